What follows belongs to an exercise in optimizing a design on an open flow for small area and a short achievable clock period; a production flow would make more cautious choices.
The RTL was checked by simulation tests, not by an equivalence proof against the original design.
Order is by start time. A run may have started before the one above it ended, and the first run may already hold edits.
Not every run is shown, and edits may drop behaviour that the tests do not exercise.
Power and IR drop assume default switching activity.

$ cat flow/design.v
`timescale 1ns / 1ps
module mmu_l1tlb_entry (
    input         rstn,
    input         clk,
    output [31:0] o_normal_valid_32,
    output [ 3:0] o_super_valid_4,
    input  [28:0] i_read_contrast_29,
    output [31:0] o_hit_pte_32,
    output [ 1:0] o_hit_2,
    input  [ 4:0] i_write_position_5,
    input  [60:0] i_write_data_61,
    input  [ 1:0] i_write_en_2,
    input  [38:0] i_flush_contrast_39,
    input         i_flush_en_1
);
    wire [19:0] w_write_vpn_20;
    wire [ 8:0] w_write_asid_9;
    wire [31:0] w_write_pte_32;
    assign {w_write_vpn_20, w_write_asid_9, w_write_pte_32} = i_write_data_61;
    wire [19:0] w_flush_vpn_20;
    wire [ 8:0] w_flush_asid_9;
    wire [ 4:0] w_flush_rs1_5;
    wire [ 4:0] w_flush_rs2_5;
    assign {w_flush_rs2_5, w_flush_rs1_5, w_flush_asid_9, w_flush_vpn_20} = i_flush_contrast_39;
    wire w_flush_asid_any_1 = (w_flush_rs2_5 == 5'd0);
    wire w_flush_vpn_any_1  = (w_flush_rs1_5 == 5'd0);
    wire w_wr_normal_1 = i_write_en_2[0];
    wire w_wr_super_1  = ~i_write_en_2[0] & i_write_en_2[1];
    wire w_flush_1     = (i_write_en_2 == 2'b00) & i_flush_en_1;
    reg  [31:0] r_normal_valid_32;
    reg  [ 3:0] r_super_valid_4;
    wire [31:0] w_normal_hit_32;
    wire [ 3:0] w_super_hit_4;
    wire [31:0] w_normal_we_32;
    wire [ 3:0] w_super_we_4;
    wire [31:0] w_normal_fm_32;
    wire [ 3:0] w_super_fm_4;
    wire [36*31-1:0] w_pte_hi;
    genvar i;
    generate
        for (i = 0; i < 32; i = i + 1) begin : g_normal
            reg [28:0] r_tag_29;    
            reg [30:0] r_pte_31;    
            assign w_normal_we_32[i] = w_wr_normal_1 & (i_write_position_5 == i);
            always @(posedge clk) begin
                if (w_normal_we_32[i]) begin
                    r_tag_29 <= {w_write_asid_9, w_write_vpn_20};
                    r_pte_31 <= w_write_pte_32[31:1];
                end
            end
            tlb_flush_match #(.AW(9), .VW(20)) u_fm (
                .i_tag({r_tag_29[28:20], r_tag_29[19:0]}),
                .i_asid(w_flush_asid_9), .i_vpn(w_flush_vpn_20),
                .i_asid_any(w_flush_asid_any_1), .i_vpn_any(w_flush_vpn_any_1),
                .o_match(w_normal_fm_32[i]));
            tlb_hit #(.W(29)) u_hit (
                .i_valid(r_normal_valid_32[i]), .i_tag(r_tag_29), .i_key(i_read_contrast_29),
                .o_hit(w_normal_hit_32[i]));
            assign w_pte_hi[i*31 +: 31] = r_pte_31;
        end
        for (i = 0; i < 4; i = i + 1) begin : g_super
            reg [18:0] r_tag_19;    
            reg [30:0] r_pte_31;
            assign w_super_we_4[i] = w_wr_super_1 & (i_write_position_5 == i);
            always @(posedge clk) begin
                if (w_super_we_4[i]) begin
                    r_tag_19 <= {w_write_asid_9, w_write_vpn_20[19:10]};
                    r_pte_31 <= w_write_pte_32[31:1];
                end
            end
            tlb_flush_match #(.AW(9), .VW(10)) u_fm (
                .i_tag(r_tag_19),
                .i_asid(w_flush_asid_9), .i_vpn(w_flush_vpn_20[19:10]),
                .i_asid_any(w_flush_asid_any_1), .i_vpn_any(w_flush_vpn_any_1),
                .o_match(w_super_fm_4[i]));
            tlb_hit #(.W(19)) u_hit (
                .i_valid(r_super_valid_4[i]), .i_tag(r_tag_19), .i_key(i_read_contrast_29[28:10]),
                .o_hit(w_super_hit_4[i]));
            assign w_pte_hi[(32+i)*31 +: 31] = r_pte_31;
        end
    endgenerate
    always @(posedge clk or negedge rstn) begin
        if (!rstn) begin
            r_normal_valid_32 <= 32'b0;
            r_super_valid_4   <= 4'b0;
        end else begin
            r_normal_valid_32 <= (w_normal_we_32 & {32{w_write_pte_32[0]}}) |
                                 (~w_normal_we_32 & r_normal_valid_32 & ~({32{w_flush_1}} & w_normal_fm_32));
            r_super_valid_4   <= (w_super_we_4 & {4{w_write_pte_32[0]}}) |
                                 (~w_super_we_4 & r_super_valid_4 & ~({4{w_flush_1}} & w_super_fm_4));
        end
    end
    assign o_normal_valid_32 = r_normal_valid_32;
    assign o_super_valid_4   = r_super_valid_4;
    tlb_hit_select u_sel (
        .i_hit({w_super_hit_4, w_normal_hit_32}), .i_pte_hi(w_pte_hi),
        .o_hit_2(o_hit_2), .o_hit_pte_32(o_hit_pte_32));
endmodule
module tlb_hit #(parameter W = 29) (
    input          i_valid,
    input  [W-1:0] i_tag,
    input  [W-1:0] i_key,
    output         o_hit
);
    assign o_hit = i_valid & (i_tag == i_key);
endmodule
module tlb_flush_match #(parameter AW = 9, parameter VW = 20) (
    input  [AW+VW-1:0] i_tag,
    input  [AW-1:0]    i_asid,
    input  [VW-1:0]    i_vpn,
    input              i_asid_any,
    input              i_vpn_any,
    output             o_match
);
    assign o_match = (i_asid_any | (i_tag[AW+VW-1:VW] == i_asid)) &
                     (i_vpn_any  | (i_tag[VW-1:0] == i_vpn));
endmodule
module tlb_hit_select (
    input  [35:0]      i_hit,
    input  [36*31-1:0] i_pte_hi,
    output [ 1:0]      o_hit_2,
    output [31:0]      o_hit_pte_32
);
    wire [ 8:0] w_grp_any_9;
    wire [35:0] w_local_sel_36;
    genvar g;
    generate
        for (g = 0; g < 9; g = g + 1) begin : g_grp
            wire [3:0] h = i_hit[4*g +: 4];
            assign w_grp_any_9[g] = |h;
            assign w_local_sel_36[4*g+0] = h[0];
            assign w_local_sel_36[4*g+1] = h[1] & ~h[0];
            assign w_local_sel_36[4*g+2] = h[2] & ~(h[0] | h[1]);
            assign w_local_sel_36[4*g+3] = h[3] & ~(h[0] | h[1] | h[2]);
        end
    endgenerate
    wire [8:0] w_grp_before_9;
    assign w_grp_before_9[0] = 1'b0;
    assign w_grp_before_9[1] = w_grp_any_9[0];
    assign w_grp_before_9[2] = |w_grp_any_9[1:0];
    assign w_grp_before_9[3] = |w_grp_any_9[2:0];
    assign w_grp_before_9[4] = |w_grp_any_9[3:0];
    assign w_grp_before_9[5] = |w_grp_any_9[4:0];
    assign w_grp_before_9[6] = |w_grp_any_9[5:0];
    assign w_grp_before_9[7] = |w_grp_any_9[6:0];
    assign w_grp_before_9[8] = |w_grp_any_9[7:0];
    wire [35:0] w_sel_36;
    genvar k;
    generate
        for (k = 0; k < 36; k = k + 1) begin : g_sel
            assign w_sel_36[k] = w_local_sel_36[k] & ~w_grp_before_9[k/4];
        end
    endgenerate
    wire [30:0] r_pte_hi_31;
    tlb_pte_mux u_mux (.i_sel(w_sel_36), .i_pte_hi(i_pte_hi), .o_pte_hi(r_pte_hi_31));
    wire w_any_normal_1 = w_grp_before_9[8];
    wire w_any_super_1  = w_grp_any_9[8];
    assign o_hit_2      = {~w_any_normal_1 & w_any_super_1, w_any_normal_1};
    assign o_hit_pte_32 = {r_pte_hi_31, w_any_normal_1 | w_any_super_1};
endmodule
module tlb_pte_mux (
    input  [35:0]      i_sel,
    input  [36*31-1:0] i_pte_hi,
    output reg [30:0]  o_pte_hi
);
    integer j;
    always @(*) begin
        o_pte_hi = 31'b0;
        for (j = 0; j < 36; j = j + 1)
            o_pte_hi = o_pte_hi | ({31{i_sel[j]}} & i_pte_hi[j*31 +: 31]);
    end
endmodule
$ cat flow/run.sh
#!/bin/bash
# synth_recipe.tcl (not shown) runs the flow's synth.tcl, then flattens the netlist and writes it again
# the make line also repeats each setting of config.mk as NAME=value (left out here)
make -C /OpenROAD-flow-scripts/flow DESIGN_CONFIG=/design/flow/config.mk WORK_HOME=/design/flow/orfs CLKGATE_MAP_FILE= SYNTH_SCRIPT=/design/flow/synth_recipe.tcl finish
$ cat flow/config.mk
export PLATFORM = sky130hd
export DESIGN_NAME = mmu_l1tlb_entry
export DESIGN_NICKNAME = mmu_l1tlb_entry
export VERILOG_FILES = /design/flow/design.v
export SDC_FILE = /design/flow/constraint.sdc
export NUM_CORES = 4
export LEC_CHECK = 0
export CAP_MARGIN = 20
export CORE_MARGIN = 2
export CORE_UTILIZATION = 65
export SETUP_SLACK_MARGIN = 5
export SLEW_MARGIN = 20
export SYNTH_HIERARCHICAL = 1
$ cat flow/constraint.sdc
create_clock -name core_clock -period 12.0 [get_ports {clk}]
set_input_delay 2.4000 -clock core_clock [delete_from_list [all_inputs] [get_ports {clk}]]
set_output_delay 2.4000 -clock core_clock [all_outputs]
set_load 0.01 [all_outputs]
==> run summary, run 1 <==
status: finished clean
Final Skew: 0.0532 ns
Worst-Margin Slew: 1.24 ns
via/cell ratio: 7.48
Hold Path Stages: 2
CP Class: in -> out
Synth warnings: 8
required time of the worst setup path: 9.60 ns
area of the multi-input gates: 30,800 um^2
Final TNS setup: 0 ns
Synth Cell Area: 94,600 um^2
CTS Root Cell: clkbuf_16
worst vdd ir: 0.000192 V
Final nets: 7,072
met3 Use GR: 18.3%
CTS Buf Count: 211
Non-Filler Instances: 9,033
part of the cycle the worst path needs: 73.3%
DRT iter0 DRCs: 13,100
Avg Cell Area, Syn: 15.6 um^2
worst r2r src: g_normal[1].r_tag_29[26]$_DFFE_PP_
Die ar.: 149,000 um^2
leading area contributor after synthesis: edfxtp_1
largest net degree at the start of global routing: 55
max incr delay on CP: 0.47 ns
crit path launch type: input pin
Slew Viols, Final: 0
CP max FO: 7
relative slew slack: 17.0%
global-route wire length before repair: 512,000 um
overall power: 16,500 uW
met2 Track Usage GR: 74.0%
register area share after synthesis: 68.3%
Chip Width: 385 um
clk buf depth: 3
GR Layer Usage met1: 63.9%
prevailing post-synth register cell: edfxtp_1
flop2flop setup slack: 9.84 ns
fraction of registers with async set/reset: 1.67%
Reg2Reg Depth: 7
Row Count: 139
Yosys top cell area share: 67.3%
Pwr Density: 146 nW/um^2
Worst path slowest cell: nor4_4
IO Port Bufs: 208
initial antenna violation count: 23
DR WL/cell: 42.8 um
# setup viols final: 0
critical path arrival: 6.40 ns
most common cell in the netlist: edfxtp_1
Cells after DPL: 8,267
maximum clock frequency: 114 MHz
cells after synthesis: 6,078
Static Leak: 0.0363 uW
Syn Nets: 6,217
busiest grt layer: met2
final hold viol count: 0
Storage cell area: 64,600 um^2
hold worst-path end: r_normal_valid_32[30]$_DFF_PN0_
RSZ-0062 raised after global routing: yes
TritonCTS clock tree: yes
I/O pins: 209
EDFF count, synth: 2,120
Post-synth top cells: 2,120 x edfxtp_1, 1,388 x xnor2_1, 492 x a22oi_1, 492 x xor2_1, 456 x nand4_1
core box area: 144,000 um^2
Final ANT Viol Nets: 0
chain of cells forming the critical path: buf_16 -> buf_16 -> buf_12 -> xnor2_2 -> nand4_1 -> nor4_2 -> and4_4 -> nor2_4 -> nand3b_1 -> buf_4 -> or3_4 -> buf_4 -> nor3_4 -> buf_6 -> buf_12 -> buf_16 -> a22oi_1 -> nand4_1 -> nor4_4 -> nand4_1 -> buf_2
Worst Hold Class: reg -> reg
Reg clk slew, reported paths: 0.06 ns
# clock sinks: 2,156
synthesis-to-layout area growth: 20.0%
WL final: 387,000 um
GRT overflow: 0
Yosys cell types: 53
Max-Cap Viols: 0
Final HPWL DP: 194,000 um
placer congestion estimate: 0.952
RR Endpoint: r_normal_valid_32[1]$_DFF_PN0_
layout cells sized above 1: 18.8%
CP Capture Type: output port
chip height: 385 um
drc violations: 0
initial core utilization: 65.7%
filler cell count: 8,117
via count: 67,600
H-tree depth reported by CTS: 4
drt pass-1 iters: 8
flops & latches, synth: 2,156
Tot GR Track Use: 51.2%
Area contributors post-synth: edfxtp_1 67%, xnor2_1 13%, xor2_1 4.6%, a22oi_1 3.9%, nand4_1 3.0%
number of global-route vias before repair: 64,100
Hold Path Origin: r_normal_valid_32[30]$_DFF_PN0_
clock latency on the worst-skew pair: 0.89 ns
min Tclk post-route: 8.80 ns
[critical path: cells and delay by family]
family          cells  cell delay, ns
compound gates      1            0.23
xor+xnor            1            0.11
buf+inv             9            1.36
simple gates       10            2.26
[kinds of logic (layout without fill, tap and decap cells)]
family / Yosys count / count (layout) / share of synthesized area (%)
AO/OA/AOI/OAI: 766 / 766 / 6.06
XOR/XNOR: 1912 / 1912 / 18.0
buffers and inverters: 234 / 1263 / 1.01
flip-flops: 2156 / 2156 / 68.3
multiplexers: 32 / 32 / 0.381
other: 0 / 16 / 0
AND/OR/NAND/NOR: 978 / 985 / 6.29
[Yosys stat by module (local to each module, per instance), a selection]
module / cells / times used
mmu_l1tlb_entry: 2312 / 1
tlb_pte_mux: 851 / 1
tlb_hit_select: 83 / 1
[per-layer routing]
| layer | vias up | routed length (um) |
|---|---|---|
| met5 | - | 147 |
| met4 | 18 | 37500 |
| met3 | 2070 | 68000 |
| met2 | 7475 | 163000 |
| met1 | 32700 | 118000 |
| li1 | 25300 | - |
[worst max path at each step]
| stage | start | endpoint | slack, ns | cells after the start |
|---|---|---|---|---|
| 3_3_place_gp | i_read_contrast_29[7] | o_hit_pte_32[10] | 1.44 | 17 |
| 6_report | i_read_contrast_29[6] | o_hit_pte_32[4] | 3.20 | 21 |
| 2_1_floorplan | i_read_contrast_29[27] | o_hit_pte_32[25] | 4.43 | 15 |
| 4_1_cts | i_read_contrast_29[7] | o_hit_pte_32[11] | 3.58 | 19 |
| 5_1_grt | i_read_contrast_29[6] | o_hit_pte_32[13] | 3.18 | 19 |
| 3_5_place_dp | i_read_contrast_29[4] | o_hit_pte_32[23] | 1.45 | 16 |
[timing repair]
item                                    4_1_cts  5_1_grt
cloned                                       28        3
endpoints found under the setup margin       34       34
hold buffers                                  0        0
buffers inserted                            245       79
pin swaps                                   143      129
gates resized for setup                     641      132
[layout by cell type, fill, tap and decap left out, types with 14 or more instances in the layout]
| cell type | instances |
|---|---|
| nor4_4 | 22 |
| nor2_4 | 40 |
| clkdlybuf4s50_1 | 57 |
| clkinv_2 | 44 |
| o21ai_0 | 27 |
| a31oi_1 | 64 |
| nor2_1 | 77 |
| edfxtp_1 | 2120 |
| and4_4 | 33 |
| inv_1 | 103 |
| buf_12 | 93 |
| a22o_1 | 33 |
| dfrtp_1 | 36 |
| bufinv_16 | 15 |
| a22oi_2 | 47 |
| xor2_1 | 492 |
| nor4_1 | 153 |
| mux2_2 | 29 |
| buf_6 | 59 |
| nor4_2 | 45 |
| o22ai_1 | 31 |
| clkbuf_1 | 57 |
| nor3_4 | 14 |
| nand4_1 | 456 |
| buf_8 | 27 |
| xnor2_1 | 1364 |
| xnor2_2 | 21 |
| buf_2 | 96 |
| clkbuf_16 | 216 |
| a21boi_0 | 32 |
| buf_4 | 364 |
| buf_16 | 53 |
| a222oi_1 | 32 |
| diode_2 | 16 |
| nand2_1 | 31 |
| nor3_1 | 38 |
| xor2_2 | 32 |
| a22oi_1 | 445 |
| a221oi_1 | 35 |
| clkinv_1 | 42 |
[state kept, by name (all words and copies together) (netlist names)]
name,flops
g_normal.r_pte_31,992
g_normal.r_tag_29,928
g_super.r_pte_31,124
g_super.r_tag_19,76
r_normal_valid_32,32
r_super_valid_4,4
[area by class of cell]
cell class / count / area share (%)
clock buffer: 281 / 5.02
timing repair buffer: 760 / 7.43
inverter: 109 / 0.368
sequential: 2156 / 56.9
clock inverter: 113 / 0.995
antenna: 16 / 0.0353
multi-input combinational: 3695 / 27.1
tap: 1903 / 2.10
[report_power, final]
| group | internal [uW] | switching, uW | total, uW |
|---|---|---|---|
| combinational | 471 | 865 | 1340 |
| sequential | 8380 | 87.4 | 8470 |
| clock | 3670 | 3030 | 6700 |
| total | 12500 | 3980 | 16500 |
[metrics by stage]
stage          hold slack (ns)  setup WS [ns]  cell area, um^2  utilization (%)
4_1_cts                  0.723           3.58           112000             77.9
6_report                 0.750           3.20           113000             78.8
3_3_place_gp             0.690           1.44           100000             69.5
3_5_place_dp             0.710           1.45           100000             69.5
5_1_grt                  0.780           3.18           113000             78.8
2_1_floorplan            0.692           4.43            94700                -
==> run 2, diff against run 1 <==
--- a/flow/config.mk
+++ b/flow/config.mk
@@ -9,3 +9,3 @@
 export CORE_MARGIN = 2
-export CORE_UTILIZATION = 65
+export CORE_UTILIZATION = 40
 export SETUP_SLACK_MARGIN = 5
==> run summary, run 2 <==
status: finished clean (unchanged)
initial core utilization: 40.2% (was 65.7%)
number of global-route vias before repair: 62,700 (was 64,100)
Post-synth top cells: 2,120 x edfxtp_1, 1,388 x xnor2_1, 492 x a22oi_1, 492 x xor2_1, 456 x nand4_1 (unchanged)
clk buf depth: 3 (unchanged)
max incr delay on CP: 0.49 ns (was 0.47 ns)
Final HPWL DP: 215,000 um (was 194,000 um)
Worst path slowest cell: or4_4 (was nor4_4)
via count: 65,900 (was 67,600)
Slew Viols, Final: 0 (unchanged)
hold worst-path end: r_normal_valid_32[15]$_DFF_PN0_ (was r_normal_valid_32[30]$_DFF_PN0_)
# setup viols final: 0 (unchanged)
# clock sinks: 2,156 (unchanged)
Final ANT Viol Nets: 0 (unchanged)
worst vdd ir: 0.000127 V (was 0.000192 V)
Synth warnings: 8 (unchanged)
worst r2r src: g_normal[1].r_tag_29[26]$_DFFE_PP_ (unchanged)
IO Port Bufs: 208 (unchanged)
synthesis-to-layout area growth: 22.2% (was 20.0%)
Yosys cell types: 53 (unchanged)
drt pass-1 iters: 9 (was 8)
largest net degree at the start of global routing: 53 (was 55)
WP buf/inv: 5 (was 9)
leading cell type in the layout, fill and taps excluded: edfxtp_1 (unchanged)
CTS Root Cell: clkbuf_16 (unchanged)
Area contributors post-synth: edfxtp_1 67%, xnor2_1 13%, xor2_1 4.6%, a22oi_1 3.9%, nand4_1 3.0% (unchanged)
drc violations: 0 (unchanged)
Final nets: 7,110 (was 7,072)
Chip Width: 490 um (was 385 um)
maximum clock frequency: 115 MHz (was 114 MHz)
WL final: 398,000 um (was 387,000 um)
Synth Cell Area: 94,600 um^2 (unchanged)
via/cell ratio: 6.39 (was 7.48)
fraction of registers with async set/reset: 1.67% (unchanged)
Pwr Density: 142 nW/um^2 (was 146 nW/um^2)
Avg Cell Area, Syn: 15.6 um^2 (unchanged)
top cell family by delay on the critical path: simple AND/OR/NAND/NOR gates (unchanged)
leading area contributor after synthesis: edfxtp_1 (unchanged)
Max-Cap Viols: 0 (unchanged)
crit path launch type: input pin (unchanged)
Syn Nets: 6,217 (unchanged)
post-route setup slack: 3.27 ns (was 3.20 ns)
EDFF count, synth: 2,120 (unchanged)
chain of cells forming the critical path: buf_16 -> buf_8 -> xnor2_1 -> nand4_1 -> nor4_4 -> and4_4 -> or4_4 -> or3_4 -> nor3_4 -> and4_4 -> buf_4 -> buf_12 -> a22oi_1 -> nand4_1 -> nor4_2 -> nand4_1 -> buf_2 (was buf_16 -> buf_16 -> buf_12 -> xnor2_2 -> nand4_1 -> nor4_2 -> and4_4 -> nor2_4 -> nand3b_1 -> buf_4 -> or3_4 -> buf_4 -> nor3_4 -> buf_6 -> buf_12 -> buf_16 -> a22oi_1 -> nand4_1 -> nor4_4 -> nand4_1 -> buf_2)
Static Leak: 0.0366 uW (was 0.0363 uW)
flop2flop setup slack: 9.35 ns (was 9.84 ns)
Reg clk slew, reported paths: 0.06 ns (about the same)
Setup WS pre-CTS: 1.34 ns (was 1.45 ns)
clock latency on the worst-skew pair: 0.88 ns (was 0.89 ns)
I/O pins: 209 (unchanged)
most frequent cells in the layout: 2,120 x edfxtp_1, 1,341 x xnor2_1, 491 x xor2_1 (was 2,120 x edfxtp_1, 1,364 x xnor2_1, 492 x xor2_1)
Reg2Reg Depth: 7 (unchanged)
relative slew slack: 16.4% (was 17.0%)
RSZ-0062 raised after global routing: yes (unchanged)
initial antenna violation count: 28 (was 23)
most common cell in the netlist: edfxtp_1 (unchanged)
TritonCTS clock tree: yes (unchanged)
min Tclk post-route: 8.73 ns (was 8.80 ns)
cells after synthesis: 6,078 (unchanged)
CP max FO: 7 (unchanged)
CP Capture Type: output port (unchanged)
final hold viol count: 0 (unchanged)
Regs by FF count: g_normal.r_pte_31: 992 flops, g_normal.r_tag_29: 928 flops, g_super.r_pte_31: 124 flops (unchanged)
GRT overflow: 0 (unchanged)
DRT iter0 DRCs: 12,200 (was 13,100)
Worst-Margin Slew: 1.25 ns (was 1.24 ns)
register area share after synthesis: 68.3% (unchanged)
CP Class: in -> out (unchanged)
CTS Buf Count: 214 (was 211)
Most common cell on crit path: nand4_1
Die ar.: 240,000 um^2 (was 149,000 um^2)
Largest register FFs: 992 (unchanged)
H-tree depth reported by CTS: 4 (unchanged)
Tot GR Track Use: 32.0% (was 51.2%)
critical path arrival: 6.33 ns (was 6.40 ns)
largest reg by FF count: g_normal.r_pte_31 (unchanged)
prevailing post-synth register cell: edfxtp_1 (unchanged)
Worst Hold Class: reg -> reg (unchanged)
Final Skew: 0.0367 ns (was 0.0532 ns)
core box area: 235,000 um^2 (was 144,000 um^2)
required time of the worst setup path: 9.60 ns (about the same)
placer congestion estimate: 0.912 (was 0.952)
Final TNS setup: 0 ns (unchanged)
DR WL/cell: 38.6 um (was 42.8 um)
layout cells sized above 1: 20.1% (was 18.8%)
chip height: 490 um (was 385 um)
global-route wire length before repair: 530,000 um (was 512,000 um)
Hold Path Origin: r_normal_valid_32[15]$_DFF_PN0_ (was r_normal_valid_32[30]$_DFF_PN0_)
flops & latches, synth: 2,156 (unchanged)
Row Count: 178 (was 139)
Yosys top cell area share: 67.3% (unchanged)
part of the cycle the worst path needs: 72.7% (was 73.3%)
RR Endpoint: r_normal_valid_32[1]$_DFF_PN0_ (unchanged)
critical path depth: 17 (was 21)
Hold Path Stages: 2 (unchanged)
==> run 2: cells by family after synthesis <==
kind of cell,synth area share [%]
xor gates and xnor gates,18.0
DFF,68.3
muxes,0.381
AOI/OAI and AO/OA,6.06
and+or+nand+nor,6.29
buffers and inverters,1.01
==> run 2: layer usage <==
metal | share of wire [%] | global-route usage, % | vias to the layer above | wire, um
met5 | 0.031 | 0.0198 | - | 122
met4 | 6.5 | 16.9 | 18 | 25800
met3 | 14 | 9.22 | 1273 | 57600
met2 | 43 | 47.2 | 5667 | 171000
met1 | 36 | 42.7 | 33500 | 144000
li1 | - | - | 25400 | -
==> run 2: worst min-delay path: stages, from the launching register on <==
cell and delay [ns]:
dfrtp_1 0.38, a21boi_0 0.18, mux2_2 0.17
==> run 2: per-module statistics from Yosys (local to each module, per instance), a selection <==
module,times used,area [um^2],cells inside,flops+latches
mmu_l1tlb_entry,1,65700,2312,2156
tlb_hit_select,1,546,83,0
tlb_pte_mux,1,5820,851,0
==> run 2: power breakdown <==
part / internal [uW] / leakage, uW / switching [uW]
combinational: 473 / 0.0137 / 856
sequential: 8380 / 0.0195 / 108
clock: 3600 / 0.00327 / 2970
total: 12500 / 0.0366 / 3930
==> run 2: what timing repair did <==
item                       CTS  global route
cloned                      28             6
buffers inserted           252            90
hold buffers                 0             0
pin swaps                  159           157
resized for setup          646           184
setup endpoints to repair   34            34
==> run 2: cell type report <==
class                   instances  area (um^2)
flip-flops and latches       2156        64600
clock buffers                 282         5780
clock inverters               115          883
multi-input cells            3699        31200
well taps                    3150         3940
repair buffers                791         8730
diodes                         21         52.6
fillers                     19900       120000
inverters                     109          418
==> run 2: stage by stage <==
step	instance area [um^2]	cells	hold WS, ns	total power (uW)	util (%)
floorplan	94700	6078	0.692	9030	-
global placement	102000	9523	0.709	9780	43.3
detailed placement	102000	9525	0.722	9790	43.3
CTS	114000	10200	0.746	16300	48.3
global route	116000	10300	0.772	16700	49.1
finish	116000	10300	0.755	16400	49.1
==> run 2: how the worst max path moves through the flow <==
| stage | startpoint | end | slack, ns |
|---|---|---|---|
| floorplan | i_read_contrast_29[27] | o_hit_pte_32[25] | 4.43 |
| finish | i_read_contrast_29[10] | o_hit_pte_32[21] | 3.27 |
| CTS | i_read_contrast_29[0] | o_hit_pte_32[18] | 3.48 |
| detailed placement | i_read_contrast_29[0] | o_hit_pte_32[13] | 1.34 |
| global route | i_read_contrast_29[0] | o_hit_pte_32[2] | 3.27 |
| global placement | i_read_contrast_29[0] | o_hit_pte_32[13] | 1.37 |
==> run 3, diff against run 2 <==
--- a/flow/design.v
+++ b/flow/design.v
@@ -31,4 +31,4 @@
     reg  [ 3:0] r_super_valid_4;
-    wire [31:0] w_normal_hit_32;
-    wire [ 3:0] w_super_hit_4;
+    wire [31:0] w_normal_hit_n_32;
+    wire [ 3:0] w_super_hit_n_4;
     wire [31:0] w_normal_we_32;
@@ -57,3 +57,3 @@
                 .i_valid(r_normal_valid_32[i]), .i_tag(r_tag_29), .i_key(i_read_contrast_29),
-                .o_hit(w_normal_hit_32[i]));
+                .o_hit_n(w_normal_hit_n_32[i]));
             assign w_pte_hi[i*31 +: 31] = r_pte_31;
@@ -77,3 +77,3 @@
                 .i_valid(r_super_valid_4[i]), .i_tag(r_tag_19), .i_key(i_read_contrast_29[28:10]),
-                .o_hit(w_super_hit_4[i]));
+                .o_hit_n(w_super_hit_n_4[i]));
             assign w_pte_hi[(32+i)*31 +: 31] = r_pte_31;
@@ -95,3 +95,3 @@
     tlb_hit_select u_sel (
-        .i_hit({w_super_hit_4, w_normal_hit_32}), .i_pte_hi(w_pte_hi),
+        .i_hit_n({w_super_hit_n_4, w_normal_hit_n_32}), .i_pte_hi(w_pte_hi),
         .o_hit_2(o_hit_2), .o_hit_pte_32(o_hit_pte_32));
@@ -102,5 +102,5 @@
     input  [W-1:0] i_key,
-    output         o_hit
-);
-    assign o_hit = i_valid & (i_tag == i_key);
+    output         o_hit_n
+);
+    assign o_hit_n = ~(i_valid & (i_tag == i_key));
 endmodule
@@ -118,3 +118,3 @@
 module tlb_hit_select (
-    input  [35:0]      i_hit,
+    input  [35:0]      i_hit_n,
     input  [36*31-1:0] i_pte_hi,
@@ -123,43 +123,59 @@
 );
-    wire [ 8:0] w_grp_any_9;
     wire [35:0] w_local_sel_36;
+    wire [6*31-1:0] w_grp_pte;
     genvar g;
     generate
-        for (g = 0; g < 9; g = g + 1) begin : g_grp
-            wire [3:0] h = i_hit[4*g +: 4];
-            assign w_grp_any_9[g] = |h;
-            assign w_local_sel_36[4*g+0] = h[0];
-            assign w_local_sel_36[4*g+1] = h[1] & ~h[0];
-            assign w_local_sel_36[4*g+2] = h[2] & ~(h[0] | h[1]);
-            assign w_local_sel_36[4*g+3] = h[3] & ~(h[0] | h[1] | h[2]);
-        end
-    endgenerate
-    wire [8:0] w_grp_before_9;
-    assign w_grp_before_9[0] = 1'b0;
-    assign w_grp_before_9[1] = w_grp_any_9[0];
-    assign w_grp_before_9[2] = |w_grp_any_9[1:0];
-    assign w_grp_before_9[3] = |w_grp_any_9[2:0];
-    assign w_grp_before_9[4] = |w_grp_any_9[3:0];
-    assign w_grp_before_9[5] = |w_grp_any_9[4:0];
-    assign w_grp_before_9[6] = |w_grp_any_9[5:0];
-    assign w_grp_before_9[7] = |w_grp_any_9[6:0];
-    assign w_grp_before_9[8] = |w_grp_any_9[7:0];
-    wire [35:0] w_sel_36;
+        for (g = 0; g < 6; g = g + 1) begin : g_grp
+            tlb_grp_sel u_gs (.i_hit_n(i_hit_n[6*g +: 6]), .o_sel(w_local_sel_36[6*g +: 6]));
+            tlb_grp_mux u_gm (.i_sel(w_local_sel_36[6*g +: 6]), .i_pte_hi(i_pte_hi[6*g*31 +: 6*31]),
+                              .o_pte_hi(w_grp_pte[g*31 +: 31]));
+        end
+    endgenerate
+    wire [5:1] w_none_below_5;
+    tlb_none_below u_nb (.i_hit_n(i_hit_n[29:0]), .o_none(w_none_below_5));
+    wire [30:0] w_pte_hi_31;
+    tlb_top_mux u_tm (.i_pass(w_none_below_5), .i_pte_hi(w_grp_pte), .o_pte_hi(w_pte_hi_31));
+    tlb_hit_code u_hc (.i_hit_n(i_hit_n), .o_hit_2(o_hit_2), .o_any(o_hit_pte_32[0]));
+    assign o_hit_pte_32[31:1] = w_pte_hi_31;
+endmodule
+module tlb_grp_sel (
+    input  [5:0] i_hit_n,
+    output [5:0] o_sel
+);
     genvar k;
     generate
-        for (k = 0; k < 36; k = k + 1) begin : g_sel
-            assign w_sel_36[k] = w_local_sel_36[k] & ~w_grp_before_9[k/4];
-        end
-    endgenerate
-    wire [30:0] r_pte_hi_31;
-    tlb_pte_mux u_mux (.i_sel(w_sel_36), .i_pte_hi(i_pte_hi), .o_pte_hi(r_pte_hi_31));
-    wire w_any_normal_1 = w_grp_before_9[8];
-    wire w_any_super_1  = w_grp_any_9[8];
-    assign o_hit_2      = {~w_any_normal_1 & w_any_super_1, w_any_normal_1};
-    assign o_hit_pte_32 = {r_pte_hi_31, w_any_normal_1 | w_any_super_1};
-endmodule
-module tlb_pte_mux (
-    input  [35:0]      i_sel,
-    input  [36*31-1:0] i_pte_hi,
-    output reg [30:0]  o_pte_hi
+        for (k = 0; k < 6; k = k + 1) begin : g_s
+            if (k == 0) begin : g0
+                assign o_sel[k] = ~i_hit_n[0];
+            end else begin : gk
+                assign o_sel[k] = ~i_hit_n[k] & (&i_hit_n[k-1:0]);
+            end
+        end
+    endgenerate
+endmodule
+module tlb_none_below (
+    input  [29:0] i_hit_n,
+    output [ 5:1] o_none
+);
+    genvar k;
+    generate
+        for (k = 1; k < 6; k = k + 1) begin : g_n
+            assign o_none[k] = &i_hit_n[6*k-1:0];
+        end
+    endgenerate
+endmodule
+module tlb_hit_code (
+    input  [35:0] i_hit_n,
+    output [ 1:0] o_hit_2,
+    output        o_any
+);
+    wire w_any_normal_1 = ~(&i_hit_n[31:0]);
+    wire w_any_super_1  = ~(&i_hit_n[35:32]);
+    assign o_hit_2 = {~w_any_normal_1 & w_any_super_1, w_any_normal_1};
+    assign o_any   = w_any_normal_1 | w_any_super_1;
+endmodule
+module tlb_grp_mux (
+    input  [5:0]      i_sel,
+    input  [6*31-1:0] i_pte_hi,
+    output reg [30:0] o_pte_hi
 );
@@ -168,3 +184,3 @@
         o_pte_hi = 31'b0;
-        for (j = 0; j < 36; j = j + 1)
+        for (j = 0; j < 6; j = j + 1)
             o_pte_hi = o_pte_hi | ({31{i_sel[j]}} & i_pte_hi[j*31 +: 31]);
@@ -172 +188,13 @@
 endmodule
+module tlb_top_mux (
+    input  [5:1]      i_pass,
+    input  [6*31-1:0] i_pte_hi,
+    output reg [30:0] o_pte_hi
+);
+    integer j;
+    always @(*) begin
+        o_pte_hi = i_pte_hi[0 +: 31];
+        for (j = 1; j < 6; j = j + 1)
+            o_pte_hi = o_pte_hi | ({31{i_pass[j]}} & i_pte_hi[j*31 +: 31]);
+    end
+endmodule
--- a/flow/config.mk
+++ b/flow/config.mk
@@ -10,3 +10,6 @@
 export CORE_UTILIZATION = 40
-export SETUP_SLACK_MARGIN = 5
+export CTS_BUF_LIST = sky130_fd_sc_hd__clkbuf_16
+export CTS_CLUSTER_DIAMETER = 60
+export CTS_CLUSTER_SIZE = 20
+export SETUP_SLACK_MARGIN = 4
 export SLEW_MARGIN = 20
==> run summary, run 3 <==
Static Leak: 0.0352 uW (was 0.0366 uW)
crit path launch type: input pin (unchanged)
largest net degree at the start of global routing: 62 (was 53)
RR Endpoint: r_normal_valid_32[3]$_DFF_PN0_ (was r_normal_valid_32[1]$_DFF_PN0_)
Hold Buf Count CTS: 0 (unchanged)
Worst Hold Class: reg -> reg (unchanged)
DRT iter0 DRCs: 11,800 (was 12,200)
XOR/XNOR share of the synthesized area: 17.7% (was 18.0%)
leading cell type in the layout, fill and taps excluded: edfxtp_1 (unchanged)
total placed instance area: 102,000 um^2 (about the same)
leading area contributor after synthesis: edfxtp_1 (unchanged)
Post-synth top cells: 2,120 x edfxtp_1, 1,388 x xnor2_1, 606 x a22oi_1, 492 x xor2_1, 384 x nand4_1 (was 2,120 x edfxtp_1, 1,388 x xnor2_1, 492 x a22oi_1, 492 x xor2_1, 456 x nand4_1)
maximum clock frequency: 123 MHz (was 115 MHz)
max incr delay on CP: 0.36 ns (was 0.49 ns)
Final Skew: 0.0374 ns (was 0.0367 ns)
via/cell ratio: 6.44 (was 6.39)
Most common cell on crit path: nand4_1 (unchanged)
initial antenna violation count: 23 (was 28)
CP max FO: 8 (was 7)
Synth Area in Compound Gates: 6.63% (was 6.06%)
Reg clk slew, reported paths: 0.07 ns (was 0.06 ns)
overall power: 15,200 uW (was 16,400 uW)
largest family of logic cells by synthesized area: XOR/XNOR gates (unchanged)
cell area after layout: 112,000 um^2 (was 116,000 um^2)
Hold Path Stages: 2 (unchanged)
relative slew slack: 18.8% (was 16.4%)
chain of cells forming the critical path: buf_16 -> buf_12 -> buf_4 -> xnor2_2 -> nand4_1 -> nor4_2 -> nand4_1 -> buf_6 -> nand4_1 -> buf_4 -> nor3b_4 -> clkbuf_16 -> buf_12 -> a22oi_1 -> nand3_1 -> a22oi_2 -> nand3_2 -> dlygate4sd2_1 (was buf_16 -> buf_8 -> xnor2_1 -> nand4_1 -> nor4_4 -> and4_4 -> or4_4 -> or3_4 -> nor3_4 -> and4_4 -> buf_4 -> buf_12 -> a22oi_1 -> nand4_1 -> nor4_2 -> nand4_1 -> buf_2)
WP buf/inv: 8 (was 5)
critical path depth: 18 (was 17)
CTS Root Cell: clkbuf_16 (unchanged)
CP Class: in -> out (unchanged)
drc violations: 0 (unchanged)
critical path arrival: 5.76 ns (was 6.33 ns)
GRT overflow: 0 (unchanged)
Regs by FF count: g_normal.r_pte_31: 992 flops, g_normal.r_tag_29: 928 flops, g_super.r_pte_31: 124 flops (unchanged)
TritonCTS clock tree: yes (unchanged)
Die ar.: 243,000 um^2 (was 240,000 um^2)
Area contributors post-synth: edfxtp_1 67%, xnor2_1 13%, a22oi_1 4.8%, xor2_1 4.5%, nand4_1 2.5% (was edfxtp_1 67%, xnor2_1 13%, xor2_1 4.6%, a22oi_1 3.9%, nand4_1 3.0%)
number of global-route vias before repair: 60,900 (was 62,700)
core box area: 238,000 um^2 (was 235,000 um^2)
synthesis-to-layout area growth: 16.9% (was 22.2%)
clock latency on the worst-skew pair: 0.85 ns (was 0.88 ns)
# setup viols final: 0 (unchanged)
placer congestion estimate: 0.923 (was 0.912)
most common cell in the netlist: edfxtp_1 (unchanged)
clk buf depth: 3 (unchanged)
final hold viol count: 0 (unchanged)
Synth Cell Area: 95,700 um^2 (was 94,600 um^2)
via count: 65,200 (was 65,900)
Setup WS pre-CTS: 2.06 ns (was 1.34 ns)
top cell family by delay on the critical path: buffers and inverters (was simple AND/OR/NAND/NOR gates)
Reg2Reg Depth: 7 (unchanged)
DR WL/cell: 38.5 um (was 38.6 um)
IO Port Bufs: 208 (unchanged)
register area share after synthesis: 67.5% (was 68.3%)
status: finished clean (unchanged)
H-tree depth reported by CTS: 4 (unchanged)
Avg Cell Area, Syn: 15.4 um^2 (was 15.6 um^2)
crit path to: o_hit_pte_32[26] (was o_hit_pte_32[21])
adder-cell share of the synthesized area: 0% (unchanged)
CTS Buf Count: 150 (was 214)
Final ANT Viol Nets: 0 (unchanged)
Max-Cap Viols: 0 (unchanged)
Yosys top cell area share: 66.5% (was 67.3%)
Synth warnings: 9 (was 8)
Pwr Density: 136 nW/um^2 (was 142 nW/um^2)
post-route setup slack: 3.84 ns (was 3.27 ns)
WL final: 389,000 um (was 398,000 um)
Worst path slowest cell: nor4_2 (was or4_4)
worst r2r src: g_normal[3].r_tag_29[28]$_DFFE_PP_ (was g_normal[1].r_tag_29[26]$_DFFE_PP_)
initial core utilization: 40.2% (about the same)
layout cells sized above 1: 16.0% (was 20.1%)
min Tclk post-route: 8.16 ns (was 8.73 ns)
EDFF count, synth: 2,120 (unchanged)
Slew Viols, Final: 0 (unchanged)
cells after synthesis: 6,216 (was 6,078)
Final nets: 6,962 (was 7,110)
Final HPWL DP: 205,000 um (was 215,000 um)
Worst-Margin Slew: 1.22 ns (was 1.25 ns)
largest reg by FF count: g_normal.r_pte_31 (unchanged)
required time of the worst setup path: 9.60 ns (about the same)
Largest register FFs: 992 (unchanged)
mux contribution to synthesized area: 0.377% (was 0.381%)
chip height: 493 um (was 490 um)
Row Count: 179 (was 178)
prevailing post-synth register cell: edfxtp_1 (unchanged)
Yosys cell types: 51 (was 53)
I/O pins: 209 (unchanged)
flop2flop setup slack: 9.63 ns (was 9.35 ns)
most frequent cells in the layout: 2,120 x edfxtp_1, 1,372 x xnor2_1, 532 x a22oi_1 (was 2,120 x edfxtp_1, 1,341 x xnor2_1, 491 x xor2_1)
part of the cycle the worst path needs: 68.0% (was 72.7%)
CP Capture Type: output port (unchanged)
Tot GR Track Use: 30.7% (was 32.0%)
flops & latches, synth: 2,156 (unchanged)
Hold WS: 0.755 ns (about the same)
worst vdd ir: 0.000140 V (was 0.000127 V)
fraction of registers with async set/reset: 1.67% (unchanged)
simple-gate portion of the synthesized area: 6.14% (was 6.29%)
Final TNS setup: 0 ns (unchanged)
crit path launch: i_read_contrast_29[24] (was i_read_contrast_29[10])
drt pass-1 iters: 29 (was 9)
Chip Width: 493 um (was 490 um)
global-route wire length before repair: 513,000 um (was 530,000 um)
# clock sinks: 2,156 (unchanged)
Syn Nets: 6,355 (was 6,217)
RSZ-0062 raised after global routing: yes (unchanged)
## run 3: changes by cell type after synthesis, moves of 11 or more
cell	before	now
nand3_1	13	220
a221oi_1	37	4
buf_6	1	77
buf_1	12	1
and4_1	36	2
clkbuf_1	55	9
nand2_1	35	13
a22oi_2	0	14
a22o_1	33	0
nor2_1	114	125
nand4_1	456	384
nor4_1	215	172
a21oi_1	0	31
a22oi_1	492	606
## run 3: report_power, final
group / switching, uW / leakage (uW) / total [uW] / internal [uW]
Combinational: 862 / 0.0132 / 1300 / 442
Sequential: 99.4 / 0.0195 / 8470 / 8370
Clock: 2830 / 0.00245 / 5470 / 2640
Total: 3790 / 0.0352 / 15200 / 11400
## run 3: what timing repair did
action	in CTS	in global routing
gates resized for setup	384	164
setup buffers	82	53
setup endpoints to repair	34	31
pin swaps	76	72
cloned	32	5
## run 3: worst min-delay path, delay by kind of cell, from the launching register on
kind	cells	cell delay (ns)
DFF	1	0.39
muxes	1	0.16
AOI/OAI and AO/OA	1	0.18
## run 3: worst min-delay path by stage
| stage | from | to | slack (ns) |
|---|---|---|---|
| floorplan | r_normal_valid_32[5]$_DFF_PN0_ | r_normal_valid_32[5]$_DFF_PN0_ | 0.69 |
| global placement | r_normal_valid_32[15]$_DFF_PN0_ | r_normal_valid_32[15]$_DFF_PN0_ | 0.69 |
| detailed placement | r_normal_valid_32[15]$_DFF_PN0_ | r_normal_valid_32[15]$_DFF_PN0_ | 0.73 |
| CTS | r_normal_valid_32[15]$_DFF_PN0_ | r_normal_valid_32[15]$_DFF_PN0_ | 0.75 |
| global route | r_normal_valid_32[0]$_DFF_PN0_ | r_normal_valid_32[0]$_DFF_PN0_ | 0.83 |
| finish | r_normal_valid_32[22]$_DFF_PN0_ | r_normal_valid_32[22]$_DFF_PN0_ | 0.76 |
## run 3: final cells by class
type                    count  area [um^2]
well taps                3167         3960
diodes                     20         50.0
flip-flops and latches   2156        64600
clock inverters           103         1150
fillers                 20600       126000
multi-input cells        3820        31300
repair buffers            584         6650
inverters                 111          424
clock buffers             151         3780
## run 3: per-stage QoR
stage               util [%]  cells
detailed placement      43.0   9664
global route            47.0  10100
CTS                     46.4  10000
finish                  47.0  10100
global placement        43.0   9663
floorplan                  -   6216
## run 3: layer usage
metal  GRT usage [%]  vias up  part of all wire [%]
met3            8.52     1049                    15
li1                -    25200                     -
met2            44.5     5525                    42
met1            42.4    33400                    37
met4            15.4       10                   6.1
met5               0        -                 0.014
## run 3: logic make-up (layout without fill, tap and decap cells)
| kind of cell | count (synthesis) | after routing |
|---|---|---|
| flops | 2156 | 2156 |
| xor+xnor | 1912 | 1912 |
| simple gates | 1009 | 1017 |
| compound gates | 859 | 859 |
| buf+inv | 248 | 949 |
| mux | 32 | 32 |
| other cells | 0 | 20 |
## run 3: modules after synthesis (local to each module, per instance), a selection
module           cells inside  copies in the design  cell area (um^2)
mmu_l1tlb_entry          2312                     1             65700
tlb_grp_mux               142                     6              1030
tlb_top_mux               139                     1               895
tlb_none_below             18                     1               116
tlb_hit_code               15                     1               115
tlb_grp_sel                 8                     6              45.0
==> run 4, diff against run 3 <==
--- a/flow/design.v
+++ b/flow/design.v
@@ -31,4 +31,4 @@
     reg  [ 3:0] r_super_valid_4;
-    wire [31:0] w_normal_hit_n_32;
-    wire [ 3:0] w_super_hit_n_4;
+    wire [31:0] w_normal_hit_32;
+    wire [ 3:0] w_super_hit_4;
     wire [31:0] w_normal_we_32;
@@ -57,3 +57,3 @@
                 .i_valid(r_normal_valid_32[i]), .i_tag(r_tag_29), .i_key(i_read_contrast_29),
-                .o_hit_n(w_normal_hit_n_32[i]));
+                .o_hit(w_normal_hit_32[i]));
             assign w_pte_hi[i*31 +: 31] = r_pte_31;
@@ -77,3 +77,3 @@
                 .i_valid(r_super_valid_4[i]), .i_tag(r_tag_19), .i_key(i_read_contrast_29[28:10]),
-                .o_hit_n(w_super_hit_n_4[i]));
+                .o_hit(w_super_hit_4[i]));
             assign w_pte_hi[(32+i)*31 +: 31] = r_pte_31;
@@ -95,3 +95,3 @@
     tlb_hit_select u_sel (
-        .i_hit_n({w_super_hit_n_4, w_normal_hit_n_32}), .i_pte_hi(w_pte_hi),
+        .i_hit({w_super_hit_4, w_normal_hit_32}), .i_pte_hi(w_pte_hi),
         .o_hit_2(o_hit_2), .o_hit_pte_32(o_hit_pte_32));
@@ -102,5 +102,5 @@
     input  [W-1:0] i_key,
-    output         o_hit_n
+    output         o_hit
 );
-    assign o_hit_n = ~(i_valid & (i_tag == i_key));
+    assign o_hit = i_valid & (i_tag == i_key);
 endmodule
@@ -118,3 +118,3 @@
 module tlb_hit_select (
-    input  [35:0]      i_hit_n,
+    input  [35:0]      i_hit,
     input  [36*31-1:0] i_pte_hi,
@@ -124,8 +124,8 @@
     wire [35:0] w_local_sel_36;
-    wire [6*31-1:0] w_grp_pte;
+    wire [9*31-1:0] w_grp_pte;
     genvar g;
     generate
-        for (g = 0; g < 6; g = g + 1) begin : g_grp
-            tlb_grp_sel u_gs (.i_hit_n(i_hit_n[6*g +: 6]), .o_sel(w_local_sel_36[6*g +: 6]));
-            tlb_grp_mux u_gm (.i_sel(w_local_sel_36[6*g +: 6]), .i_pte_hi(i_pte_hi[6*g*31 +: 6*31]),
+        for (g = 0; g < 9; g = g + 1) begin : g_grp
+            tlb_grp_sel u_gs (.i_hit(i_hit[4*g +: 4]), .o_sel(w_local_sel_36[4*g +: 4]));
+            tlb_grp_mux u_gm (.i_sel(w_local_sel_36[4*g +: 4]), .i_pte_hi(i_pte_hi[4*g*31 +: 4*31]),
                               .o_pte_hi(w_grp_pte[g*31 +: 31]));
@@ -133,7 +133,7 @@
     endgenerate
-    wire [5:1] w_none_below_5;
-    tlb_none_below u_nb (.i_hit_n(i_hit_n[29:0]), .o_none(w_none_below_5));
+    wire [8:0] w_none_below_9;
+    tlb_none_below u_nb (.i_hit(i_hit[31:0]), .o_none(w_none_below_9));
     wire [30:0] w_pte_hi_31;
-    tlb_top_mux u_tm (.i_pass(w_none_below_5), .i_pte_hi(w_grp_pte), .o_pte_hi(w_pte_hi_31));
-    tlb_hit_code u_hc (.i_hit_n(i_hit_n), .o_hit_2(o_hit_2), .o_any(o_hit_pte_32[0]));
+    tlb_top_mux u_tm (.i_pass(w_none_below_9), .i_pte_hi(w_grp_pte), .o_pte_hi(w_pte_hi_31));
+    tlb_hit_code u_hc (.i_hit(i_hit), .o_hit_2(o_hit_2), .o_any(o_hit_pte_32[0]));
     assign o_hit_pte_32[31:1] = w_pte_hi_31;
@@ -141,4 +141,13 @@
 module tlb_grp_sel (
-    input  [5:0] i_hit_n,
-    output [5:0] o_sel
+    input  [3:0] i_hit,
+    output [3:0] o_sel
+);
+    assign o_sel[0] = i_hit[0];
+    assign o_sel[1] = i_hit[1] & ~i_hit[0];
+    assign o_sel[2] = i_hit[2] & ~(i_hit[0] | i_hit[1]);
+    assign o_sel[3] = i_hit[3] & ~(i_hit[0] | i_hit[1] | i_hit[2]);
+endmodule
+module tlb_none_below (
+    input  [31:0] i_hit,
+    output [ 8:0] o_none
 );
@@ -146,7 +155,7 @@
     generate
-        for (k = 0; k < 6; k = k + 1) begin : g_s
+        for (k = 0; k < 9; k = k + 1) begin : g_n
             if (k == 0) begin : g0
-                assign o_sel[k] = ~i_hit_n[0];
+                assign o_none[k] = 1'b1;
             end else begin : gk
-                assign o_sel[k] = ~i_hit_n[k] & (&i_hit_n[k-1:0]);
+                assign o_none[k] = ~(|i_hit[4*k-1:0]);
             end
@@ -155,15 +164,4 @@
 endmodule
-module tlb_none_below (
-    input  [29:0] i_hit_n,
-    output [ 5:1] o_none
-);
-    genvar k;
-    generate
-        for (k = 1; k < 6; k = k + 1) begin : g_n
-            assign o_none[k] = &i_hit_n[6*k-1:0];
-        end
-    endgenerate
-endmodule
 module tlb_hit_code (
-    input  [35:0] i_hit_n,
+    input  [35:0] i_hit,
     output [ 1:0] o_hit_2,
@@ -171,4 +169,4 @@
 );
-    wire w_any_normal_1 = ~(&i_hit_n[31:0]);
-    wire w_any_super_1  = ~(&i_hit_n[35:32]);
+    wire w_any_normal_1 = |i_hit[31:0];
+    wire w_any_super_1  = |i_hit[35:32];
     assign o_hit_2 = {~w_any_normal_1 & w_any_super_1, w_any_normal_1};
@@ -177,4 +175,14 @@
 module tlb_grp_mux (
-    input  [5:0]      i_sel,
-    input  [6*31-1:0] i_pte_hi,
+    input  [3:0]      i_sel,
+    input  [4*31-1:0] i_pte_hi,
+    output [30:0]     o_pte_hi
+);
+    assign o_pte_hi = ({31{i_sel[0]}} & i_pte_hi[0*31 +: 31]) |
+                      ({31{i_sel[1]}} & i_pte_hi[1*31 +: 31]) |
+                      ({31{i_sel[2]}} & i_pte_hi[2*31 +: 31]) |
+                      ({31{i_sel[3]}} & i_pte_hi[3*31 +: 31]);
+endmodule
+module tlb_top_mux (
+    input  [8:0]      i_pass,
+    input  [9*31-1:0] i_pte_hi,
     output reg [30:0] o_pte_hi
@@ -184,15 +192,3 @@
         o_pte_hi = 31'b0;
-        for (j = 0; j < 6; j = j + 1)
-            o_pte_hi = o_pte_hi | ({31{i_sel[j]}} & i_pte_hi[j*31 +: 31]);
-    end
-endmodule
-module tlb_top_mux (
-    input  [5:1]      i_pass,
-    input  [6*31-1:0] i_pte_hi,
-    output reg [30:0] o_pte_hi
-);
-    integer j;
-    always @(*) begin
-        o_pte_hi = i_pte_hi[0 +: 31];
-        for (j = 1; j < 6; j = j + 1)
+        for (j = 0; j < 9; j = j + 1)
             o_pte_hi = o_pte_hi | ({31{i_pass[j]}} & i_pte_hi[j*31 +: 31]);
==> run summary, run 4 <==
Worst Hold Class: reg -> reg (unchanged)
relative slew slack: 22.4% (was 18.8%)
Synth Cell Area: 96,300 um^2 (was 95,700 um^2)
critical path arrival: 5.65 ns (was 5.76 ns)
Hold WS: 0.738 ns (was 0.755 ns)
largest reg by FF count: g_normal.r_pte_31 (unchanged)
Synth warnings: 8 (was 9)
initial core utilization: 40.1% (was 40.2%)
worst r2r src: g_normal[11].r_tag_29[28]$_DFFE_PP_ (was g_normal[3].r_tag_29[28]$_DFFE_PP_)
via/cell ratio: 6.33 (was 6.44)
crit path to: o_hit_pte_32[3] (was o_hit_pte_32[26])
leading cell type in the layout, fill and taps excluded: edfxtp_1 (unchanged)
part of the cycle the worst path needs: 67.1% (was 68.0%)
Area contributors post-synth: edfxtp_1 66%, xnor2_1 13%, a22oi_1 4.6%, xor2_1 4.5%, nand4_1 2.2% (was edfxtp_1 67%, xnor2_1 13%, a22oi_1 4.8%, xor2_1 4.5%, nand4_1 2.5%)
flop2flop setup slack: 9.39 ns (was 9.63 ns)
Reg clk slew, reported paths: 0.08 ns (was 0.07 ns)
crit path launch type: input pin (unchanged)
required time of the worst setup path: 9.60 ns (about the same)
Tot GR Track Use: 30.7% (about the same)
chip height: 495 um (was 493 um)
Syn Nets: 6,481 (was 6,355)
cells after synthesis: 6,342 (was 6,216)
Hold Buf Count CTS: 0 (unchanged)
Post-synth top cells: 2,120 x edfxtp_1, 1,388 x xnor2_1, 589 x a22oi_1, 492 x xor2_1, 333 x nand4_1 (was 2,120 x edfxtp_1, 1,388 x xnor2_1, 606 x a22oi_1, 492 x xor2_1, 384 x nand4_1)
CTS Root Cell: clkbuf_16 (unchanged)
Slew Viols, Final: 0 (unchanged)
post-route core utilization: 46.9% (was 47.0%)
Avg Cell Area, Syn: 15.2 um^2 (was 15.4 um^2)
clk buf depth: 3 (unchanged)
# setup viols final: 0 (unchanged)
register area share after synthesis: 67.0% (was 67.5%)
layout cells sized above 1: 15.2% (was 16.0%)
Pwr Density: 135 nW/um^2 (was 136 nW/um^2)
crit path launch: i_read_contrast_29[27] (was i_read_contrast_29[24])
fraction of registers with async set/reset: 1.67% (unchanged)
Chip Width: 495 um (was 493 um)
Row Count: 180 (was 179)
Final Skew: 0.0235 ns (was 0.0374 ns)
TritonCTS clock tree: yes (unchanged)
maximum clock frequency: 124 MHz (was 123 MHz)
CP max FO: 33 (was 8)
IO Port Bufs: 208 (unchanged)
via count: 64,700 (was 65,200)
DRT iter0 DRCs: 11,200 (was 11,800)
final hold viol count: 0 (unchanged)
Final TNS setup: 0 ns (unchanged)
EDFF count, synth: 2,120 (unchanged)
Storage cell area: 64,600 um^2 (unchanged)
largest net degree at the start of global routing: 62 (unchanged)
core box area: 240,000 um^2 (was 238,000 um^2)
Final ANT Viol Nets: 0 (unchanged)
status: finished clean (unchanged)
prevailing post-synth register cell: edfxtp_1 (unchanged)
leading area contributor after synthesis: edfxtp_1 (unchanged)
Reg2Reg Depth: 7 (unchanged)
most frequent cells in the layout: 2,120 x edfxtp_1, 1,374 x xnor2_1, 567 x a22oi_1 (was 2,120 x edfxtp_1, 1,372 x xnor2_1, 532 x a22oi_1)
flops & latches, synth: 2,156 (unchanged)
worst vdd ir: 0.000129 V (was 0.000140 V)
I/O pins: 209 (unchanged)
CP Class: in -> out (unchanged)
filler cell count: 20,800 (was 20,600)
# clock sinks: 2,156 (unchanged)
RSZ-0062 raised after global routing: yes (unchanged)
Largest register FFs: 992 (unchanged)
clock latency on the worst-skew pair: 0.81 ns (was 0.85 ns)
WL final: 388,000 um (was 389,000 um)
overall power: 15,200 uW (about the same)
min Tclk post-route: 8.05 ns (was 8.16 ns)
Worst-Margin Slew: 1.16 ns (was 1.22 ns)
Final nets: 7,065 (was 6,962)
Max-Cap Viols: 0 (unchanged)
GRT overflow: 0 (unchanged)
most common cell in the netlist: edfxtp_1 (unchanged)
number of global-route vias before repair: 61,500 (was 60,900)
DR WL/cell: 37.9 um (was 38.5 um)
Die ar.: 245,000 um^2 (was 243,000 um^2)
CTS Buf Count: 151 (was 150)
Yosys top cell area share: 66.1% (was 66.5%)
Final HPWL DP: 206,000 um (was 205,000 um)
global-route wire length before repair: 515,000 um (was 513,000 um)
synthesis-to-layout area growth: 17.0% (was 16.9%)
CP Capture Type: output port (unchanged)
Yosys cell types: 53 (was 51)
placer congestion estimate: 0.923 (about the same)
Regs by FF count: g_normal.r_pte_31: 992 flops, g_normal.r_tag_29: 928 flops, g_super.r_pte_31: 124 flops (unchanged)
initial antenna violation count: 22 (was 23)
drt pass-1 iters: 9 (was 29)
area of the multi-input gates: 31,900 um^2 (was 31,300 um^2)
Static Leak: 0.0362 uW (was 0.0352 uW)
drc violations: 0 (unchanged)
RR Endpoint: r_normal_valid_32[11]$_DFF_PN0_ (was r_normal_valid_32[3]$_DFF_PN0_)
H-tree depth reported by CTS: 4 (unchanged)
==> run 4: cell count changes after synthesis, moves of 17 or more <==
cell / before / now
a21oi_1: 31 / 0
a221oi_2: 0 / 29
a222oi_1: 32 / 63
a22o_1: 0 / 31
a22oi_1: 606 / 589
and4_1: 2 / 32
buf_2: 48 / 94
buf_6: 77 / 30
nand2_1: 13 / 282
nand3_1: 220 / 37
nand4_1: 384 / 333
nor2_1: 125 / 101
nor4_1: 172 / 190
==> run 4: worst max-delay path: stages <==
cell             delay, ns
buf_16                0.15
xnor2_1               0.27
nand4_1               0.12
nor2_1                0.25
and4_4                0.42
buf_16                0.30
nor3b_2               0.11
buf_8                 0.21
a22oi_1               0.21
nand2_1               0.14
a221oi_4              0.33
nand3_2               0.19
clkdlybuf4s15_2       0.27
==> run 4: metal layers <==
metal	up-vias	wire, um	track usage (%)
met5	-	93	0
met2	5053	168000	45.9
met1	33100	143000	40.8
met3	1038	51400	8.26
met4	14	25100	16.0
li1	25500	-	-
==> run 4: timing repair <==
item                                    in CTS  in global routing
buffers inserted                            88                 44
pin swaps                                   87                 86
gates cloned                                34                  6
resized for setup                          491                121
endpoints found under the setup margin      34                 33
==> run 4: stage by stage <==
| step | area [um^2] | cells | worst slack [ns] |
|---|---|---|---|
| floorplan | 96300 | 6342 | 5.19 |
| detailed placement | 103000 | 9782 | 2.08 |
| global route | 113000 | 10200 | 3.98 |
| global placement | 103000 | 9781 | 2.11 |
| finish | 113000 | 10200 | 3.95 |
| CTS | 112000 | 10200 | 3.95 |
==> run 4: layout make-up <==
cell class	instances	share of cell area (%)
Clock inverter	102	0.859
Sequential cell	2156	57.3
Multi-Input combinational cell	3924	28.3
Antenna cell	11	0.0244
Inverter	107	0.366
Tap cell	3185	3.54
Clock buffer	156	3.46
Timing Repair Buffer	586	6.15
==> run 4: kinds of logic (layout without fill, tap and decap cells) <==
group,count (synthesis),after routing,synth area share [%]
flops,2156,2156,67.0
xor+xnor,1912,1912,17.6
simple gates,1085,1089,6.32
compound gates,890,890,7.18
buf+inv,266,951,1.44
mux,32,32,0.374
other cells,1,12,0.00389
==> run 4: worst min-delay path by stage <==
stage | start | endpoint | depth (start not counted)
detailed placement | r_normal_valid_32[24]$_DFF_PN0_ | r_normal_valid_32[24]$_DFF_PN0_ | 2
global placement | r_normal_valid_32[14]$_DFF_PN0_ | r_normal_valid_32[14]$_DFF_PN0_ | 2
global route | r_normal_valid_32[16]$_DFF_PN0_ | r_normal_valid_32[16]$_DFF_PN0_ | 2
floorplan | r_normal_valid_32[5]$_DFF_PN0_ | r_normal_valid_32[5]$_DFF_PN0_ | 2
finish | r_super_valid_4[0]$_DFF_PN0_ | r_super_valid_4[0]$_DFF_PN0_ | 2
CTS | r_normal_valid_32[24]$_DFF_PN0_ | r_normal_valid_32[24]$_DFF_PN0_ | 2
==> run 4: per-module statistics from Yosys (local to each module, per instance), excerpt <==
module,flip-flops and latches,copies in the design
mmu_l1tlb_entry,2156,1
tlb_top_mux,0,1
tlb_grp_mux,0,9
tlb_none_below,0,1
tlb_hit_code,0,1
tlb_grp_sel,0,9
==> run 4: power breakdown <==
part	internal, uW	total, uW	switching [uW]
clock	2630	5410	2770
sequential	8370	8470	102
combinational	452	1310	853
total	11500	15200	3730
==> run 5, diff against run 4 <==
==> flow/design.v: back to that of run 3 <==
==> flow/flow/run.sh (new file) <==
#!/bin/bash
# Layout flow: the standard ORFS flow (standard.sh) with three changes to
# how the layout is made, none to the design or its constraints:
#  - the port buffers that buffer_ports inserts are buf_4 cells,
#  - clock tree synthesis inserts no dummy loads,
#  - the resizer may swap a cell for one with a different footprint.
# Synthesis is the standard one, run unchanged.
set -euo pipefail
bash standard.sh synth > synth_make.log 2>&1
bash standard.sh \
  MATCH_CELL_FOOTPRINT=0 \
  "BUFFER_PORTS_ARGS=-buffer_cell sky130_fd_sc_hd__buf_4" \
  "CTS_ARGS=-sink_clustering_enable -repair_clock_nets -sink_clustering_size 20 -sink_clustering_max_diameter 60 -buf_list sky130_fd_sc_hd__clkbuf_16 -dont_use_dummy_load" \
  finish > layout_make.log 2>&1
==> flow/standard.sh (new file) <==
#!/bin/bash
# synth_recipe.tcl (not shown) runs the flow's synth.tcl, then flattens the netlist and writes it again
# the make line also repeats each setting of config.mk as NAME=value (left out here)
make -C /OpenROAD-flow-scripts/flow DESIGN_CONFIG=/design/flow/config.mk WORK_HOME=/design/flow/orfs CLKGATE_MAP_FILE= SYNTH_SCRIPT=/design/flow/synth_recipe.tcl "${@:-finish}"
removed: flow/run.sh
==> run summary, run 5 <==
leading area contributor after synthesis: edfxtp_1 (unchanged)
CP max FO: 31 (was 33)
required time of the worst setup path: 9.60 ns (about the same)
Die ar.: 243,000 um^2 (was 245,000 um^2)
placer congestion estimate: 0.911 (was 0.923)
flop2flop setup slack: 9.33 ns (was 9.39 ns)
synthesis-to-layout area growth: 13.5% (was 17.0%)
via count: 63,000 (was 64,700)
global-route wire length before repair: 490,000 um (was 515,000 um)
Tot GR Track Use: 29.1% (was 30.7%)
RSZ-0062 raised after global routing: yes (unchanged)
Reg clk slew, reported paths: 0.07 ns (was 0.08 ns)
Hold WS: 0.748 ns (was 0.738 ns)
I/O pins: 209 (unchanged)
clock power share: 33.0% (was 35.6%)
min Tclk post-route: 8.09 ns (was 8.05 ns)
chip height: 493 um (was 495 um)
prevailing post-synth register cell: edfxtp_1 (unchanged)
H-tree depth reported by CTS: 4 (unchanged)
internal power: 11,100 uW (was 11,500 uW)
crit path launch type: input pin (unchanged)
DR WL/cell: 37.1 um (was 37.9 um)
Pwr Density: 133 nW/um^2 (was 135 nW/um^2)
Largest register FFs: 992 (unchanged)
fraction of registers with async set/reset: 1.67% (unchanged)
TritonCTS clock tree: yes (unchanged)
cells after synthesis: 6,216 (was 6,342)
Slew Viols, Final: 0 (unchanged)
initial core utilization: 40.2% (was 40.1%)
# setup viols final: 0 (unchanged)
Worst Hold Class: reg -> reg (unchanged)
Syn Nets: 6,355 (was 6,481)
overall power: 14,500 uW (was 15,200 uW)
worst vdd ir: 0.000138 V (was 0.000129 V)
CTS Buf Count: 156 (was 151)
clk buf depth: 3 (unchanged)
core box area: 238,000 um^2 (was 240,000 um^2)
part of the cycle the worst path needs: 67.4% (was 67.1%)
GRT overflow: 0 (unchanged)
Final ANT Viol Nets: 0 (unchanged)
flops & latches, synth: 2,156 (unchanged)
switching share of power: 23.6% (was 24.6%)
leading cell type in the layout, fill and taps excluded: edfxtp_1 (unchanged)
clock latency on the worst-skew pair: 0.81 ns (about the same)
Post-synth top cells: 2,120 x edfxtp_1, 1,388 x xnor2_1, 606 x a22oi_1, 492 x xor2_1, 384 x nand4_1 (was 2,120 x edfxtp_1, 1,388 x xnor2_1, 589 x a22oi_1, 492 x xor2_1, 333 x nand4_1)
Area contributors post-synth: edfxtp_1 67%, xnor2_1 13%, a22oi_1 4.8%, xor2_1 4.5%, nand4_1 2.5% (was edfxtp_1 66%, xnor2_1 13%, a22oi_1 4.6%, xor2_1 4.5%, nand4_1 2.2%)
Avg Cell Area, Syn: 15.4 um^2 (was 15.2 um^2)
RR Endpoint: r_normal_valid_32[0]$_DFF_PN0_ (was r_normal_valid_32[11]$_DFF_PN0_)
Reg2Reg Depth: 7 (unchanged)
Final nets: 6,841 (was 7,065)
drt pass-1 iters: 24 (was 9)
most common cell in the netlist: edfxtp_1 (unchanged)
Synth Cell Area: 95,700 um^2 (was 96,300 um^2)
WL final: 366,000 um (was 388,000 um)
# clock sinks: 2,156 (unchanged)
Hold Buf Count CTS: 0 (unchanged)
maximum clock frequency: 124 MHz (about the same)
Row Count: 179 (was 180)
Worst-Margin Slew: 1.18 ns (was 1.16 ns)
relative slew slack: 21.7% (was 22.4%)
most frequent cells in the layout: 2,120 x edfxtp_1, 1,387 x xnor2_1, 548 x a22oi_1 (was 2,120 x edfxtp_1, 1,374 x xnor2_1, 567 x a22oi_1)
Final HPWL DP: 202,000 um (was 206,000 um)
Sw Pwr: 3410 uW (was 3730 uW)
Hold Path Stages: 2 (unchanged)
largest reg by FF count: g_normal.r_pte_31 (unchanged)
Synth warnings: 9 (was 8)
via/cell ratio: 6.38 (was 6.33)
drc violations: 0 (unchanged)
worst r2r src: g_normal[0].r_tag_29[26]$_DFFE_PP_ (was g_normal[11].r_tag_29[28]$_DFFE_PP_)
critical path arrival: 5.69 ns (was 5.65 ns)
hold worst-path end: r_normal_valid_32[8]$_DFF_PN0_ (was r_super_valid_4[0]$_DFF_PN0_)
initial antenna violation count: 23 (was 22)
final hold viol count: 0 (unchanged)
Yosys top cell area share: 66.5% (was 66.1%)
register area share after synthesis: 67.5% (was 67.0%)
Chip Width: 493 um (was 495 um)
post-route core utilization: 45.7% (was 46.9%)
CTS Root Cell: clkbuf_16 (unchanged)
Final Skew: 0.0511 ns (was 0.0235 ns)
CP Class: in -> out (unchanged)
Yosys cell types: 51 (was 53)
DRT iter0 DRCs: 10,700 (was 11,200)
sequential share of power: 58.5% (was 55.8%)
Regs by FF count: g_normal.r_pte_31: 992 flops, g_normal.r_tag_29: 928 flops, g_super.r_pte_31: 124 flops (unchanged)
layout cells sized above 1: 14.0% (was 15.2%)
filler cell count: 20,800 (about the same)
combinational cell fraction of total power: 8.5% (was 8.6%)
IO Port Bufs: 208 (unchanged)
Static Leak: 0.0334 uW (was 0.0362 uW)
largest net degree at the start of global routing: 62 (unchanged)
Max-Cap Viols: 0 (unchanged)
number of global-route vias before repair: 59,500 (was 61,500)
CP Capture Type: output port (unchanged)
EDFF count, synth: 2,120 (unchanged)
status: finished clean (unchanged)
Final TNS setup: 0 ns (unchanged)
Hold Path Origin: r_normal_valid_32[8]$_DFF_PN0_ (was r_super_valid_4[0]$_DFF_PN0_)
-- run 5: cell count changes after synthesis, moves of 30 or more --
| cell | delta |
|---|---|
| a21oi_1 | +31 |
| a222oi_1 | -31 |
| a22o_1 | -31 |
| and4_1 | -30 |
| buf_2 | -46 |
| buf_6 | +47 |
| nand2_1 | -269 |
| nand3_1 | +183 |
| nand4_1 | +51 |
-- run 5: power by group through the flow --
stage	Combinational, uW	Sequential (uW)	Clock (uW)
global placement	1120	8630	0
detailed placement	1130	8630	0
finish	1230	8460	4780
CTS	1170	8460	4810
global route	1250	8470	5050
floorplan	426	8600	0
-- run 5: worst max-delay path: stages --
cell and delay (ns):
buf_12 0.31, buf_4 0.40, xor2_1 0.13, nor4_1 0.41, nand4_1 0.14, buf_4 0.17, buf_4 0.16, nor3b_2 0.16
buf_6 0.22, a22oi_1 0.24, nand3_1 0.19, a22oi_1 0.22, nand3_2 0.20, buf_4 0.20
-- run 5: cells by family after synthesis --
kind of cell	Yosys count	share of synthesized area [%]
AND/OR/NAND/NOR	1009	6.14
buffers and inverters	248	1.65
XOR/XNOR	1912	17.7
AO/OA/AOI/OAI	859	6.63
multiplexers	32	0.377
flip-flops	2156	67.5
-- run 5: metal layers --
layer	part of all wire, %	track usage (%)	routed length, um
met1	39	41.1	142000
met2	44	43.8	161000
met3	13	6.52	48600
met4	4.2	10.7	15400
met5	0.013	0	48
-- run 5: cell type report --
class                   instances  area (um^2)  share of cell area, %
diodes                         11         27.5                 0.0253
flip-flops and latches       2156        64600                   59.4
clock buffers                 156         3900                   3.59
well taps                    3167         3960                   3.65
repair buffers                460         4890                   4.51
inverters                     111          428                  0.394
multi-input cells            3817        30800                   28.4
-- run 5: stage by stage --
stage	cells	cell area (um^2)	worst slack, ns
finish	9878	109000	3.91
global route	9867	109000	3.91
CTS	9828	107000	4.00
detailed placement	9588	102000	2.41
floorplan	6216	95700	5.45
global placement	9587	102000	2.36
-- run 5: timing repair --
item                                    4_1_cts  5_1_grt
gates cloned                                  7        8
pin swaps                                    41       45
resized for setup                           282      151
setup buffers                                77       29
endpoints found under the setup margin       34       31
-- run 5: worst max-delay path by stage --
| stage | startpoint | cells past startpoint | endpoint | slack [ns] |
|---|---|---|---|---|
| CTS | i_read_contrast_29[26] | 16 | o_hit_pte_32[11] | 4.00 |
| finish | i_read_contrast_29[18] | 14 | o_hit_pte_32[6] | 3.91 |
| global route | i_read_contrast_29[4] | 15 | o_hit_pte_32[6] | 3.91 |
| detailed placement | i_read_contrast_29[12] | 14 | o_hit_pte_32[19] | 2.41 |
| global placement | i_read_contrast_29[12] | 14 | o_hit_pte_32[19] | 2.36 |
| floorplan | i_read_contrast_29[2] | 10 | o_hit_pte_32[23] | 5.45 |
-- run 5: per-module statistics from Yosys (local to each module, per instance), a selection --
module	cell area, um^2	copies in the design	flip-flops and latches	cells
tlb_none_below	116	1	0	18
tlb_grp_mux	1030	6	0	142
mmu_l1tlb_entry	65700	1	2156	2312
tlb_hit_code	115	1	0	15
tlb_top_mux	895	1	0	139
tlb_grp_sel	45.0	6	0	8
==> run 6, diff against run 5 <==
--- a/flow/design.v
+++ b/flow/design.v
@@ -104,3 +104,39 @@
 );
-    assign o_hit_n = ~(i_valid & (i_tag == i_key));
+    localparam NG = W / 3;                     
+    localparam R  = W - 3 * NG;                
+    wire [NG:0] w_ne;                          
+    genvar k;
+    generate
+        for (k = 0; k < NG; k = k + 1) begin : g_l1
+            tlb_eq3_n u_eq (.i_a(i_tag[3*k +: 3]), .i_b(i_key[3*k +: 3]), .o_ne(w_ne[k]));
+        end
+        if (R == 0) begin : g_v0
+            assign w_ne[NG] = ~i_valid;
+        end else begin : g_vr
+            tlb_eqv_n #(.R(R)) u_eqv (.i_valid(i_valid), .i_a(i_tag[W-1 -: R]), .i_b(i_key[W-1 -: R]),
+                                      .o_ne(w_ne[NG]));
+        end
+    endgenerate
+    tlb_any #(.N(NG + 1)) u_any (.i_a(w_ne), .o_y(o_hit_n));
+endmodule
+module tlb_eq3_n (
+    input  [2:0] i_a,
+    input  [2:0] i_b,
+    output       o_ne
+);
+    assign o_ne = ~(i_a == i_b);
+endmodule
+module tlb_eqv_n #(parameter R = 2) (
+    input          i_valid,
+    input  [R-1:0] i_a,
+    input  [R-1:0] i_b,
+    output         o_ne
+);
+    assign o_ne = ~(i_valid & (i_a == i_b));
+endmodule
+module tlb_any #(parameter N = 10) (
+    input  [N-1:0] i_a,
+    output         o_y
+);
+    assign o_y = |i_a;
 endmodule
==> run summary, run 6 <==
RSZ-0062 raised after global routing: yes (unchanged)
area of the multi-input gates: 31,900 um^2 (was 30,800 um^2)
Storage cell area: 64,600 um^2 (unchanged)
via count: 58,000 (was 63,000)
GRT overflow: 0 (unchanged)
register area share after synthesis: 67.4% (was 67.5%)
chip height: 493 um (about the same)
Largest register FFs: 992 (unchanged)
post-route core utilization: 45.4% (was 45.7%)
number of global-route vias before repair: 58,500 (was 59,500)
global-route wire length before repair: 440,000 um (was 490,000 um)
CTS Buf Count: 155 (was 156)
Hold Buf Count CTS: 0 (unchanged)
largest reg by FF count: g_normal.r_pte_31 (unchanged)
Final TNS setup: 0 ns (unchanged)
RR Endpoint: r_normal_valid_32[2]$_DFF_PN0_ (was r_normal_valid_32[0]$_DFF_PN0_)
leading area contributor after synthesis: edfxtp_1 (unchanged)
Post-synth top cells: 2,120 x edfxtp_1, 1,596 x xnor2_1, 606 x a22oi_1, 596 x nand3_1, 380 x xor2_1 (was 2,120 x edfxtp_1, 1,388 x xnor2_1, 606 x a22oi_1, 492 x xor2_1, 384 x nand4_1)
Worst Hold Class: reg -> reg (unchanged)
Static Leak: 0.0326 uW (was 0.0334 uW)
clock power share: 33.1% (was 33.0%)
CP max FO: 31 (unchanged)
post-route setup slack: 3.96 ns (was 3.91 ns)
Pwr Density: 132 nW/um^2 (was 133 nW/um^2)
Syn Nets: 6,399 (was 6,355)
most common cell in the netlist: edfxtp_1 (unchanged)
H-tree depth reported by CTS: 4 (unchanged)
EDFF count, synth: 2,120 (unchanged)
Die ar.: 244,000 um^2 (was 243,000 um^2)
crit path launch type: input pin (unchanged)
Avg Cell Area, Syn: 15.3 um^2 (was 15.4 um^2)
Final ANT Viol Nets: 0 (unchanged)
layout cells sized above 1: 13.0% (was 14.0%)
drc violations: 0 (unchanged)
WL final: 318,000 um (was 366,000 um)
CTS Root Cell: clkbuf_16 (unchanged)
placer congestion estimate: 0.961 (was 0.911)
final hold viol count: 0 (unchanged)
IO Port Bufs: 208 (unchanged)
crit path launch: i_read_contrast_29[16] (was i_read_contrast_29[18])
Slew Viols, Final: 0 (unchanged)
CP Class: in -> out (unchanged)
Cells after DPL: 9,637 (was 9,588)
worst vdd ir: 0.000149 V (was 0.000138 V)
CP Capture Type: output port (unchanged)
Row Count: 179 (unchanged)
busiest grt layer: met2 (unchanged)
sequential share of power: 59.3% (was 58.5%)
Regs by FF count: g_normal.r_pte_31: 992 flops, g_normal.r_tag_29: 928 flops, g_super.r_pte_31: 124 flops (unchanged)
Reg2Reg Depth: 7 (unchanged)
Max-Cap Viols: 0 (unchanged)
Reg clk slew, reported paths: 0.07 ns (about the same)
flops & latches, synth: 2,156 (unchanged)
initial core utilization: 40.3% (was 40.2%)
DRT iter0 DRCs: 6,436 (was 10,700)
clock latency on the worst-skew pair: 0.81 ns (about the same)
# clock sinks: 2,156 (unchanged)
total placed instance area: 102,000 um^2 (about the same)
internal power: 11,000 uW (was 11,100 uW)
critical path arrival: 5.64 ns (was 5.69 ns)
met2 Track Usage GR: 41.8% (was 43.8%)
cell area after layout: 108,000 um^2 (was 109,000 um^2)
Non-Filler Instances: 9,839 (was 9,878)
Tot GR Track Use: 25.4% (was 29.1%)
combinational cell fraction of total power: 7.6% (was 8.5%)
Area contributors post-synth: edfxtp_1 66%, xnor2_1 15%, a22oi_1 4.7%, xor2_1 3.5%, nand3_1 3.1% (was edfxtp_1 67%, xnor2_1 13%, a22oi_1 4.8%, xor2_1 4.5%, nand4_1 2.5%)
clk buf depth: 3 (unchanged)
met3 Use GR: 4.90% (was 6.52%)
cells after synthesis: 6,260 (was 6,216)
TritonCTS clock tree: yes (unchanged)
via/cell ratio: 5.90 (was 6.38)
relative slew slack: 20.5% (was 21.7%)
crit path to: o_hit_pte_32[18] (was o_hit_pte_32[6])
status: finished clean (unchanged)
flop2flop setup slack: 9.24 ns (was 9.33 ns)
prevailing post-synth register cell: edfxtp_1 (unchanged)
Final HPWL DP: 199,000 um (was 202,000 um)
largest net degree at the start of global routing: 62 (unchanged)
core box area: 238,000 um^2 (about the same)
leading cell type in the layout, fill and taps excluded: edfxtp_1 (unchanged)
most frequent cells in the layout: 2,120 x edfxtp_1, 1,594 x xnor2_1, 590 x a22oi_1 (was 2,120 x edfxtp_1, 1,387 x xnor2_1, 548 x a22oi_1)
# setup viols final: 0 (unchanged)
part of the cycle the worst path needs: 67.0% (was 67.4%)
min Tclk post-route: 8.04 ns (was 8.09 ns)
Chip Width: 493 um (about the same)
Synth Cell Area: 95,800 um^2 (was 95,700 um^2)
I/O pins: 209 (unchanged)
Final nets: 6,810 (was 6,841)
Yosys cell types: 48 (was 51)
Final Skew: 0.0623 ns (was 0.0511 ns)
Sw Pwr: 3230 uW (was 3410 uW)
worst r2r src: g_normal[2].r_tag_29[18]$_DFFE_PP_ (was g_normal[0].r_tag_29[26]$_DFFE_PP_)
maximum clock frequency: 124 MHz (about the same)
drt pass-1 iters: 5 (was 24)
DR WL/cell: 32.4 um (was 37.1 um)
initial antenna violation count: 9 (was 23)
fraction of registers with async set/reset: 1.67% (unchanged)
Synth warnings: 9 (unchanged)
Worst-Margin Slew: 1.19 ns (was 1.18 ns)
required time of the worst setup path: 9.60 ns (about the same)
Setup WS pre-CTS: 2.43 ns (was 2.41 ns)
filler cell count: 20,800 (about the same)
GR Layer Usage met1: 32.7% (was 41.1%)
switching share of power: 22.7% (was 23.6%)
synthesis-to-layout area growth: 12.9% (was 13.5%)
Yosys top cell area share: 66.4% (was 66.5%)
==> run 6: routing by layer <==
metal / vias to the layer above / wire length, um
li1: 24500 / -
met1: 30300 / 125000
met2: 2645 / 153000
met3: 590 / 25200
met4: 8 / 15500
met5: - / 55
==> run 6: what timing repair did <==
action	4_1_cts	5_1_grt
gates cloned	2	6
pin swaps	26	35
setup buffers	24	12
endpoints found under the setup margin	34	31
resized for setup	345	90
==> run 6: final cells by class <==
cell class                      instances  share of cell area (%)
Sequential cell                      2156                    59.7
Multi-Input combinational cell       3952                    29.5
Tap cell                             3167                    3.66
Clock buffer                          155                    3.59
Timing Repair Buffer                  391                    3.52
Inverter                               15                  0.0694
Antenna cell                            3                 0.00694
==> run 6: critical path, stage by stage <==
cell and delay, ns:
buf_8 0.23, buf_12 0.26, xnor2_1 0.14, nand3_1 0.16, nor4_4 0.38, nand3_1 0.32, nand4_1 0.27, nor3b_4 0.07
buf_6 0.23, a22oi_1 0.21, nand3_1 0.26, a21oi_2 0.27, nand3_1 0.15, buf_4 0.17
==> run 6: how the worst min path moves through the flow <==
stage                                    startpoint                               to  slack, ns  cells after the start
finish              r_normal_valid_32[29]$_DFF_PN0_  r_normal_valid_32[29]$_DFF_PN0_       0.71                      2
detailed placement  r_normal_valid_32[29]$_DFF_PN0_  r_normal_valid_32[29]$_DFF_PN0_       0.71                      2
floorplan            r_normal_valid_32[5]$_DFF_PN0_   r_normal_valid_32[5]$_DFF_PN0_       0.70                      2
global route        r_normal_valid_32[19]$_DFF_PN0_  r_normal_valid_32[19]$_DFF_PN0_       0.76                      2
global placement    r_normal_valid_32[29]$_DFF_PN0_  r_normal_valid_32[29]$_DFF_PN0_       0.70                      2
CTS                 r_normal_valid_32[29]$_DFF_PN0_  r_normal_valid_32[29]$_DFF_PN0_       0.73                      2
==> run 6: cells by family (layout without fill, tap and decap cells) <==
logic type	Yosys count	after routing	share of synthesized area [%]
XOR/XNOR	2008	2008	18.6
buffers and inverters	152	561	1.27
flip-flops	2156	2156	67.4
AND/OR/NAND/NOR	1149	1149	6.48
multiplexers	32	32	0.376
other	0	3	0
AO/OA/AOI/OAI	763	763	5.91
==> run 6: metrics by stage <==
stage               hold WS (ns)  power (uW)
global placement           0.704        9640
finish                     0.714       14300
CTS                        0.728       14300
detailed placement         0.711        9660
floorplan                  0.697        9050
global route               0.761       14700
==> run 6: power by group through the flow <==
stage / logic (uW) / registers, uW / clock network [uW]
final: 1090 / 8450 / 4720
after CTS: 1070 / 8460 / 4790
after global routing: 1150 / 8460 / 5050
after floorplan: 440 / 8610 / 0
after detailed placement: 1030 / 8620 / 0
after global placement: 1020 / 8620 / 0
==> run 6: modules after synthesis, one instance, submodules excluded, excerpt <==
module           cells  area, um^2  flops+latches  times used
mmu_l1tlb_entry   2312       65700           2156           1
tlb_grp_mux        142        1030              0           6
tlb_top_mux        139         895              0           1
tlb_none_below      18         116              0           1
tlb_hit_code        15         115              0           1
tlb_grp_sel          8        45.0              0           6
tlb_eq3_n            4        31.3              0         312

## what the ideal ports hide
No port has a modelled driver above. Below, the same layouts with a new extraction and two added sets of constraints. Step 1 (the two cells are an assumption about what drives the block):
set clk [get_ports {clk}]
set_driving_cell -lib_cell sky130_fd_sc_hd__clkbuf_16 $clk
set_driving_cell -lib_cell sky130_fd_sc_hd__buf_2 [delete_from_list [all_inputs] $clk]
Step 2, shift: input delay + t, output delay - t, t = (earliest + latest rising clock arrival at the registers) / 2. This alone moves slack from input paths to output paths. a / b / c = ideal / step 1 / step 2; a / b = the first two.
run | t (ns) | setup WS [ns] | worst setup path after step 2 | clock arrival spread, ns
run 1 | 0.968 | 3.201 / 2.957 / 2.957 | input to output | 0.081 / 0.082
run 2 | 0.947 | 3.271 / 3.128 / 3.128 | input to output | 0.040 / 0.040
run 3 | 0.930 | 3.837 / 3.500 / 3.500 | input to output | 0.045 / 0.046
run 4 | 0.893 | 3.953 / 3.692 / 3.692 | input to output | 0.040 / 0.040
run 5 | 0.897 | 3.912 / 3.708 / 3.708 | input to output | 0.108 / 0.109
run 6 | 0.889 | 3.959 / 3.840 / 3.840 | input to output | 0.093 / 0.093
After both steps every run listed still meets setup and hold. For run 3, which loses most, drivers alone change the setup slack by -0.337 ns; drivers and shift together by -0.337 ns.
